What follows belongs to an exercise in optimizing a design on an open flow for small area; a production flow would make more cautious choices.
RTL that was checked went through simulation tests only; none was proved equivalent to the original.
Order is by start time. A run may have started before the one above it ended, and the first run may already hold edits.
Some runs may be left out. An edit can pass the tests and still lose a function that they never use.
Only the layout flow was run in run 2; the RTL was not checked for function there.
The flow treats the clock pin as an ideal source, which a real chip does not have.
No activity file was given, so power comes from the tool's default toggle rates.

[design/flow/run.sh]
#!/bin/bash
# synth_recipe.tcl (not shown) runs the flow's synth.tcl, then flattens the netlist and writes it again
# the make line also repeats each setting of config.mk as NAME=value (left out here)
make -C /OpenROAD-flow-scripts/flow DESIGN_CONFIG=/design/flow/config.mk WORK_HOME=/design/flow/orfs CLKGATE_MAP_FILE= SYNTH_SCRIPT=/design/flow/synth_recipe.tcl finish
[design/flow/config.mk]
export PLATFORM = sky130hd
export DESIGN_NAME = module_top
export DESIGN_NICKNAME = module_top
export VERILOG_FILES = /design/flow/design.v
export SDC_FILE = /design/flow/constraint.sdc
export NUM_CORES = 4
export LEC_CHECK = 0
export CAP_MARGIN = 20
export CORE_MARGIN = 2
export CORE_UTILIZATION = 40
export SLEW_MARGIN = 20
[design/flow/constraint.sdc]
create_clock -name core_clock -period 20.0 [get_ports {clk}]
set_input_delay 4.0000 -clock core_clock [delete_from_list [all_inputs] [get_ports {clk}]]
set_output_delay 4.0000 -clock core_clock [all_outputs]
set_load 0.01 [all_outputs]
[design/flow/design.v]
`timescale 1ns/1ps
module module_lecture(
    input        clk,
    input        n_reset,
    input  [3:0] filas_raw,
    output [3:0] columnas,
    output [3:0] sample
);
    reg [16:0] counter;
    reg [1:0] col_index;
    reg [3:0] columnas_reg;
    reg [3:0] sample_reg;
    reg [3:0] last_tecla;
    reg [9:0] same_count;
    always @(posedge clk or negedge n_reset) begin
        if (!n_reset) begin
            counter <= 0;
            col_index <= 0;
            columnas_reg <= 4'b0001;
            sample_reg <= 4'h0;
            last_tecla <= 4'h0;
            same_count <= 0;
        end else begin
            counter <= counter + 1;
            if (counter[16]) begin
                counter <= 0;
                col_index <= col_index + 1;
                case (col_index)
                    2'd0: columnas_reg <= 4'b0001;
                    2'd1: columnas_reg <= 4'b0010;
                    2'd2: columnas_reg <= 4'b0100;
                    2'd3: columnas_reg <= 4'b1000;
                endcase
            end
            if (filas_raw != 4'b1111) begin
                case ({columnas_reg, filas_raw})
                    8'b0001_1110: if (last_tecla != 4'h2) begin last_tecla <= 4'h2; same_count <= 0; end
                    8'b0001_1101: if (last_tecla != 4'h5) begin last_tecla <= 4'h5; same_count <= 0; end
                    8'b0001_1011: if (last_tecla != 4'h8) begin last_tecla <= 4'h8; same_count <= 0; end
                    8'b0001_0111: if (last_tecla != 4'h0) begin last_tecla <= 4'h0; same_count <= 0; end
                    8'b0010_1110: if (last_tecla != 4'h3) begin last_tecla <= 4'h3; same_count <= 0; end
                    8'b0010_1101: if (last_tecla != 4'h6) begin last_tecla <= 4'h6; same_count <= 0; end
                    8'b0010_1011: if (last_tecla != 4'h9) begin last_tecla <= 4'h9; same_count <= 0; end
                    8'b0010_0111: if (last_tecla != 4'hF) begin last_tecla <= 4'hF; same_count <= 0; end
                    8'b0100_1110: if (last_tecla != 4'h1) begin last_tecla <= 4'h1; same_count <= 0; end
                    8'b0100_1101: if (last_tecla != 4'h4) begin last_tecla <= 4'h4; same_count <= 0; end
                    8'b0100_1011: if (last_tecla != 4'h7) begin last_tecla <= 4'h7; same_count <= 0; end
                    8'b0100_0111: if (last_tecla != 4'hE) begin last_tecla <= 4'hE; same_count <= 0; end
                    8'b1000_1110: if (last_tecla != 4'hA) begin last_tecla <= 4'hA; same_count <= 0; end
                    8'b1000_1101: if (last_tecla != 4'hB) begin last_tecla <= 4'hB; same_count <= 0; end
                    8'b1000_1011: if (last_tecla != 4'hC) begin last_tecla <= 4'hC; same_count <= 0; end
                    8'b1000_0111: if (last_tecla != 4'hD) begin last_tecla <= 4'hD; same_count <= 0; end
                endcase
                if (same_count < 10'h3FF) begin
                    same_count <= same_count + 1;
                end else begin
                    sample_reg <= last_tecla;
                end
            end else begin
                same_count <= 0;
                last_tecla <= 4'h0;
            end
        end
    end
    assign columnas = columnas_reg;
    assign sample = sample_reg;
endmodule
module module_suma #(
    parameter RESULT_WIDTH = 14
)(
    input  wire                  clk,
    input  wire                  rst_n,
    input  wire [3:0]            key_code,
    input  wire                  key_pulse,
    output reg [RESULT_WIDTH-1:0] result,
    output reg                  result_valid,
    output reg                  result_pulse,
    output wire                 overflow
);
    reg [RESULT_WIDTH-1:0] current_value;
    reg [RESULT_WIDTH-1:0] stored_value;
    reg accumulating;
    assign overflow = (result >= 10000);
    always @(posedge clk or negedge rst_n) begin
        if (!rst_n) begin
            current_value <= 0;
            stored_value <= 0;
            result <= 0;
            result_valid <= 0;
            result_pulse <= 0;
            accumulating <= 0;
        end else begin
            result_pulse <= 0;  
            if (key_pulse) begin
                case (key_code)
                    4'h0, 4'h1, 4'h2, 4'h3, 4'h4, 
                    4'h5, 4'h6, 4'h7, 4'h8, 4'h9: begin
                        if (!accumulating) begin
                            current_value <= key_code;
                            accumulating <= 1;
                        end else begin
                            current_value <= (current_value * 10) + key_code;
                        end
                        result_valid <= 0;
                    end
                    4'd10: begin
                        stored_value <= current_value;
                        current_value <= 0;
                        accumulating <= 0;
                        result_valid <= 1;
                        result_pulse <= 1;
                    end
                    4'd11: begin
                        result <= stored_value + current_value;
                        current_value <= 0;
                        stored_value <= 0;
                        accumulating <= 0;
                        result_valid <= 1;
                        result_pulse <= 1;
                    end
                    4'd12: begin
                        current_value <= 0;
                        stored_value <= 0;
                        result <= 0;
                        accumulating <= 0;
                        result_valid <= 0;
                    end
                endcase
            end
        end
    end
endmodule
`timescale 1ns/1ps
module module_bin_to_bcd (
    input  [11:0] i_bin,    
    output reg [15:0] o_bcd     
);
    reg [11:0] bin_shift;
    reg [15:0] bcd;
    integer i;
    always @(*) begin
        bcd = 0;
        bin_shift = i_bin;
        for (i = 0; i < 12; i = i + 1) begin
            if (bcd[3:0]   >= 5) bcd[3:0]   = bcd[3:0]   + 3;
            if (bcd[7:4]   >= 5) bcd[7:4]   = bcd[7:4]   + 3;
            if (bcd[11:8]  >= 5) bcd[11:8]  = bcd[11:8]  + 3;
            if (bcd[15:12] >= 5) bcd[15:12] = bcd[15:12] + 3;
            bcd = {bcd[14:0], bin_shift[11]};
            bin_shift = bin_shift << 1;
        end
        o_bcd = bcd;
    end
endmodule
`timescale 1ns/1ps
module module_disp_controller #(
    parameter DIVIDER = 100000
)(
    input wire clk,
    input wire rst,
    input wire [15:0] data,
    output wire [6:0] seg,
    output reg [3:0] an
);
    reg [31:0] count;
    reg [1:0] sel;
    reg [3:0] digit;
    reg [6:0] seg_corrected;
    always @(posedge clk) begin
        if (rst) begin
            count <= 0;
            sel <= 0;
        end else begin
            count <= count + 1;
            if (count == DIVIDER) begin
                count <= 0;
                if (sel == 3)
                    sel <= 0;
                else
                    sel <= sel + 1;
            end
        end
    end
    always @(*) begin
        case(sel)
            2'b00: digit = data[3:0];
            2'b01: digit = data[7:4];
            2'b10: digit = data[11:8];
            2'b11: digit = data[15:12];
            default: digit = 4'b0000;
        endcase
    end
    always @(*) begin
        case(digit)
            4'h0: seg_corrected = 7'b0111111;  
            4'h1: seg_corrected = 7'b0000110;  
            4'h2: seg_corrected = 7'b1011011;  
            4'h3: seg_corrected = 7'b1001111;  
            4'h4: seg_corrected = 7'b1100110;  
            4'h5: seg_corrected = 7'b1101101;  
            4'h6: seg_corrected = 7'b1111101;  
            4'h7: seg_corrected = 7'b0000111;  
            4'h8: seg_corrected = 7'b1111111;  
            4'h9: seg_corrected = 7'b1101111;  
            default: seg_corrected = 7'b0000000;  
        endcase
    end
    assign seg = seg_corrected;
    always @(*) begin
        case(sel)
            2'b00: an = 4'b1110;  
            2'b01: an = 4'b1101;  
            2'b10: an = 4'b1011;  
            2'b11: an = 4'b0111;  
        endcase
    end
endmodule
`timescale 1ns/1ps
module module_top(
    input  wire        clk,
    input  wire        rst_n,
    output wire [3:0]  columnas,
    input  wire [3:0]  filas_raw,
    output wire [3:0]  a,
    output wire [6:0]  d
);
    wire [3:0] key_sample;
    wire [13:0] resultado_suma;
    wire result_valid;
    wire result_pulse;
    wire overflow;
    wire [11:0] bin_para_conversor;
    wire [15:0] bcd_para_display;
    wire [6:0] segments;
    wire [3:0] anodos;
    reg [3:0] last_key_sample;
    reg key_pulse;
    always @(posedge clk or negedge rst_n) begin
        if (!rst_n) begin
            last_key_sample <= 0;
            key_pulse <= 0;
        end else begin
            if (key_sample != 0 && key_sample != last_key_sample) begin
                key_pulse <= 1'b1;
            end else begin
                key_pulse <= 1'b0;
            end
            last_key_sample <= key_sample;
        end
    end
    module_lecture u_lecture (
        .clk(clk),
        .n_reset(rst_n),
        .filas_raw(filas_raw),
        .columnas(columnas),
        .sample(key_sample)
    );
    wire [3:0] key_code_para_suma;
    assign key_code_para_suma = 
        (key_sample == 4'h2) ? 4'h1 :  
        (key_sample == 4'h5) ? 4'h2 :  
        (key_sample == 4'h8) ? 4'h3 :  
        (key_sample == 4'h3) ? 4'h4 :  
        (key_sample == 4'h6) ? 4'h5 :  
        (key_sample == 4'h9) ? 4'h6 :  
        (key_sample == 4'h1) ? 4'h7 :  
        (key_sample == 4'h4) ? 4'h8 :  
        (key_sample == 4'h7) ? 4'h9 :  
        (key_sample == 4'h0) ? 4'h0 :  
        (key_sample == 4'hA) ? 4'd10 :  
        (key_sample == 4'hB) ? 4'd11 :  
        (key_sample == 4'hC) ? 4'd12 :  
        4'd15;  
    module_suma u_suma (
        .clk(clk),
        .rst_n(rst_n),
        .key_code(key_code_para_suma),
        .key_pulse(key_pulse),   
        .result(resultado_suma),
        .result_valid(result_valid),
        .result_pulse(result_pulse),
        .overflow(overflow)
    );
    assign bin_para_conversor = resultado_suma[11:0];
    module_bin_to_bcd u_bin_to_bcd (
        .i_bin(bin_para_conversor),
        .o_bcd(bcd_para_display)
    );
    module_disp_controller u_display (
        .clk(clk),
        .rst(~rst_n),
        .data(bcd_para_display),
        .seg(segments),
        .an(anodos)
    );
    assign a = anodos;
    assign d = segments;
endmodule
==> results.yml, run 1 <==
die:
  rows: 57
  io_pins: 21
  coreArea_sq_mm: 0.0242
  die_y_um: 161
  initial_core_util_pct: 40.5
  dieArea_sq_mm: 0.0258
  die_x_um: 161
synth:
  syn_avg_cell_area_sq_um: 8.34
  syn_area_sq_mm: 0.00983
  synth_top_area_cell: "dfrtp_1"
  synth_edf_count: 0
  synth_area_leaders: "dfrtp_1 (21%), ha_1 (8.9%), dfxtp_1 (6.9%)"
  yosysUniqueCellTypes: 110
  synthCells: 1179
  synthesis.nets: 1258
  async_flop_share_pct: 70.9
  synth_seq_cells: 117
  yosysSeqAreaShare_pct: 28.1
  synth-main-ff-cell: "dfrtp_1"
  netlist.area_leader.share_pct: 20.9
  ys.warnings.count: 5
cts:
  cts_setup_buffers: 0
  cts-root-buf: "clkbuf_16"
  ctsResizeCount: 0
  clock_sinks: 117
  cts_tree: "done"
  insertion_delay_ns: 0.41
  cts_buffers: 17
  cts_buffer_depth: 2
  htree_levels: 4
  ctsHoldBuffers: 0
  path_clk_slew_ns: 0.05
cells_and_area:
  largest_register_ffs: 32
  synthToLayoutAreaGrowth_pct: 11.3
  final_cell_mix: "nand2_1 (115), nor2_1 (105), o21ai_0 (83)"
  diodes: 0
  top_register: "u_display.count"
  final_common_cell: "nand2_1"
  drive_above_1_share_pct: 8.63
  nFillCells: 2407
  reg_top3: "u_display.count x32, u_lecture.counter x17"
  fin_nets: 1260
setup_path:
  cpMaxStageDelayCell: "clkdlybuf4s50_1"
  end_kind: "output port"
  worstPathArrival_ns: 11.28
  required_ns: 16.00
  path_class: "flip-flop to output port"
  rrSetupSlack_ns: 16.76
  critPathTopFamily: "compound AO/OA/AOI/OAI gates"
  startpoint_type: "flip-flop"
  crit_fanout: 9
  r2r_cells: 11
  rr_endpoint: "u_suma.current_value[11]"
  reg2reg_from: "u_lecture.sample_reg[2]"
  cpPeakStageDelay_ns: 0.53
  crit_top_cell: "ha_1"
  cp_num_buf_inv: 9
sta:
  finalCritPeriodShare_pct: 76.4
  skew_ns: 0.00788
  fin_setup_tns_ns: 0
  setup_viol: 0
  slew_headroom_pct: 28.2
  fin_crit_ns: 15.28
  finalHoldViolCount: 0
  slew_viol_final: 0
  fmaxAchievable_mhz: 65.4
  worst_pin_slew_ns: 1.06
  rsz0062_at_grt: "no"
run:
  maxCapViolCount: 0
detailed_routing:
  firstDrtPassIters: 5
  drt_iter0_markers: 422
  final_antenna_net_count: 0
  wl_per_cell_um: 13.5
  viasPerCell: 5.47
  drc: 0
  vias: 8306
  routed_wl_mm: 20.5
global_routing:
  gr-total-overflow: 0
  first_global_vias: 7911
  antenna_found_initial: 0
  grt_start_max_net_pins: 71
  grt_usage_pct: 16.6
  grt_pass1_wl_mm: 36.9
min_path:
  hold_path.class: "flip-flop to flip-flop"
  whs_path_depth: 1
  hold_path_end: "u_display.count[0]"
  hp-start: "u_display.count[0]"
placed_design:
  dpl.hpwl_mm: 15.4
  place_congestion: 0.859
  port-buffer-count: 20
outcome:
  outcome: "no timing/DRC/antenna violations"
power:
  vdd_drop_max_v: 0.0000460
  finalPower_mw: 0.620
  p_leak_nw: 4.61
  cellPowerDensity_mw_per_mm2: 56.7
[per-layer routing]
| metal | track usage, % | up-vias | wire, um |
|---|---|---|---|
| met5 | 0 | - | 0 |
| met1 | 22.4 | 3893 | 9990 |
| met3 | 2.20 | 14 | 453 |
| li1 | - | 4286 | - |
| met2 | 28.2 | 113 | 9810 |
| met4 | 3.98 | 0 | 204 |
[worst register-to-register path, stage by stage (launching register included)]
cell and delay (ns):
dfrtp_1 0.60, inv_1 0.17, o311ai_0 0.73, fa_1 0.35, a21o_1 0.13, nand2_1 0.08
nor3_1 0.29, and3_1 0.25, nand3_1 0.09, xnor2_1 0.21, xnor2_1 0.14, o21ai_0 0.08
[kinds of logic after synthesis]
| kind of cell | share of synthesized area [%] |
|---|---|
| simple gates | 21.2 |
| xor+xnor | 8.24 |
| compound gates | 23.8 |
| fa+ha+maj | 9.52 |
| buf+inv | 4.35 |
| mux | 4.75 |
| flops | 28.1 |
[worst max path at each step]
stage,endpoint,from,cells after the start,slack [ns]
2_1_floorplan,d[3],u_suma.result[9],50,6.89
3_3_place_gp,d[3],u_suma.result[9],49,5.57
3_5_place_dp,d[3],u_suma.result[9],49,5.17
4_1_cts,d[3],u_suma.result[9],49,4.72
5_1_grt,d[5],u_suma.result[9],50,3.60
6_report,d[3],u_suma.result[9],49,4.72
[synthesized netlist by cell type (4+ instances only)]
cell type and n:
nand2_1 115, nor2_1 105, o21ai_0 83, dfrtp_1 82
ha_1 70, inv_1 63, a21oi_1 61, xor2_1 49
nand3_1 44, xnor2_1 39, clkbuf_1 38, dfxtp_1 34
a21o_1 22, mux2i_1 22, nor3_1 20, a22o_1 19
and3_1 19, o211ai_1 19, nand4_1 14, or3_1 14
mux2_2 12, and2_1 11, nor2b_1 11, nor4_1 11
o21bai_1 10, a211oi_1 9, a31oi_1 9, nand2b_1 8
nor3b_1 6, a2111oi_0 5, inv_2 5, nand4b_1 5
nor4b_1 5, o21a_1 5, o21ai_1 5, o221ai_1 5
a22oi_1 4, nand3b_1 4, o211a_1 4, o31a_1 4
or2_2 4
[area by class of cell]
cell class / instances / area, sq um / area share (%)
multi-input cells: 950 / 6650 / 60.8
flip-flops and latches: 117 / 2760 / 25.2
clock buffers: 24 / 502 / 4.59
well taps: 324 / 405 / 3.71
inverters: 70 / 263 / 2.40
repair buffers: 25 / 235 / 2.15
clock inverters: 8 / 120 / 1.10
[per-stage QoR]
step / cell area [sq um] / setup WS, ns / hold slack, ns / cells / util [%]
finish: 10900 / 4.72 / 0.472 / 1518 / 45.1
global route: 10900 / 3.60 / 0.505 / 1518 / 45.1
CTS: 10900 / 4.72 / 0.473 / 1518 / 45.1
global placement: 10300 / 5.57 / 0.450 / 1486 / 42.5
detailed placement: 10300 / 5.17 / 0.461 / 1486 / 42.5
floorplan: 9830 / 6.89 / 0.352 / 1179 / -
[report_power, final]
| group | total, mW | switching (mW) | internal, mW |
|---|---|---|---|
| clock | 0.313 | 0.102 | 0.212 |
| sequential | 0.259 | 0.0126 | 0.246 |
| combinational | 0.0481 | 0.0255 | 0.0226 |
| total | 0.620 | 0.140 | 0.480 |
==> run 2, diff against run 1 <==
==> design/flow/design.v (replaced) <==
`timescale 1ns/1ps
module module_top(
    input  wire        clk,
    input  wire        rst_n,
    output wire [3:0]  columnas,
    input  wire [3:0]  filas_raw,
    output wire [3:0]  a,
    output wire [6:0]  d
);
    wire rst = ~rst_n;
    localparam [16:0] SC_X = 17'b01101101111111110;
    localparam [16:0] SC_T = 17'b10110110111111111;
    localparam [16:0] PM17 = 17'b01010101010101010;
    reg  [16:0] scan_q;
    wire [16:0] scan = scan_q ^ PM17;
    wire        stick = (scan == SC_T);
    wire        scan_fb = ~(scan[16] ^ scan[13]) ^ stick;
    reg         first;
    reg  [1:0]  col;
    always @(posedge clk) begin
        if (rst) begin
            scan_q <= SC_X ^ PM17;
            first  <= 1'b1;
            col    <= 2'd0;
        end else begin
            scan_q <= {scan[15:0], scan_fb} ^ PM17;
            if (stick) begin
                first <= 1'b0;
                if (!first) col <= col + 2'd1;
            end
        end
    end
    assign columnas = {col == 2'd3, col == 2'd2, col == 2'd1, col == 2'd0};
    localparam [9:0] DB_R = 10'b1111111110;
    localparam [9:0] PM10 = 10'b0101010101;
    localparam [3:0] NONE = 4'b0011;           
    reg  [9:0] db_q;
    wire [9:0] db = db_q ^ PM10;
    wire       db9 = &db[8:0];
    wire       sat = db9 & db[9];
    wire       rel = &filas_raw;
    wire       match = (filas_raw == 4'b1110) | (filas_raw == 4'b1101) |
                       (filas_raw == 4'b1011) | (filas_raw == 4'b0111);
    wire [3:0] newk = {col, ~(filas_raw[2] & filas_raw[3]), ~(filas_raw[1] & filas_raw[3])};
    reg  [3:0] last;
    reg  [3:0] sample;
    reg        chg;
    reg        pulse;
    wire       db_clr = rel | (sat & match & (newk != last));
    always @(posedge clk) begin
        if (rst) begin
            db_q   <= DB_R ^ PM10;
            last   <= NONE;
            sample <= NONE;
            chg    <= 1'b0;
            pulse  <= 1'b0;
        end else begin
            if (db_clr) db_q <= DB_R ^ PM10;
            else db_q <= {db[8:0], ~(db[9] ^ db[6]) | db9} ^ PM10;
            if (rel) last <= NONE;
            else if (match) last <= newk;
            if (!rel && sat) sample <= last;
            chg   <= !rel && sat && (last != sample);
            pulse <= chg;
        end
    end
    reg [11:0] cur;
    reg [11:0] stored;
    reg [11:0] result;
    wire       k_cmd = sample[3] & sample[2];
    wire       k_dig = !k_cmd && !(sample[1] & sample[0]);
    wire       k_add = k_cmd && sample[1:0] == 2'b00;
    wire       k_eq  = k_cmd && sample[1:0] == 2'b01;
    wire       k_clr = k_cmd && sample[1:0] == 2'b10;
    reg  [3:0] val;
    always @(*) begin
        case (sample)
            4'b0000: val = 4'd1;
            4'b0001: val = 4'd2;
            4'b0010: val = 4'd3;
            4'b0100: val = 4'd4;
            4'b0101: val = 4'd5;
            4'b0110: val = 4'd6;
            4'b1000: val = 4'd7;
            4'b1001: val = 4'd8;
            default: val = 4'd9;
        endcase
    end
    wire [11:0] mx = {cur[8:0], 3'b000};
    wire [11:0] my = {cur[10:0], 1'b0};
    wire [11:0] mz = {8'd0, val};
    wire [11:0] mp = mx ^ my ^ mz;
    wire [11:0] mg = (mx & my) | (mx & mz) | (my & mz);    
    wire [11:0] mg1 = {mg[10:0], 1'b0};
    wire [12:0] mc;
    wire [11:0] mul;
    assign mc[0] = 1'b0;
    genvar gi;
    generate
        for (gi = 0; gi < 12; gi = gi + 1) begin : g_mul
            assign mul[gi] = mp[gi] ^ mg1[gi] ^ mc[gi];
            assign mc[gi+1] = (mp[gi] & mg1[gi]) | (mp[gi] & mc[gi]) | (mg1[gi] & mc[gi]);
        end
    endgenerate
    wire [12:0] sc;
    wire [11:0] sum;
    assign sc[0] = 1'b0;
    generate
        for (gi = 0; gi < 12; gi = gi + 1) begin : g_sum
            assign sum[gi] = stored[gi] ^ cur[gi] ^ sc[gi];
            assign sc[gi+1] = (stored[gi] & cur[gi]) | (stored[gi] & sc[gi]) | (cur[gi] & sc[gi]);
        end
    endgenerate
    always @(posedge clk) begin
        if (rst) begin
            cur    <= 12'd0;
            stored <= 12'd0;
            result <= 12'd0;
        end else if (pulse) begin
            if (k_dig) cur <= mul;
            if (k_add) begin
                stored <= cur;
                cur <= 12'd0;
            end
            if (k_eq) begin
                result <= sum;
                cur <= 12'd0;
                stored <= 12'd0;
            end
            if (k_clr) begin
                cur <= 12'd0;
                stored <= 12'd0;
                result <= 12'd0;
            end
        end
    end
    localparam [16:0] DC_X = 17'b10011000111000100;
    localparam [16:0] DC_T = 17'b01001100011100010;
    reg  [16:0] disp_q;
    wire [16:0] disp = disp_q ^ PM17;
    wire        dtick = (disp == DC_T);
    wire        disp_fb = ~(disp[16] ^ disp[13]) ^ dtick;
    reg  [1:0]  sel;
    always @(posedge clk) begin
        if (rst) begin
            disp_q <= DC_X ^ PM17;
            sel    <= 2'd0;
        end else begin
            disp_q <= {disp[15:0], disp_fb} ^ PM17;
            if (dtick) sel <= sel + 2'd1;
        end
    end
    assign a = ~{sel == 2'd3, sel == 2'd2, sel == 2'd1, sel == 2'd0};
    function [3:0] add3(input [3:0] x);
        add3 = {x[3] | (x[2] & (x[1] | x[0])),
                (x[3] & x[0]) | (x[2] & ~x[1] & ~x[0]),
                (x[3] & ~x[0]) | (~x[2] & x[1]) | (x[1] & x[0]),
                (x[3] & ~x[0]) | (~x[3] & ~x[2] & x[0]) | (x[2] & x[1] & ~x[0])};
    endfunction
    reg [15:0] bcd;
    integer i;
    always @(*) begin
        bcd = 16'd0;
        for (i = 11; i >= 0; i = i - 1) begin
            bcd[3:0]   = add3(bcd[3:0]);
            bcd[7:4]   = add3(bcd[7:4]);
            bcd[11:8]  = add3(bcd[11:8]);
            bcd[15:12] = add3(bcd[15:12]);
            bcd = {bcd[14:0], result[i]};
        end
    end
    reg [3:0] dig;
    always @(*) begin
        case (sel)
            2'd0: dig = bcd[3:0];
            2'd1: dig = bcd[7:4];
            2'd2: dig = bcd[11:8];
            default: dig = bcd[15:12];
        endcase
    end
    assign d[0] = dig[3] | dig[1] | (dig[2] & dig[0]) | (~dig[2] & ~dig[0]);
    assign d[1] = ~dig[2] | (~dig[1] & ~dig[0]) | (dig[1] & dig[0]);
    assign d[2] = dig[2] | ~dig[1] | dig[0];
    assign d[3] = dig[3] | (~dig[2] & ~dig[0]) | (~dig[2] & dig[1]) | (dig[1] & ~dig[0]) | (dig[2] & ~dig[1] & dig[0]);
    assign d[4] = (~dig[2] & ~dig[0]) | (dig[1] & ~dig[0]);
    assign d[5] = dig[3] | (~dig[1] & ~dig[0]) | (dig[2] & ~dig[1]) | (dig[2] & ~dig[0]);
    assign d[6] = dig[3] | (dig[2] & ~dig[1]) | (~dig[2] & dig[1]) | (dig[1] & ~dig[0]);
endmodule
==> design/flow/flow/run.sh (new file) <==
#!/bin/bash
# Own layout flow:
#  1. the standard synthesis (standard.sh synth), unchanged;
#  2. the combinational logic of that netlist is re-mapped for area with
#     ABC (resynth.ys); every flip-flop instance is kept as it is, with its
#     name and cell type;
#  3. the rest of the standard flow (floorplan to finish) on that netlist.
# Each tool's output goes to a log file of its own in this folder.
set -euo pipefail
R=orfs/results/sky130hd/module_top/base
bash standard.sh synth > log_1_standard_synth.txt 2>&1
cp $R/1_2_yosys.v std_1_2_yosys.v
LIB=$FLOW_HOME/platforms/sky130hd/lib/sky130_fd_sc_hd__tt_025C_1v80.lib
DU=$(sed -n '/^export DONT_USE_CELLS/,/^$/p' $FLOW_HOME/platforms/sky130hd/config.mk | tr -d '\\' | tr ' ' '\n' | grep '^sky130' | sed 's/^/-dont_use /' | tr '\n' ' ')
sed -e "s#@LIB@#$LIB#g" -e "s#@DU@#$DU#g" -e "s#@ABC@#$PWD/flow/area.abc#g" flow/resynth.ys > resynth_run.ys
yosys -s resynth_run.ys > log_2_resynth.txt 2>&1
cp resynth.v $R/1_2_yosys.v
touch $R/1_2_yosys.v
# port buffers: the smallest buffer instead of the default delay cell
export BUFFER_PORTS_ARGS="-buffer_cell sky130_fd_sc_hd__buf_1"
bash standard.sh finish > log_3_standard_layout.txt 2>&1
==> design/flow/flow/area.abc (new file) <==
strash
&get -n
&deepsyn -T 120
&put
dch -f
amap
topo
==> design/flow/flow/resynth.ys (new file) <==
# Re-map the combinational logic of the standard netlist for area.
# Flip-flop cells are black boxes here, so they keep their instance names.
read_liberty -ignore_miss_func @LIB@
blackbox sky130_fd_sc_hd__df* sky130_fd_sc_hd__edf* sky130_fd_sc_hd__sdf* sky130_fd_sc_hd__dl*
read_verilog std_1_2_yosys.v
hierarchy -top module_top
flatten
opt_clean -purge
opt -full
abc -liberty @LIB@ @DU@ -script @ABC@
opt_clean -purge
setundef -zero
hilomap -singleton -hicell sky130_fd_sc_hd__conb_1 HI -locell sky130_fd_sc_hd__conb_1 LO
splitnets
opt_clean -purge
insbuf -buf sky130_fd_sc_hd__buf_1 A X
opt_clean -purge
tee -o resynth_stat.txt stat -liberty @LIB@
write_verilog -noattr -nohex -nodec resynth.v
==> design/flow/standard.sh (new file) <==
#!/bin/bash
# synth_recipe.tcl (not shown) runs the flow's synth.tcl, then flattens the netlist and writes it again
# the make line also repeats each setting of config.mk as NAME=value (left out here)
make -C /OpenROAD-flow-scripts/flow DESIGN_CONFIG=/design/flow/config.mk WORK_HOME=/design/flow/orfs CLKGATE_MAP_FILE= SYNTH_SCRIPT=/design/flow/synth_recipe.tcl "${@:-finish}"
--- a/design/flow/config.mk
+++ b/design/flow/config.mk
@@ -5,6 +5,7 @@
 export SDC_FILE = /design/flow/constraint.sdc
 export NUM_CORES = 4
 export LEC_CHECK = 0
+export ABC_AREA = 1
 export CAP_MARGIN = 20
 export CORE_MARGIN = 2
 export CORE_UTILIZATION = 40
removed: design/flow/run.sh
==> results.yml, run 2 <==
cells_and_area:
  final_common_cell: "nor2_1"
  synthToLayoutAreaGrowth_pct: 12.7
  final_cell_mix: "nor2_1 (125), dfxtp_1 (99), clkinv_1 (93)"
  reg_top3: "disp_q x17, scan_q x17"
  diodes: 0
  nFillCells: 1135
  fin_nets: 666
  drive_above_1_share_pct: 2.71
sta:
  rsz0062_at_grt: "no"
  finalHoldViolCount: 0
  fin_crit_ns: 10.38
  slew_headroom_pct: 42.0
  setup_viol: 0
  slew_viol_final: 0
  whs_ns: 0.381
  finalCritPeriodShare_pct: 51.9
  fmaxAchievable_mhz: 96.3
  fin_setup_tns_ns: 0
  worst_pin_slew_ns: 0.848
  skew_ns: 0.0109
  layout_setup_ws_ns: 9.62
detailed_routing:
  drt_iter0_markers: 235
  viasPerCell: 5.48
  drc: 0
  topRoutingLayerUsed: "met4"
  wl_per_cell_um: 13.1
  firstDrtPassIters: 5
  final_antenna_net_count: 0
  met2_length_mm: 4.73
  dr_wl_met3_um: 380
  routed_wl_mm: 10.5
  vias: 4426
  drt-met1-wl_mm: 5.24
run:
  maxCapViolCount: 0
setup_path:
  path_class: "flip-flop to output port"
  reg2reg_from: "cur[1]"
  rrSetupSlack_ns: 15.73
  end_kind: "output port"
  required_ns: 16.00
  critPathTopFamily: "compound AO/OA/AOI/OAI gates"
  worstPathArrival_ns: 6.38
  crit_fanout: 8
  rr_endpoint: "cur[11]"
  startpoint_type: "flip-flop"
  crit_top_cell: "clkinv_1"
  cpMaxStageDelayCell: "a2111oi_0"
  cp_num_buf_inv: 8
  cpPeakStageDelay_ns: 0.76
  r2r_cells: 28
die:
  dieArea_sq_mm: 0.0124
  die_x_um: 111
  die_y_um: 111
  coreArea_sq_mm: 0.0113
  io_pins: 21
  rows: 39
  initial_core_util_pct: 40.7
global_routing:
  grt_usage_pct: 17.6
  antenna_found_initial: 0
  grt_pass1_wl_mm: 18.5
  grt_start_max_net_pins: 28
  gr-total-overflow: 0
  first_global_vias: 4164
power:
  p_leak_nw: 1.82
  switching_share_pct: 26.0
  power_frac_seq_pct: 51.0
  cellPowerDensity_mw_per_mm2: 78.7
  p_comb_share_pct: 5.4
  vdd_drop_max_v: 0.0000575
  intPower_mw: 0.302
  pwr-share-clk_pct: 43.7
  p_switching_mw: 0.106
cts:
  ctsResizeCount: 0
  path_clk_slew_ns: 0.08
  cts_buffers: 9
  htree_levels: 3
  cts-root-buf: "clkbuf_16"
  cts_buffer_depth: 2
  cts_tree: "done"
  clock_sinks: 99
  insertion_delay_ns: 0.35
  cts_setup_buffers: 0
  ctsHoldBuffers: 0
placed_design:
  place_congestion: 0.888
  place_ws_ns: 10.13
  port-buffer-count: 20
  dpl.hpwl_mm: 7.83
synth:
  syn_avg_cell_area_sq_um: 7.33
  synthCells: 628
  ys.warnings.count: 1
  synthesis.nets: 634
  syn_area_sq_mm: 0.00461
min_path:
  hold_path.class: "flip-flop to flip-flop"
  hp-start: "db_q[8]"
  whs_path_depth: 1
  hold_path_end: "db_q[9]"
outcome:
  outcome: "no timing/DRC/antenna violations"
run 2: power by group through the flow:
stage               logic, mW  registers, mW  clock network (mW)
finish                 0.0219          0.208               0.178
global route           0.0250          0.209               0.191
global placement       0.0211          0.213                   0
floorplan              0.0165          0.212                   0
detailed placement     0.0217          0.213                   0
CTS                    0.0218          0.208               0.183
run 2: final cells by class:
class	count	area, sq um	share of cell area [%]
clock buffers	9	225	4.34
inverters	93	349	6.73
well taps	143	179	3.45
flip-flops and latches	99	1980	38.2
repair buffers	21	82.6	1.59
clock inverters	7	93.8	1.81
multi-input cells	436	2280	43.9
run 2: how the worst max path moves through the flow:
stage | start | endpoint | cells past startpoint
floorplan | result[10] | d[0] | 29
detailed placement | result[10] | d[0] | 29
finish | result[10] | d[0] | 26
global route | result[10] | d[0] | 30
global placement | result[10] | d[0] | 29
CTS | result[10] | d[0] | 29
run 2: per-layer routing:
layer / global-route usage (%) / vias up
li1: - / 2307
met1: 22.9 / 2009
met2: 28.8 / 86
met3: 4.43 / 24
met4: 6.01 / 0
met5: 0 / -
run 2: worst reg2reg max path, delay by kind of cell (launching register included):
kind                   cells  cell delay (ns)
flip-flops                 1             0.43
AND/OR/NAND/NOR           15             1.53
buffers and inverters      2             0.38
AO/OA/AOI/OAI             11             1.82
run 2: per-stage QoR:
stage	instances	cell area (sq um)	utilization, %	total power [mW]
2_1_floorplan	628	4610	-	0.228
3_3_place_gp	792	4870	43.0	0.234
3_5_place_dp	792	4870	43.0	0.235
4_1_cts	808	5190	45.8	0.413
5_1_grt	808	5190	45.8	0.425
6_report	808	5190	45.8	0.408
==> run 3, diff against run 2 <==
--- a/design/flow/design.v
+++ b/design/flow/design.v
@@ -13,7 +13,8 @@
     localparam [16:0] PM17 = 17'b01010101010101010;
     reg  [16:0] scan_q;
     wire [16:0] scan = scan_q ^ PM17;
-    wire        stick = (scan == SC_T);
+    localparam [16:0] SC_M = 17'b11110100111101111;
+    wire        stick = ((scan ^ SC_T) & SC_M) == 17'd0;
     wire        scan_fb = ~(scan[16] ^ scan[13]) ^ stick;
     reg         first;
     reg  [1:0]  col;
@@ -72,20 +73,12 @@
     wire       k_add = k_cmd && sample[1:0] == 2'b00;
     wire       k_eq  = k_cmd && sample[1:0] == 2'b01;
     wire       k_clr = k_cmd && sample[1:0] == 2'b10;
-    reg  [3:0] val;
-    always @(*) begin
-        case (sample)
-            4'b0000: val = 4'd1;
-            4'b0001: val = 4'd2;
-            4'b0010: val = 4'd3;
-            4'b0100: val = 4'd4;
-            4'b0101: val = 4'd5;
-            4'b0110: val = 4'd6;
-            4'b1000: val = 4'd7;
-            4'b1001: val = 4'd8;
-            default: val = 4'd9;
-        endcase
-    end
+    wire [1:0] kc = sample[3:2];
+    wire [1:0] kr = sample[1:0];
+    wire [3:0] val = {(kr[0] & kc[1]) | (kr[1] & kc[1]),
+                      kc[0] | (~kr[0] & ~kr[1] & kc[1]),
+                      (kr[1] & ~kc[1]) | (~kr[0] & ~kr[1] & kc[1]) | (kr[0] & ~kc[0] & ~kc[1]),
+                      ~(kr[0] ^ kc[0])};
     wire [11:0] mx = {cur[8:0], 3'b000};
     wire [11:0] my = {cur[10:0], 1'b0};
     wire [11:0] mz = {8'd0, val};
@@ -138,7 +131,8 @@
     localparam [16:0] DC_T = 17'b01001100011100010;
     reg  [16:0] disp_q;
     wire [16:0] disp = disp_q ^ PM17;
-    wire        dtick = (disp == DC_T);
+    localparam [16:0] DC_M = 17'b10111111111110111;
+    wire        dtick = ((disp ^ DC_T) & DC_M) == 17'd0;
     wire        disp_fb = ~(disp[16] ^ disp[13]) ^ dtick;
     reg  [1:0]  sel;
     always @(posedge clk) begin
--- a/design/flow/flow/run.sh
+++ b/design/flow/flow/run.sh
@@ -18,4 +18,6 @@
 touch $R/1_2_yosys.v
 # port buffers: the smallest buffer instead of the default delay cell
 export BUFFER_PORTS_ARGS="-buffer_cell sky130_fd_sc_hd__buf_1"
+# clock tree: small buffers, no dummy loads
+export CTS_ARGS="-sink_clustering_enable -repair_clock_nets -dont_use_dummy_load -buf_list sky130_fd_sc_hd__clkbuf_4"
 bash standard.sh finish > log_3_standard_layout.txt 2>&1
--- a/design/flow/config.mk
+++ b/design/flow/config.mk
@@ -8,5 +8,5 @@
 export ABC_AREA = 1
 export CAP_MARGIN = 20
 export CORE_MARGIN = 2
-export CORE_UTILIZATION = 40
+export CORE_UTILIZATION = 85
 export SLEW_MARGIN = 20
==> results.yml, run 3 <==
outcome:
  outcome: "did not finish"
  haltStage: "global placement without I/O"
  error_line: "[ERROR GPL-0301] Utilization 101.973 % exceeds 100%."
die:
  die_x_um: 76.1
  die_y_um: 76.1
  initial_core_util_pct: 87.1
  rows: 26
synth:
  ys.warnings.count: 1
  synthCells: 594
  syn_area_sq_mm: 0.00442
  syn_avg_cell_area_sq_um: 7.44
  synthesis.nets: 600
==> run 4, diff against run 3 <==
--- a/design/flow/flow/run.sh
+++ b/design/flow/flow/run.sh
@@ -19,5 +19,5 @@
 # port buffers: the smallest buffer instead of the default delay cell
 export BUFFER_PORTS_ARGS="-buffer_cell sky130_fd_sc_hd__buf_1"
 # clock tree: small buffers, no dummy loads
-export CTS_ARGS="-sink_clustering_enable -repair_clock_nets -dont_use_dummy_load -buf_list sky130_fd_sc_hd__clkbuf_4"
+export CTS_ARGS="-sink_clustering_enable -repair_clock_nets -dont_use_dummy_load -buf_list sky130_fd_sc_hd__clkbuf_8"
 bash standard.sh finish > log_3_standard_layout.txt 2>&1
--- a/design/flow/config.mk
+++ b/design/flow/config.mk
@@ -8,5 +8,5 @@
 export ABC_AREA = 1
 export CAP_MARGIN = 20
 export CORE_MARGIN = 2
-export CORE_UTILIZATION = 85
+export CORE_UTILIZATION = 70
 export SLEW_MARGIN = 20
==> results.yml, run 4 <==
global_routing:
  busiest_layer: "met2"
  grtUsageMet3_pct: 5.84
  gr-total-overflow: 0
  grt_usage_pct: 28.2
  first_global_vias: 3955
  met2_usage_pct: 49.8
  grt.met1_usage_pct: 33.9
  grt_start_max_net_pins: 28
  antenna_found_initial: 0
  grt_pass1_wl_mm: 16.6
die:
  coreArea_sq_mm: 0.00603
  rows: 28
  die_x_um: 83.5
  dieArea_sq_mm: 0.00697
  die_y_um: 83.5
  initial_core_util_pct: 73.4
  io_pins: 21
min_path:
  hold_path.class: "flip-flop to flip-flop"
  hold_path_end: "scan_q[10]"
  whs_path_depth: 1
  hp-start: "scan_q[9]"
cts:
  cts-root-buf: "clkbuf_8"
  cts_buffer_depth: 2
  path_clk_slew_ns: 0.07
  cts_tree: "done"
  cts_buffers: 9
  insertion_delay_ns: 0.36
  ctsResizeCount: 0
  htree_levels: 3
  clock_sinks: 95
  ctsHoldBuffers: 0
  cts_setup_buffers: 0
power:
  vdd_drop_max_v: 0.0000593
  cellPowerDensity_mw_per_mm2: 66.8
  intPower_mw: 0.243
  p_switching_mw: 0.0726
  switching_share_pct: 23.0
  pwr-share-clk_pct: 30.9
  p_leak_nw: 1.70
  power_frac_seq_pct: 63.2
  p_comb_share_pct: 5.9
cells_and_area:
  diodes: 0
  final_common_cell: "dfxtp_1"
  fin_nets: 626
  utilization_pct: 78.3
  reg_top3: "disp_q x17, scan_q x17"
  final_cell_mix: "dfxtp_1 (95), nor2_1 (93), clkinv_1 (81)"
  synthToLayoutAreaGrowth_pct: 6.79
  drive_above_1_share_pct: 1.62
  fin_area_sq_mm: 0.00472
sta:
  fin_setup_tns_ns: 0
  worst_pin_slew_ns: 0.754
  rsz0062_at_grt: "no"
  skew_ns: 0.0297
  layout_setup_ws_ns: 9.62
  slew_headroom_pct: 49.7
  finalCritPeriodShare_pct: 51.9
  setup_viol: 0
  fmaxAchievable_mhz: 96.3
  whs_ns: 0.379
  fin_crit_ns: 10.38
  slew_viol_final: 0
  finalHoldViolCount: 0
detailed_routing:
  vias: 4335
  drt_iter0_markers: 282
  viasPerCell: 6.26
  wl_per_cell_um: 14.0
  drc: 0
  final_antenna_net_count: 0
  firstDrtPassIters: 5
  routed_wl_mm: 9.74
placed_design:
  place_ws_ns: 10.15
  placed_area_sq_mm: 0.00460
  dpl.hpwl_mm: 7.16
  port-buffer-count: 20
  place_congestion: 0.943
setup_path:
  end_kind: "output port"
  rr_endpoint: "cur[11]"
  rrSetupSlack_ns: 16.25
  r2r_cells: 24
  cpMaxStageDelayCell: "dfxtp_1"
  worstPathArrival_ns: 6.38
  startpoint_type: "flip-flop"
  path_class: "flip-flop to output port"
  cpPeakStageDelay_ns: 0.42
  required_ns: 16.00
  crit_fanout: 13
  reg2reg_from: "sample[0]"
run:
  maxCapViolCount: 0
outcome:
  outcome: "no timing/DRC/antenna violations"
synth:
  synthCells: 588
  synthesis.nets: 594
  syn_area_sq_mm: 0.00442
  syn_avg_cell_area_sq_um: 7.52
  ys.warnings.count: 1
==> run 4: final cells by class <==
cell class	instances	area [sq um]
Clock buffer	9	124
Fill cell	450	1310
Multi-Input combinational cell	412	2210
Timing Repair Buffer	21	82.6
Tap cell	75	93.8
Sequential cell	95	1900
Inverter	81	304
==> run 4: layer usage <==
layer	wire length, um	share of wire [%]
met5	0	0
met2	4810	49
met4	191	2.0
met3	458	4.7
met1	4270	44
==> run 4: how the worst max path moves through the flow <==
stage | from | to | slack [ns] | depth (start not counted)
after CTS | result[10] | d[0] | 9.75 | 29
final | result[10] | d[0] | 9.62 | 29
after floorplan | result[10] | d[0] | 11.04 | 28
after global routing | result[10] | d[0] | 8.93 | 31
after detailed placement | result[10] | d[0] | 10.15 | 29
after global placement | result[10] | d[0] | 10.53 | 29
==> run 4: power by group through the flow <==
stage               Clock, mW  Combinational, mW  Sequential [mW]
global route            0.104             0.0212            0.200
CTS                    0.0976             0.0187            0.199
detailed placement          0             0.0187            0.204
floorplan                   0             0.0140            0.202
finish                 0.0973             0.0186            0.199
global placement            0             0.0179            0.203
==> run 4: critical path: cells and delay by family, from the launching register on <==
kind            cells  cell delay (ns)
compound gates     14             2.78
simple gates        9             1.70
buf+inv             5             0.94
flops               1             0.42
xor+xnor            1             0.17
==> run 4: per-stage QoR <==
| stage | power (mW) | std cells |
|---|---|---|
| finish | 0.315 | 693 |
| detailed placement | 0.222 | 684 |
| global placement | 0.221 | 684 |
| global route | 0.325 | 693 |
| CTS | 0.316 | 693 |
| floorplan | 0.216 | 588 |
==> run 5, diff against run 4 <==
--- a/design/flow/flow/run.sh
+++ b/design/flow/flow/run.sh
@@ -19,5 +19,7 @@
 # port buffers: the smallest buffer instead of the default delay cell
 export BUFFER_PORTS_ARGS="-buffer_cell sky130_fd_sc_hd__buf_1"
 # clock tree: small buffers, no dummy loads
-export CTS_ARGS="-sink_clustering_enable -repair_clock_nets -dont_use_dummy_load -buf_list sky130_fd_sc_hd__clkbuf_8"
+export CTS_ARGS="-sink_clustering_enable -repair_clock_nets -dont_use_dummy_load -buf_list sky130_fd_sc_hd__clkbuf_4"
+# after CTS: upsize only the clock buffers whose flip-flops see a slow clock slew
+export POST_CTS_TCL=$PWD/flow/post_cts.tcl
 bash standard.sh finish > log_3_standard_layout.txt 2>&1
==> design/flow/flow/area.abc (replaced) <==
strash
&get -n
&deepsyn -T 300
&put
dch -f
amap
mfs -a -W 4
amap
topo
==> design/flow/flow/post_cts.tcl (new file) <==
# Upsize only the clock buffers whose flip-flop clock pins see a slow slew.
proc my_fix_clock_slew { lim } {
  estimate_parasitics -placement
  set fixed {}
  foreach pin [get_pins -hierarchical */CLK] {
    if {[get_property $pin slew_max] > $lim} {
      set net [get_nets -of_objects $pin]
      foreach dp [get_pins -of_objects $net -filter "direction == output"] {
        set inst [get_cells -of_objects $dp]
        set name [get_property $inst full_name]
        if {[lsearch $fixed $name] < 0 && [string match "*clkbuf_4*" [get_property $inst ref_name]]} {
          lappend fixed $name
        }
      }
    }
  }
  foreach name $fixed {
    puts "clock slew fix: $name -> sky130_fd_sc_hd__clkbuf_8"
    replace_cell [get_cells $name] sky130_fd_sc_hd__clkbuf_8
  }
  if {[llength $fixed] > 0} { detailed_placement }
  estimate_parasitics -placement
}
my_fix_clock_slew 0.110
--- a/design/flow/config.mk
+++ b/design/flow/config.mk
@@ -8,5 +8,5 @@
 export ABC_AREA = 1
 export CAP_MARGIN = 20
 export CORE_MARGIN = 2
-export CORE_UTILIZATION = 70
+export CORE_UTILIZATION = 78
 export SLEW_MARGIN = 20
==> results.yml, run 5 <==
outcome:
  outcome: "no timing/DRC/antenna violations"
placed_design:
  place_congestion: 0.869
  dp.cells: 666
  dpl.hpwl_mm: 7.52
  placed_area_sq_mm: 0.00454
  port-buffer-count: 20
  place_ws_ns: 8.79
sta:
  rsz0062_at_grt: "no"
  skew_ns: 0.0356
  worst_pin_slew_ns: 1.03
  setup_viol: 0
  finalHoldViolCount: 0
  finalCritPeriodShare_pct: 60.2
  layout_setup_ws_ns: 7.96
  fin_crit_ns: 12.04
  slew_headroom_pct: 29.4
  whs_ns: 0.356
  fin_setup_tns_ns: 0
  slew_viol_final: 0
  fmaxAchievable_mhz: 83.0
power:
  intPower_mw: 0.230
  pwr-share-clk_pct: 28.3
  p_comb_share_pct: 6.0
  cellPowerDensity_mw_per_mm2: 65.2
  switching_share_pct: 23.8
  power_frac_seq_pct: 65.7
  finalPower_mw: 0.302
  p_switching_mw: 0.0718
  vdd_drop_max_v: 0.0000844
  p_leak_nw: 1.63
global_routing:
  grt_start_max_net_pins: 26
  gr-total-overflow: 0
  grt_pass1_wl_mm: 17.1
  first_global_vias: 4010
  grt_usage_pct: 34.4
  antenna_found_initial: 0
die:
  dieArea_sq_mm: 0.00622
  coreArea_sq_mm: 0.00547
  io_pins: 21
  die_x_um: 78.9
  initial_core_util_pct: 79.9
  rows: 27
  die_y_um: 78.9
synth:
  synthesis.nets: 579
  syn_avg_cell_area_sq_um: 7.63
  syn_area_sq_mm: 0.00437
  synthCells: 573
  ys.warnings.count: 1
setup_path:
  required_ns: 16.00
  worstPathArrival_ns: 8.04
  cpMaxStageDelayCell: "dfxtp_1"
  cpPeakStageDelay_ns: 0.46
  startpoint_type: "flip-flop"
  end_kind: "output port"
  startpoint: "result[11]"
  reg2reg_from: "sample[3]"
  crit_fanout: 7
  path_class: "flip-flop to output port"
  cp_num_buf_inv: 8
  critPathTopFamily: "compound AO/OA/AOI/OAI gates"
  crit_top_cell: "nor2_1"
cells_and_area:
  drive_above_1_share_pct: 1.66
  fin_area_sq_mm: 0.00464
  final_cells: 675
  diodes: 0
  nFillCells: 360
  reg_top3: "disp_q x17, scan_q x17"
  utilization_pct: 84.7
  synthToLayoutAreaGrowth_pct: 6.07
  final_common_cell: "dfxtp_1"
  final_cell_mix: "dfxtp_1 (95), clkinv_1 (86), nor2_1 (80)"
  fin_nets: 611
detailed_routing:
  wl_per_cell_um: 15.1
  final_antenna_net_count: 0
  drt_iter0_markers: 306
  viasPerCell: 6.35
  drc: 0
  firstDrtPassIters: 6
  vias: 4289
  routed_wl_mm: 10.2
min_path:
  hold_path.class: "flip-flop to flip-flop"
  hp-start: "scan_q[4]"
cts:
  insertion_delay_ns: 0.45
  path_clk_slew_ns: 0.11
  clock_sinks: 95
  cts_tree: "done"
run:
  maxCapViolCount: 0
run 5: final timing paths:
check	endpoint	slack, ns	depth (start not counted)
hold reg to reg	scan_q[5]	0.36	1
setup reg to reg	cur[11]	16.31	24
setup / recovery	d[0]	7.96	36
hold / removal	scan_q[5]	0.36	1
run 5: layer usage:
| metal | track usage [%] | up-vias | part of all wire, % |
|---|---|---|---|
| li1 | - | 2116 | - |
| met1 | 38.8 | 1977 | 42 |
| met2 | 62.9 | 166 | 50 |
| met3 | 7.73 | 30 | 5.3 |
| met4 | 13.8 | 0 | 2.4 |
| met5 | 0 | - | 0 |
run 5: power groups by stage:
stage	Clock [mW]	Combinational, mW	Sequential (mW)
3_3_place_gp	0	0.0162	0.203
5_1_grt	0.0927	0.0201	0.199
2_1_floorplan	0	0.0125	0.202
3_5_place_dp	0	0.0177	0.203
6_report	0.0855	0.0180	0.199
run 5: final cells by class:
class | instances | area [sq um] | area share, %
repair buffers | 21 | 82.6 | 1.78
multi-input cells | 392 | 2150 | 46.3
well taps | 72 | 90.1 | 1.94
clock buffers | 9 | 92.6 | 2.00
flip-flops and latches | 95 | 1900 | 41.0
inverters | 86 | 323 | 6.96
==> run 6, diff against run 5 <==
--- a/design/flow/design.v
+++ b/design/flow/design.v
@@ -79,31 +79,22 @@
                       kc[0] | (~kr[0] & ~kr[1] & kc[1]),
                       (kr[1] & ~kc[1]) | (~kr[0] & ~kr[1] & kc[1]) | (kr[0] & ~kc[0] & ~kc[1]),
                       ~(kr[0] ^ kc[0])};
-    wire [11:0] mx = {cur[8:0], 3'b000};
-    wire [11:0] my = {cur[10:0], 1'b0};
-    wire [11:0] mz = {8'd0, val};
-    wire [11:0] mp = mx ^ my ^ mz;
-    wire [11:0] mg = (mx & my) | (mx & mz) | (my & mz);    
-    wire [11:0] mg1 = {mg[10:0], 1'b0};
-    wire [12:0] mc;
-    wire [11:0] mul;
-    assign mc[0] = 1'b0;
+    wire [2:0]  w    = val[3:1];
+    wire [1:0]  wx   = w[2] ? 2'b11 : w[1:0];
+    wire [11:0] ax   = k_dig ? {cur[9:0], wx} : stored;
+    wire        cin  = k_dig & w[2];
+    wire [12:0] ac;
+    wire [11:0] aout;
+    assign ac[0] = cin;
     genvar gi;
     generate
-        for (gi = 0; gi < 12; gi = gi + 1) begin : g_mul
-            assign mul[gi] = mp[gi] ^ mg1[gi] ^ mc[gi];
-            assign mc[gi+1] = (mp[gi] & mg1[gi]) | (mp[gi] & mc[gi]) | (mg1[gi] & mc[gi]);
+        for (gi = 0; gi < 12; gi = gi + 1) begin : g_add
+            assign aout[gi] = ax[gi] ^ cur[gi] ^ ac[gi];
+            assign ac[gi+1] = (ax[gi] & cur[gi]) | (ax[gi] & ac[gi]) | (cur[gi] & ac[gi]);
         end
     endgenerate
-    wire [12:0] sc;
-    wire [11:0] sum;
-    assign sc[0] = 1'b0;
-    generate
-        for (gi = 0; gi < 12; gi = gi + 1) begin : g_sum
-            assign sum[gi] = stored[gi] ^ cur[gi] ^ sc[gi];
-            assign sc[gi+1] = (stored[gi] & cur[gi]) | (stored[gi] & sc[gi]) | (cur[gi] & sc[gi]);
-        end
-    endgenerate
+    wire [11:0] mul = {aout[10:0], val[0]};
+    wire [11:0] sum = aout;
     always @(posedge clk) begin
         if (rst) begin
             cur    <= 12'd0;
==> results.yml, run 6 <==
cells_and_area:
  utilization_pct: 86.6
  final_common_cell: "dfxtp_1"
  fin_nets: 591
  final_cell_mix: "dfxtp_1 (95), nor2_1 (93), nand2_1 (73)"
  diodes: 0
  synthToLayoutAreaGrowth_pct: 6.67
  reg_top3: "disp_q x17, scan_q x17"
  drive_above_1_share_pct: 2.06
power:
  intPower_mw: 0.231
  p_switching_mw: 0.0739
  vdd_drop_max_v: 0.0000709
  power_frac_seq_pct: 65.2
  p_comb_share_pct: 6.7
  pwr-share-clk_pct: 28.1
  switching_share_pct: 24.3
  p_leak_nw: 1.58
  cellPowerDensity_mw_per_mm2: 68.8
sta:
  worst_pin_slew_ns: 0.830
  slew_viol_final: 0
  rsz0062_at_grt: "no"
  setup_viol: 0
  slew_headroom_pct: 44.5
  skew_ns: 0.0283
  finalCritPeriodShare_pct: 54.9
  fmaxAchievable_mhz: 91.1
  fin_setup_tns_ns: 0
  whs_ns: 0.382
  finalHoldViolCount: 0
  fin_crit_ns: 10.98
setup_path:
  cp_num_buf_inv: 5
  worstPathArrival_ns: 6.98
  critPathTopFamily: "simple AND/OR/NAND/NOR gates"
  path_class: "flip-flop to output port"
  end_kind: "output port"
  cpPeakStageDelay_ns: 0.47
  crit_fanout: 12
  startpoint_type: "flip-flop"
  crit_top_cell: "nor2_1"
  cpMaxStageDelayCell: "dfxtp_1"
  required_ns: 16.00
detailed_routing:
  final_antenna_net_count: 0
  firstDrtPassIters: 5
  vias: 4252
  drc: 0
  drt_iter0_markers: 433
  wl_per_cell_um: 16.5
  routed_wl_mm: 10.8
  viasPerCell: 6.51
global_routing:
  gr-total-overflow: 0
  antenna_found_initial: 0
  first_global_vias: 4070
  grt_start_max_net_pins: 28
  grt_usage_pct: 37.7
  grt_pass1_wl_mm: 18.0
die:
  dieArea_sq_mm: 0.00592
  rows: 26
  initial_core_util_pct: 81.2
  die_y_um: 76.9
  coreArea_sq_mm: 0.00511
  die_x_um: 76.9
  io_pins: 21
synth:
  ys.warnings.count: 1
  synthesis.nets: 558
  syn_avg_cell_area_sq_um: 7.51
  synthCells: 552
  syn_area_sq_mm: 0.00415
placed_design:
  dpl.hpwl_mm: 7.54
  place_congestion: 0.944
  port-buffer-count: 20
cts:
  cts_tree: "done"
  insertion_delay_ns: 0.43
  path_clk_slew_ns: 0.10
  clock_sinks: 95
min_path:
  hold_path.class: "flip-flop to flip-flop"
outcome:
  outcome: "no timing/DRC/antenna violations"
run:
  maxCapViolCount: 0
[run 6: worst paths after layout]
path | startpoint | cells after the start | end | slack (ns)
setup / recovery | result[10] | 28 | d[6] | 9.02
hold / removal | disp_q[3] | 1 | disp_q[4] | 0.38
setup reg to reg | sample[2] | 27 | cur[11] | 14.67
hold reg to reg | disp_q[3] | 1 | disp_q[4] | 0.38
[run 6: final cells by class]
type                    count  area [sq um]
fillers                   286           683
clock buffers               9          92.6
repair buffers             22          90.1
inverters                  72           270
flip-flops and latches     95          1900
multi-input cells         385          1980
well taps                  70          87.6
[run 6: power groups by stage]
stage                     Sequential [mW]  Clock [mW]  Combinational, mW
after floorplan                     0.201           0             0.0134
after global placement              0.202           0             0.0178
after detailed placement            0.203           0             0.0194
after global routing                0.199      0.0919             0.0223
final                               0.198      0.0855             0.0205
[run 6: worst reg2reg max path: cells and delay by family, from the launching register on]
kind / cells / cell delay (ns)
AOI/OAI and AO/OA: 14 / 2.36
and+or+nand+nor: 11 / 1.66
buffers and inverters: 2 / 0.73
DFF: 1 / 0.42
[run 6: per-stage QoR]
| stage | instances | area, sq um | worst slack (ns) | power, mW |
|---|---|---|---|---|
| after detailed placement | 644 | 4330 | 9.96 | 0.222 |
| final | 653 | 4420 | 9.02 | 0.304 |
| after global placement | 644 | 4330 | 10.39 | 0.220 |
| after global routing | 653 | 4420 | 8.43 | 0.313 |
| after floorplan | 552 | 4150 | 11.04 | 0.215 |
[run 6: metal layers]
| layer | up-vias | share of wire [%] | GRT usage, % |
|---|---|---|---|
| met3 | 48 | 5.8 | 5.76 |
| met1 | 1956 | 40 | 44.5 |
| li1 | 2023 | - | - |
| met5 | - | 0 | 0 |
| met2 | 225 | 50 | 65.3 |
| met4 | 0 | 4.0 | 21.5 |
==> run 7, diff against run 6 <==
==> design/flow/flow/area.abc (replaced) <==
strash
&get -n
&deepsyn -T 300
&put
dch -f
amap -F 20 -A 30 -x
topo
--- a/design/flow/config.mk
+++ b/design/flow/config.mk
@@ -8,5 +8,5 @@
 export ABC_AREA = 1
 export CAP_MARGIN = 20
 export CORE_MARGIN = 2
-export CORE_UTILIZATION = 78
+export CORE_UTILIZATION = 81
 export SLEW_MARGIN = 20
==> results.yml, run 7 <==
synth:
  syn_area_sq_mm: 0.00410
  ys.warnings.count: 1
  syn_avg_cell_area_sq_um: 7.52
  synthCells: 545
  synthesis.nets: 551
die:
  io_pins: 21
  die_x_um: 75.1
  rows: 25
  die_y_um: 75.1
  initial_core_util_pct: 85.6
outcome:
  outcome: "did not finish"
  haltStage: "global placement"
  error_line: "[ERROR GPL-0301] Utilization 101.656 % exceeds 100%."
placed_design:
  port-buffer-count: 20
==> run 8, diff against run 7 <==
--- a/design/flow/config.mk
+++ b/design/flow/config.mk
@@ -7,6 +7,8 @@
 export LEC_CHECK = 0
 export ABC_AREA = 1
 export CAP_MARGIN = 20
+export CELL_PAD_IN_SITES_DETAIL_PLACEMENT = 0
+export CELL_PAD_IN_SITES_GLOBAL_PLACEMENT = 0
 export CORE_MARGIN = 2
-export CORE_UTILIZATION = 81
+export CORE_UTILIZATION = 86
 export SLEW_MARGIN = 20
==> results.yml, run 8 <==
outcome:
  haltStage: "global placement without I/O"
  error_line: "[ERROR GPL-0301] Utilization 102.453 % exceeds 100%."
  outcome: "did not finish"
synth:
  synthesis.nets: 551
  ys.warnings.count: 1
  syn_area_sq_mm: 0.00410
  syn_avg_cell_area_sq_um: 7.52
  synthCells: 545
die:
  die_y_um: 73.0
  die_x_um: 73.0
  rows: 25
  initial_core_util_pct: 87.9
==> run 9, diff against run 8 <==
--- a/design/flow/config.mk
+++ b/design/flow/config.mk
@@ -7,8 +7,6 @@
 export LEC_CHECK = 0
 export ABC_AREA = 1
 export CAP_MARGIN = 20
-export CELL_PAD_IN_SITES_DETAIL_PLACEMENT = 0
-export CELL_PAD_IN_SITES_GLOBAL_PLACEMENT = 0
 export CORE_MARGIN = 2
-export CORE_UTILIZATION = 86
+export CORE_UTILIZATION = 78
 export SLEW_MARGIN = 20
==> results.yml, run 9 <==
placed_design:
  place_congestion: 0.943
  dpl.hpwl_mm: 7.10
  port-buffer-count: 20
cts:
  path_clk_slew_ns: 0.10
  cts_tree: "done"
  insertion_delay_ns: 0.45
  clock_sinks: 95
global_routing:
  antenna_found_initial: 0
  grt_start_max_net_pins: 26
  gr-total-overflow: 0
  first_global_vias: 3891
  grt_pass1_wl_mm: 17.7
  grt_usage_pct: 37.4
sta:
  finalHoldViolCount: 0
  fmaxAchievable_mhz: 92.5
  rsz0062_at_grt: "no"
  slew_headroom_pct: 34.6
  slew_viol_final: 0
  skew_ns: 0.0368
  finalCritPeriodShare_pct: 54.1
  worst_pin_slew_ns: 0.978
  fin_crit_ns: 10.81
  fin_setup_tns_ns: 0
  setup_viol: 0
cells_and_area:
  final_common_cell: "dfxtp_1"
  multi_input_area_sq_mm: 0.00195
  utilization_pct: 86.3
  nFillCells: 302
  drive_above_1_share_pct: 1.91
  fin_nets: 584
  reg_top3: "disp_q x17, scan_q x17"
  final_cell_mix: "dfxtp_1 (95), nor2_1 (87), clkinv_1 (67), nand2_1 (67), o22ai_1 (58)"
  regArea_sq_mm: 0.00190
  synthToLayoutAreaGrowth_pct: 6.90
  diodes: 0
die:
  rows: 26
  dieArea_sq_mm: 0.00585
  initial_core_util_pct: 80.8
  die_y_um: 76.5
  coreArea_sq_mm: 0.00507
  die_x_um: 76.5
  io_pins: 21
power:
  intPower_mw: 0.235
  p_leak_nw: 1.54
  power_frac_seq_pct: 64.0
  p_switching_mw: 0.0758
  p_comb_share_pct: 6.3
  switching_share_pct: 24.4
  vdd_drop_max_v: 0.0000748
  cellPowerDensity_mw_per_mm2: 70.8
  pwr-share-clk_pct: 29.8
setup_path:
  end_kind: "output port"
  rr_endpoint: "result[10]"
  crit_fanout: 12
  path_class: "flip-flop to output port"
  r2r_cells: 26
  reg2reg_from: "sample[3]"
  worstPathArrival_ns: 6.81
  startpoint_type: "flip-flop"
  rrSetupSlack_ns: 14.74
  required_ns: 16.00
outcome:
  outcome: "no timing/DRC/antenna violations"
synth:
  synthCells: 545
  synthesis.nets: 551
  syn_area_sq_mm: 0.00410
  ys.warnings.count: 1
  syn_avg_cell_area_sq_um: 7.52
detailed_routing:
  drc: 0
  viasPerCell: 6.53
  firstDrtPassIters: 5
  vias: 4218
  wl_per_cell_um: 16.3
  drt_iter0_markers: 436
  routed_wl_mm: 10.5
  final_antenna_net_count: 0
min_path:
  hold_path_end: "scan_q[5]"
  hold_path.class: "flip-flop to flip-flop"
  whs_path_depth: 1
  hp-start: "scan_q[4]"
run:
  maxCapViolCount: 0
run 9: worst max-delay path by stage:
stage,start,endpoint
6_report,result[8],d[6]
5_1_grt,result[8],d[6]
3_5_place_dp,result[8],d[6]
3_3_place_gp,result[8],d[6]
2_1_floorplan,result[8],d[6]
run 9: cell type report:
| type | count | area share [%] |
|---|---|---|
| inverter | 67 | 5.74 |
| tap | 70 | 2.00 |
| sequential | 95 | 43.4 |
| timing repair buffer | 22 | 2.06 |
| multi-input combinational | 383 | 44.4 |
| clock buffer | 9 | 2.40 |
run 9: per-stage QoR:
| stage | hold slack (ns) | std cells | total power, mW | area (sq um) | setup slack [ns] |
|---|---|---|---|---|---|
| floorplan | 0.350 | 545 | 0.214 | 4100 | 10.84 |
| global placement | 0.357 | 637 | 0.219 | 4280 | 10.27 |
| detailed placement | 0.371 | 637 | 0.221 | 4280 | 9.93 |
| global route | 0.390 | 646 | 0.319 | 4380 | 8.50 |
| finish | 0.375 | 646 | 0.310 | 4380 | 9.19 |
run 9: critical path: stages (launching register included):
cell and delay, ns:
dfxtp_1 0.50, clkinv_1 0.37, nor3_1 0.48, nor2_1 0.14, o31ai_1 0.44, nor2_1 0.13
a21o_1 0.20, nor2_1 0.13, nor3_1 0.07, nor3_1 0.48, clkinv_1 0.33, nor2_1 0.20
o22ai_1 0.11, a21oi_1 0.34, o22ai_1 0.14, a21oi_1 0.30, clkinv_1 0.16, o22ai_1 0.27
nor2_1 0.13, o31ai_1 0.52, clkinv_1 0.18, a21oi_1 0.23, nor2_1 0.09, or3_1 0.30
buf_1 0.13
run 9: power groups by stage:
stage | Clock (mW) | Combinational, mW | Sequential, mW
2_1_floorplan | 0 | 0.0127 | 0.201
3_3_place_gp | 0 | 0.0169 | 0.202
3_5_place_dp | 0 | 0.0182 | 0.203
5_1_grt | 0.0983 | 0.0213 | 0.199
6_report | 0.0924 | 0.0194 | 0.199
run 9: routing by layer:
metal	share of wire (%)	track usage (%)
met3	7.6	7.58
met4	3.2	15.8
met1	40	44.5
met5	0	0
met2	49	65.6
==> run 10, diff against run 9 <==
--- a/design/flow/flow/post_cts.tcl
+++ b/design/flow/flow/post_cts.tcl
@@ -1,4 +1,9 @@
-# Upsize only the clock buffers whose flip-flop clock pins see a slow slew.
+# After CTS: rebuild the leaf level of the clock tree as 11-sink clusters of
+# clkbuf_4 (recluster.tcl), legalise, then upsize any leaf buffer whose
+# flip-flops still see a slow clock slew.
+source [file join [file dirname [info script]] recluster.tcl]
+my_recluster_clock 11 sky130_fd_sc_hd__clkbuf_4
+detailed_placement
 proc my_fix_clock_slew { lim } {
   estimate_parasitics -placement
   set fixed {}
==> design/flow/flow/recluster.tcl (new file) <==
# Rebuild the leaf level of the clock tree that CTS made: the clock sinks are
# split into ceil(sinks / max_sinks) clusters (k-means on their locations,
# then a capacity-limited nearest assignment), each driven by one leaf buffer
# placed at its cluster's centre; the root buffer drives all leaf buffers.
proc my_recluster_clock { max_sinks leaf_master } {
  set block [ord::get_db_block]
  set db [ord::get_db]
  set clknet [$block findNet clk]
  set root ""
  foreach it [$clknet getITerms] { set root [$it getInst] }
  set rootout [[$root findITerm X] getNet]
  set leaves {}
  foreach it [$rootout getITerms] {
    set inst [$it getInst]
    if {$inst == $root} continue
    lappend leaves $inst
  }
  set sinks {}
  foreach l $leaves {
    foreach it [[[$l findITerm X] getNet] getITerms] {
      if {[$it getInst] != $l} { lappend sinks $it }
    }
  }
  set ns [llength $sinks]
  set k [expr {($ns + $max_sinks - 1) / $max_sinks}]
  # sink locations (pin centre ~ instance origin)
  set px {}; set py {}
  foreach it $sinks {
    set b [[$it getInst] getBBox]
    lappend px [expr {([$b xMin] + [$b xMax]) / 2.0}]
    lappend py [expr {([$b yMin] + [$b yMax]) / 2.0}]
  }
  # initial centres: existing leaves, then the sinks farthest from any centre
  set cx {}; set cy {}
  foreach l $leaves {
    if {[llength $cx] >= $k} break
    set b [$l getBBox]
    lappend cx [expr {([$b xMin] + [$b xMax]) / 2.0}]
    lappend cy [expr {([$b yMin] + [$b yMax]) / 2.0}]
  }
  while {[llength $cx] < $k} {
    set far -1; set fi 0
    for {set i 0} {$i < $ns} {incr i} {
      set dmin 1e30
      foreach x $cx y $cy {
        set d [expr {abs([lindex $px $i]-$x) + abs([lindex $py $i]-$y)}]
        if {$d < $dmin} { set dmin $d }
      }
      if {$dmin > $far} { set far $dmin; set fi $i }
    }
    lappend cx [lindex $px $fi]; lappend cy [lindex $py $fi]
  }
  for {set iter 0} {$iter < 20} {incr iter} {
    # capacity-limited assignment: all (sink, centre) pairs by distance
    set pairs {}
    for {set i 0} {$i < $ns} {incr i} {
      for {set c 0} {$c < $k} {incr c} {
        lappend pairs [list [expr {abs([lindex $px $i]-[lindex $cx $c]) + abs([lindex $py $i]-[lindex $cy $c])}] $i $c]
      }
    }
    set pairs [lsort -real -index 0 $pairs]
    set asg [lrepeat $ns -1]; set cnt [lrepeat $k 0]
    foreach p $pairs {
      lassign $p d i c
      if {[lindex $asg $i] >= 0 || [lindex $cnt $c] >= $max_sinks} continue
      lset asg $i $c; lset cnt $c [expr {[lindex $cnt $c] + 1}]
    }
    # move centres to the mean of their sinks
    for {set c 0} {$c < $k} {incr c} {
      set sx 0; set sy 0; set n 0
      for {set i 0} {$i < $ns} {incr i} {
        if {[lindex $asg $i] == $c} { set sx [expr {$sx + [lindex $px $i]}]; set sy [expr {$sy + [lindex $py $i]}]; incr n }
      }
      if {$n > 0} { lset cx $c [expr {$sx / $n}]; lset cy $c [expr {$sy / $n}] }
    }
  }
  # leaf buffers: reuse the existing ones, create the missing ones
  set master [$db findMaster $leaf_master]
  set bufs {}
  for {set c 0} {$c < $k} {incr c} {
    if {$c < [llength $leaves]} {
      set b [lindex $leaves $c]
      $b swapMaster $master
    } else {
      set b [odb::dbInst_create $block $master "clkbuf_leaf_extra_$c"]
      set net [odb::dbNet_create $block "clknet_leaf_extra_$c"]
      $net setSigType CLOCK
      [$b findITerm A] connect $rootout
      [$b findITerm X] connect $net
    }
    $b setLocation [expr {int([lindex $cx $c])}] [expr {int([lindex $cy $c])}]
    $b setPlacementStatus PLACED
    lappend bufs $b
  }
  # leaves CTS made beyond k (not expected) are left driving nothing: remove them
  for {set c $k} {$c < [llength $leaves]} {incr c} {
    set l [lindex $leaves $c]
    set n [[$l findITerm X] getNet]
    [$l findITerm A] disconnect; [$l findITerm X] disconnect
    odb::dbInst_destroy $l
    odb::dbNet_destroy $n
  }
  for {set i 0} {$i < $ns} {incr i} {
    set it [lindex $sinks $i]
    set net [[[lindex $bufs [lindex $asg $i]] findITerm X] getNet]
    $it disconnect
    $it connect $net
  }
  puts "clock leaves reclustered: $ns sinks, $k leaves ($leaf_master), fanouts $cnt"
}
==> results.yml, run 10 <==
outcome:
  outcome: "no timing/DRC/antenna violations"
run:
  maxCapViolCount: 0
cts:
  path_clk_slew_ns: 0.11
  cts_tree: "done"
  insertion_delay_ns: 0.45
  clock_sinks: 95
cells_and_area:
  nFillCells: 307
  diodes: 0
  synthToLayoutAreaGrowth_pct: 6.47
  final_cell_mix: "dfxtp_1 (95), nor2_1 (87), clkinv_1 (67), nand2_1 (67), o22ai_1 (58)"
  final_common_cell: "dfxtp_1"
  fin_nets: 585
  drive_above_1_share_pct: 2.08
  reg_top3: "disp_q x17, scan_q x17"
  utilization_pct: 86.0
power:
  vdd_drop_max_v: 0.0000705
  cellPowerDensity_mw_per_mm2: 69.4
  p_leak_nw: 1.53
setup_path:
  end_kind: "output port"
  rr_endpoint: "result[10]"
  path_class: "flip-flop to output port"
  rrSetupSlack_ns: 14.73
  required_ns: 16.00
  reg2reg_from: "sample[3]"
  startpoint_type: "flip-flop"
  r2r_cells: 26
  crit_fanout: 12
  worstPathArrival_ns: 6.73
synth:
  syn_avg_cell_area_sq_um: 7.52
  ys.warnings.count: 1
  synthesis.nets: 551
  syn_area_sq_mm: 0.00410
  synthCells: 545
global_routing:
  grtUsageMet3_pct: 9.00
  grt_pass1_wl_mm: 17.3
  busiest_layer: "met2"
  grt.met1_usage_pct: 42.3
  grt_start_max_net_pins: 26
  grt_usage_pct: 36.5
  met2_usage_pct: 63.5
  first_global_vias: 3889
  gr-total-overflow: 0
  antenna_found_initial: 0
detailed_routing:
  firstDrtPassIters: 8
  drt_iter0_markers: 436
  routed_wl_mm: 10.4
  vias: 4219
  wl_per_cell_um: 16.1
  drc: 0
  final_antenna_net_count: 0
  viasPerCell: 6.52
die:
  die_x_um: 76.5
  die_y_um: 76.5
  coreArea_sq_mm: 0.00507
  dieArea_sq_mm: 0.00585
  rows: 26
  io_pins: 21
  initial_core_util_pct: 80.8
sta:
  slew_headroom_pct: 36.5
  setup_viol: 0
  layout_setup_ws_ns: 9.27
  slew_viol_final: 0
  fin_crit_ns: 10.73
  worst_pin_slew_ns: 0.949
  finalCritPeriodShare_pct: 53.6
  skew_ns: 0.0325
  finalHoldViolCount: 0
  fmaxAchievable_mhz: 93.2
  fin_setup_tns_ns: 0
  rsz0062_at_grt: "no"
min_path:
  hp-start: "scan_q[12]"
  whs_path_depth: 1
  hold_path_end: "scan_q[13]"
  hold_path.class: "flip-flop to flip-flop"
placed_design:
  dpl.hpwl_mm: 7.10
  port-buffer-count: 20
  place_congestion: 0.943
  place_ws_ns: 9.93
==> run 10: worst max-delay path by stage <==
stage	cells after the start	end	slack [ns]	start
after floorplan	23	d[6]	10.84	result[8]
after global placement	24	d[6]	10.27	result[8]
after detailed placement	24	d[6]	9.93	result[8]
after global routing	24	d[6]	8.60	result[8]
final	24	d[6]	9.27	result[8]
==> run 10: area by class of cell, clock buffers not listed <==
cell class	count	area [sq um]	share of cell area (%)
Sequential cell	95	1900	43.6
Buffer	1	7.51	0.172
Timing Repair Buffer	22	90.1	2.06
Multi-Input combinational cell	383	1950	44.6
Inverter	67	251	5.76
Tap cell	70	87.6	2.01
==> run 10: per-layer routing <==
layer	vias up	part of all wire [%]
met5	-	0
met4	0	3.4
met3	53	8.5
met2	252	49
met1	1910	40
li1	2004	-
==> run 10: where the power goes <==
group | switching (mW) | internal, mW | leakage (nW)
clock | 0.0574 | 0.0274 | 0.0512
sequential | 0.00396 | 0.195 | 0.776
combinational | 0.0131 | 0.00635 | 0.707
==> run 10: metrics by stage <==
step / hold WS, ns / power (mW) / std cells / cell area [sq um]
2_1_floorplan: 0.350 / 0.214 / 545 / 4100
3_3_place_gp: 0.357 / 0.219 / 637 / 4280
6_report: 0.388 / 0.303 / 647 / 4360
5_1_grt: 0.401 / 0.310 / 647 / 4360
3_5_place_dp: 0.371 / 0.221 / 637 / 4280
==> run 10: critical path, stage by stage, from the launching register on <==
cell      delay [ns]
dfxtp_1         0.50
clkinv_1        0.36
nor3_1          0.47
nor2_1          0.14
o31ai_1         0.43
nor2_1          0.13
a21o_1          0.20
nor2_1          0.13
nor3_1          0.06
nor3_1          0.48
clkinv_1        0.33
nor2_1          0.20
o22ai_1         0.11
a21oi_1         0.34
o22ai_1         0.14
a21oi_1         0.31
clkinv_1        0.17
o22ai_1         0.28
nor2_1          0.13
o31ai_1         0.47
clkinv_1        0.17
a21oi_1         0.23
nor2_1          0.09
or3_1           0.30
buf_1           0.13
==> run 11, diff against run 10 <==
--- a/design/flow/flow/post_cts.tcl
+++ b/design/flow/flow/post_cts.tcl
@@ -1,8 +1,8 @@
-# After CTS: rebuild the leaf level of the clock tree as 11-sink clusters of
+# After CTS: rebuild the leaf level of the clock tree as 10-sink clusters of
 # clkbuf_4 (recluster.tcl), legalise, then upsize any leaf buffer whose
 # flip-flops still see a slow clock slew.
 source [file join [file dirname [info script]] recluster.tcl]
-my_recluster_clock 11 sky130_fd_sc_hd__clkbuf_4
+my_recluster_clock 10 sky130_fd_sc_hd__clkbuf_4
 detailed_placement
 proc my_fix_clock_slew { lim } {
   estimate_parasitics -placement
==> results.yml, run 11 <==
outcome:
  outcome: "no timing/DRC/antenna violations"
cells_and_area:
  synthToLayoutAreaGrowth_pct: 6.35
  reg_top3: "disp_q x17, scan_q x17"
  diodes: 0
  final_cell_mix: "dfxtp_1 (95), nor2_1 (87), clkinv_1 (67), nand2_1 (67), o22ai_1 (58)"
  drive_above_1_share_pct: 2.25
  utilization_pct: 85.9
  nFillCells: 314
  fin_area_sq_mm: 0.00436
  multi_input_area_sq_mm: 0.00195
  fin_nets: 586
  regArea_sq_mm: 0.00190
  final_common_cell: "dfxtp_1"
synth:
  syn_avg_cell_area_sq_um: 7.52
  ys.warnings.count: 1
  synthCells: 545
  syn_area_sq_mm: 0.00410
  synthesis.nets: 551
detailed_routing:
  final_antenna_net_count: 0
  drc: 0
  vias: 4239
  drt_iter0_markers: 454
  wl_per_cell_um: 16.4
  viasPerCell: 6.54
  firstDrtPassIters: 6
  routed_wl_mm: 10.6
global_routing:
  grt_pass1_wl_mm: 17.5
  first_global_vias: 3878
  antenna_found_initial: 0
  grt_start_max_net_pins: 26
  gr-total-overflow: 0
  grt_usage_pct: 37.2
die:
  die_x_um: 76.5
  dieArea_sq_mm: 0.00585
  coreArea_sq_mm: 0.00507
  rows: 26
  initial_core_util_pct: 80.8
  die_y_um: 76.5
  io_pins: 21
sta:
  slew_headroom_pct: 31.2
  slew_viol_final: 0
  finalHoldViolCount: 0
  skew_ns: 0.0235
  fin_setup_tns_ns: 0
  rsz0062_at_grt: "no"
  fin_crit_ns: 10.83
  finalCritPeriodShare_pct: 54.1
  fmaxAchievable_mhz: 92.4
  worst_pin_slew_ns: 1.02
  setup_viol: 0
setup_path:
  worstPathArrival_ns: 6.83
  cpMaxStageDelayCell: "dfxtp_1"
  worstPathCellList: "clkinv_1 > nor3_1 > nor2_1 > o31ai_1 > nor2_1 > a21o_1 > nor2_1 > nor3_1 > nor3_1 > clkinv_1 > nor2_1 > o22ai_1 > a21oi_1 > o22ai_1 > a21oi_1 > clkinv_1 > o22ai_1 > nor2_1 > o31ai_1 > clkinv_1 > a21oi_1 > nor2_1 > or3_1 > buf_1"
  rrSetupSlack_ns: 14.77
  r2r_cells: 26
  startpoint_type: "flip-flop"
  crit_fanout: 12
  path_class: "flip-flop to output port"
  reg2reg_from: "sample[3]"
  cpPeakStageDelay_ns: 0.51
  rr_endpoint: "result[10]"
  end_kind: "output port"
  crit_top_cell: "nor2_1"
  required_ns: 16.00
placed_design:
  dpl.hpwl_mm: 7.10
  placed_area_sq_mm: 0.00428
  place_congestion: 0.943
  port-buffer-count: 20
min_path:
  hold_path.class: "flip-flop to flip-flop"
  whs_path_depth: 1
  hp-start: "scan_q[12]"
  hold_path_end: "scan_q[13]"
power:
  vdd_drop_max_v: 0.0000685
  cellPowerDensity_mw_per_mm2: 69.3
  p_leak_nw: 1.53
cts:
  cts_tree: "done"
  path_clk_slew_ns: 0.12
  clock_sinks: 95
  insertion_delay_ns: 0.46
run:
  maxCapViolCount: 0
## run 11: changes by cell type in the layout (fill, tap and decap cells not counted), sizes merged
cell	before	now
clkbuf	10	11
## run 11: cell type report, clock buffers not listed
type | count | area share [%]
multi-input combinational | 383 | 44.6
sequential | 95 | 43.6
timing repair buffer | 22 | 2.07
tap | 70 | 2.01
inverter | 67 | 5.77
buffer | 2 | 0.344
## run 11: report_power, final
part	internal, mW	total (mW)	switching [mW]
clock network	0.0254	0.0836	0.0581
logic	0.00634	0.0196	0.0133
registers	0.195	0.199	0.00406
## run 11: worst max-delay path: cells and delay by family, from the launching register on
kind / cells / cell delay, ns
AO/OA/AOI/OAI: 9 / 2.50
AND/OR/NAND/NOR: 10 / 2.17
buffers and inverters: 5 / 1.16
flip-flops: 1 / 0.51
## run 11: how the worst max path moves through the flow
stage	startpoint	endpoint	depth (start not counted)	slack, ns
6_report	result[8]	d[6]	24	9.17
5_1_grt	result[8]	d[6]	24	8.55
3_5_place_dp	result[8]	d[6]	24	9.93
3_3_place_gp	result[8]	d[6]	24	10.27
2_1_floorplan	result[8]	d[6]	23	10.84
## run 11: layer usage
metal / track usage (%) / share of wire (%) / up-vias
li1: - / - / 2009
met1: 43.1 / 39 / 1929
met2: 65.9 / 49 / 249
met3: 9.24 / 7.8 / 52
met4: 14.2 / 3.8 / 0
met5: 0 / 0 / -
## run 11: metrics by stage
step / cells / worst slack [ns] / hold WS, ns / power (mW)
after floorplan: 545 / 10.84 / 0.350 / 0.214
after global placement: 637 / 10.27 / 0.357 / 0.219
after detailed placement: 637 / 9.93 / 0.371 / 0.221
after global routing: 648 / 8.55 / 0.400 / 0.310
final: 648 / 9.17 / 0.386 / 0.302

## afterwards: timing with drivers on the ports
The results above use ideal ports. As a check the final layouts listed here were re-extracted and re-timed, cells and wires unchanged. Step 1: set_driving_cell puts a clkbuf_16 on clk and a buf_2 on each other input, an assumption about the parent block. Step 2 also shifts input and output timing later by t, the mid clock arrival at the registers, as if the neighbouring blocks saw the same clock. Three values: ideal, step 1, step 2; two values: the first two.
run | shift t [ns] | slack for setup (ns) | worst register clock-pin slew, ns | worst slew at a driven data input, ns
run 1 | 0.440 | 4.715 / 4.676 / 5.116 | 0.06 / 0.06 | 0.03
run 2 | 0.377 | 9.618 / 9.584 / 9.960 | 0.08 / 0.08 | 0.03
run 4 | 0.381 | 9.620 / 9.588 / 9.969 | 0.10 / 0.10 | 0.03
run 5 | 0.457 | 7.958 / 7.929 / 8.386 | 0.11 / 0.11 | 0.03
run 6 | 0.444 | 9.023 / 8.996 / 9.440 | 0.11 / 0.11 | 0.03
run 9 | 0.463 | 9.187 / 9.161 / 9.623 | 0.11 / 0.11 | 0.03
run 10 | 0.460 | 9.270 / 9.244 / 9.704 | 0.11 / 0.11 | 0.03
run 11 | 0.476 | 9.174 / 9.148 / 9.624 | 0.12 / 0.12 | 0.03
After both steps every run listed still meets setup and hold.
